This is an optimization exercise on Yosys and OpenROAD, whose aim is small area and a short achievable clock period, not a production implementation. At most, simulation tests tie the RTL to the original design; equivalence was not proved. Runs are listed by start time; runs that overlapped did not see each other's results, and the first one shown may already differ from the original design. Some runs may be left out. An edit can pass the tests and still lose a function that they never use. Only the layout flow was run in runs 1 and 3; the RTL was not checked for function there.

==> design/flow/design.v <==
module prim_flop_2sync #(
  parameter int               Width      = 16,
  parameter logic [Width-1:0] ResetValue = '0
) (
  input                    clk_i,
  input                    rst_ni,
  input        [Width-1:0] d_i,
  output logic [Width-1:0] q_o
);
  logic [Width-1:0] intq;
  always_ff @(posedge clk_i or negedge rst_ni) begin
    if (!rst_ni) begin
      intq <= ResetValue;
      q_o  <= ResetValue;
    end else begin
      intq <= d_i;
      q_o  <= intq;
    end
  end
endmodule
module prim_max_tree #(
  parameter int NumSrc = 32,
  parameter int Width = 8,
  localparam int SrcWidth = $clog2(NumSrc)
) (
  input                             clk_i,  
  input                             rst_ni,  
  input        [NumSrc-1:0][Width-1:0] values_i,
  input        [NumSrc-1:0]          valid_i,
  output logic [Width-1:0]           max_value_o,
  output logic [SrcWidth-1:0]        max_idx_o,
  output logic                       max_valid_o
);
  localparam int NumLevels = $clog2(NumSrc);
  localparam int NumNodes  = 2**(NumLevels+1)-1;
  logic [NumNodes-1:0]               vld_tree;
  logic [NumNodes-1:0][SrcWidth-1:0] idx_tree;
  logic [NumNodes-1:0][Width-1:0]    max_tree;
  for (genvar level = 0; level < NumLevels+1; level++) begin : gen_tree
    localparam int Base0 = (2**level)-1;
    localparam int Base1 = (2**(level+1))-1;
    for (genvar offset = 0; offset < 2**level; offset++) begin : gen_level
      localparam int Pa = Base0 + offset;
      localparam int C0 = Base1 + 2*offset;
      localparam int C1 = Base1 + 2*offset + 1;
      if (level == NumLevels) begin : gen_leafs
        if (offset < NumSrc) begin : gen_assign
          assign vld_tree[Pa] = valid_i[offset];
          assign idx_tree[Pa] = offset;
          assign max_tree[Pa] = values_i[offset];
        end else begin : gen_tie_off
          assign vld_tree[Pa] = 1'b0;
          assign idx_tree[Pa] = '0;
          assign max_tree[Pa] = '0;
        end
      end else begin : gen_nodes
        logic sel;
        assign sel = (~vld_tree[C0] & vld_tree[C1]) |
                     (vld_tree[C0] & vld_tree[C1] & (max_tree[C1] > max_tree[C0]));
        assign vld_tree[Pa] = (sel) ? vld_tree[C1] : vld_tree[C0];
        assign idx_tree[Pa] = (sel) ? idx_tree[C1] : idx_tree[C0];
        assign max_tree[Pa] = (sel) ? max_tree[C1] : max_tree[C0];
      end
    end
  end
  assign max_valid_o = vld_tree[0];
  assign max_idx_o   = idx_tree[0];
  assign max_value_o = max_tree[0];
endmodule
module rv_plic_gateway #(
  parameter int N_SOURCE = 32
) (
  input clk_i,
  input rst_ni,
  input [N_SOURCE-1:0] src_i,
  input [N_SOURCE-1:0] le_i,       
  input [N_SOURCE-1:0] claim_i,  
  input [N_SOURCE-1:0] complete_i,  
  output logic [N_SOURCE-1:0] ip_o
);
  logic [N_SOURCE-1:0] ia;     
  logic [N_SOURCE-1:0] set;
  logic [N_SOURCE-1:0] src_q;
  always_ff @(posedge clk_i or negedge rst_ni) begin
    if (!rst_ni) src_q <= '0;
    else         src_q <= src_i;
  end
  assign set = src_i & ~(src_q & le_i);
  always_ff @(posedge clk_i or negedge rst_ni) begin
    if (!rst_ni) begin
      ip_o <= '0;
    end else begin
      ip_o <= (ip_o | (set & ~ia & ~ip_o)) & (~(ip_o & claim_i));
    end
  end
  always_ff @(posedge clk_i or negedge rst_ni) begin
    if (!rst_ni) begin
      ia <= '0;
    end else begin
      ia <= (ia | (set & ~ia)) & (~(ia & complete_i & ~ip_o));
    end
  end
endmodule
module rv_plic_target #(
  parameter int N_SOURCE = 32,
  parameter int MAX_PRIO = 7,
  localparam int SrcWidth  = $clog2(N_SOURCE),   
  localparam int PrioWidth = $clog2(MAX_PRIO+1)  
) (
  input clk_i,
  input rst_ni,
  input [N_SOURCE-1:0]  ip_i,
  input [N_SOURCE-1:0]  ie_i,
  input [N_SOURCE-1:0][PrioWidth-1:0] prio_i,
  input               [PrioWidth-1:0] threshold_i,
  output logic                irq_o,
  output logic [SrcWidth-1:0] irq_id_o
);
  logic max_valid;
  logic [PrioWidth-1:0] max_value;
  logic [SrcWidth-1:0] max_idx;
  prim_max_tree #(
    .NumSrc(N_SOURCE),
    .Width(PrioWidth)
  ) u_prim_max_tree (
    .clk_i,
    .rst_ni,
    .values_i(prio_i),
    .valid_i(ip_i & ie_i),
    .max_value_o(max_value),
    .max_idx_o(max_idx),
    .max_valid_o(max_valid)
  );
  logic irq_d, irq_q;
  logic [SrcWidth-1:0] irq_id_d, irq_id_q;
  assign irq_d    = (max_value > threshold_i) ? max_valid : 1'b0;
  assign irq_id_d = (max_valid) ? max_idx : '0;
  always_ff @(posedge clk_i or negedge rst_ni) begin : gen_regs
    if (!rst_ni) begin
      irq_q    <= 1'b0;
      irq_id_q <= '0;
    end else begin
      irq_q    <= irq_d;
      irq_id_q <= irq_id_d;
    end
  end
  assign irq_o    = irq_q;
  assign irq_id_o = irq_id_q;
endmodule
module rv_plic_core #(
  parameter int NumSrc = 186,
  parameter logic [NumSrc-1:0] LevelEdgeTrig = '0,  
  localparam int SRCW  = $clog2(NumSrc),
  localparam int MAX_PRIO = 3,
  localparam int PRIOW = $clog2(MAX_PRIO+1)
) (
  input                     clk_i,
  input                     rst_ni,
  input  [NumSrc-1:0]       intr_src_i,
  input  [NumSrc*PRIOW-1:0] prio_i,
  input  [NumSrc-1:0]       ie_i,
  input  [PRIOW-1:0]        threshold_i,
  input                     claim_i,
  input                     complete_i,
  input  [SRCW-1:0]         complete_id_i,
  output [NumSrc-1:0]       ip_o,
  output                    irq_o,
  output [SRCW-1:0]         irq_id_o
);
  logic [NumSrc-1:0] ip;
  logic [NumSrc-1:0] claim;     
  logic [NumSrc-1:0] complete;  
  logic [NumSrc-1:0][PRIOW-1:0] prio;
  assign prio = prio_i;
  always_comb begin
    for (int s = 0; s < NumSrc; s++) begin
      claim[s]    = claim_i & (irq_id_o == SRCW'(s));
      complete[s] = complete_i & (complete_id_i == SRCW'(s));
    end
  end
  assign ip_o = ip;
  logic [NumSrc-1:0] intr_src_synced;
  prim_flop_2sync #(
    .Width(NumSrc)
  ) u_prim_flop_2sync (
    .clk_i,
    .rst_ni,
    .d_i(intr_src_i),
    .q_o(intr_src_synced)
  );
  rv_plic_gateway #(
    .N_SOURCE   (NumSrc)
  ) u_gateway (
    .clk_i,
    .rst_ni,
    .src_i      (intr_src_synced),
    .le_i       (LevelEdgeTrig),
    .claim_i    (claim),
    .complete_i (complete),
    .ip_o       (ip)
  );
  rv_plic_target #(
    .N_SOURCE    (NumSrc),
    .MAX_PRIO    (MAX_PRIO)
  ) u_target (
    .clk_i,
    .rst_ni,
    .ip_i        (ip),
    .ie_i        (ie_i),
    .prio_i      (prio),
    .threshold_i (threshold_i),
    .irq_o       (irq_o),
    .irq_id_o    (irq_id_o)
  );
endmodule
==> design/flow/run.sh <==
#!/bin/bash
# synth_recipe.tcl (not shown) runs the flow's synth.tcl, then flattens the netlist and writes it again
# the make line also repeats each setting of config.mk as NAME=value (left out here)
make -C /OpenROAD-flow-scripts/flow DESIGN_CONFIG=/design/flow/config.mk WORK_HOME=/design/flow/orfs CLKGATE_MAP_FILE= SYNTH_SCRIPT=/design/flow/synth_recipe.tcl finish
==> design/flow/config.mk <==
export PLATFORM = sky130hd
export DESIGN_NAME = rv_plic_core
export DESIGN_NICKNAME = rv_plic_core
export VERILOG_FILES = /design/flow/design.v
export SDC_FILE = /design/flow/constraint.sdc
export NUM_CORES = 4
export LEC_CHECK = 0
export CAP_MARGIN = 20
export CORE_MARGIN = 2
export CORE_UTILIZATION = 40
export SLEW_MARGIN = 20
==> design/flow/constraint.sdc <==
create_clock -name core_clock -period 12.0 [get_ports {clk_i}]
set_input_delay 2.4000 -clock core_clock [delete_from_list [all_inputs] [get_ports {clk_i}]]
set_output_delay 2.4000 -clock core_clock [all_outputs]
set_load 0.01 [all_outputs]
==> results of run 1 <==
## sequential cells by signal, summed over array words and instances (netlist names)
signal,cells
u_target.irq_id_q,8
u_prim_flop_2sync.intq,186
u_gateway.ia,186
u_prim_flop_2sync.q_o,186
u_gateway.ip_o,186
u_target.irq_q,1
## cell usage after synthesis (all sizes together) (3+ instances only)
cell type,number,area share
and2,77,0.011
mux2i,447,0.11
nand4,79,0.011
inv,587,0.050
a22oi,65,0.012
mux2,16,0.0042
clkbuf,51,0.0044
ha,372,0.11
a211oi,17,0.0030
buf,3,0.00034
a21o,16,0.0027
o21ai,126,0.015
dfrtp,753,0.43
nand2b,23,0.0040
nand2,284,0.025
nor2b,195,0.028
o21bai,3,0.00060
nor3,206,0.024
a21boi,17,0.0039
a2bb2oi,10,0.0020
a31oi,213,0.031
nand3b,11,0.0025
or2,5,0.00077
nor2,241,0.021
a221oi,5,0.0010
o211ai,7,0.0012
o311ai,66,0.032
o22a,3,0.00060
nor4,8,0.0021
nand3,27,0.0031
a22o,14,0.0028
a21oi,451,0.054
## worst min path at each step
stage                                            end  slack [ns]  depth (start not counted)                   startpoint
final                       u_prim_flop_2sync.q_o[4]        0.33                          0    u_prim_flop_2sync.intq[4]
after global placement     u_prim_flop_2sync.q_o[36]        0.33                          0   u_prim_flop_2sync.intq[36]
after detailed placement  u_prim_flop_2sync.q_o[106]        0.33                          0  u_prim_flop_2sync.intq[106]
after floorplan             u_prim_flop_2sync.q_o[0]        0.33                          0    u_prim_flop_2sync.intq[0]
after CTS                   u_prim_flop_2sync.q_o[4]        0.33                          0    u_prim_flop_2sync.intq[4]
after global routing        u_prim_flop_2sync.q_o[4]        0.33                          0    u_prim_flop_2sync.intq[4]
## per-stage QoR
| stage | TNS [ns] | hold WS, ns | util |
|---|---|---|---|
| 2_1_floorplan | 0 | 0.3312 | - |
| 3_3_place_gp | -0.3627 | 0.3313 | 0.5301 |
| 3_5_place_dp | -0.6252 | 0.3347 | 0.5304 |
| 4_1_cts | 0 | 0.3284 | 0.5556 |
| 5_1_grt | -0.2306 | 0.3327 | 0.5621 |
| 6_report | 0 | 0.3274 | 0.5621 |
## layer usage
| metal | GRT usage | vias up | part of all wire |
|---|---|---|---|
| li1 | - | 18420 | - |
| met1 | 0.3773 | 18960 | 0.41 |
| met2 | 0.5178 | 1226 | 0.49 |
| met3 | 0.06318 | 294 | 0.065 |
| met4 | 0.1237 | 38 | 0.040 |
| met5 | 0 | - | 0.0015 |
## critical path, delay by kind of cell
kind                       cells  cell delay [ns]
AOI/OAI and AO/OA             17             2.63
adders and majority gates      9             2.61
muxes                          8             2.39
and+or+nand+nor                9             1.22
buffers and inverters          8             0.98
## cell type report
cell class,instances,area [µm²]
Clock inverter,38,420.4
Fill cell,9649,47660
Timing Repair Buffer,1332,12450
Antenna cell,39,97.59
Inverter,589,2216
Multi-Input combinational cell,3028,23070
Sequential cell,753,18840
Tap cell,1414,1769
Clock buffer,111,2325
## what timing repair did
item,4_1_cts,5_1_grt
buffers inserted,0,30
setup endpoints to repair,0,9
hold buffers,0,0
resized for setup,0,97
## cells by family after synthesis
logic type | share of synthesized area
AO/OA/AOI/OAI | 0.1648
adder cells (fa/ha/maj) | 0.1062
buffers and inverters | 0.05525
flip-flops | 0.4298
multiplexers | 0.1098
AND/OR/NAND/NOR | 0.1342
==> out/results.md, run 1 <==
* 57740 µm² — standard cell area after detailed placement
* 12.56 ns — data required time at the worst endpoint
* clkdlybuf4s50_1 — slowest CP cell
* 0.3341 ns — final critical-path setup slack
* 11.67 ns — minimum period implied by the final worst setup slack
* 753 — clock sink count
* input pin — sort of element at the start of the critical path
* 0 — number of maximum-capacitance constraint violations
* u_gateway.ip_o[32] — Reg-to-Reg Start
* 0.4298 — sequential-to-total area share from yosys stat
* 0.08572 GHz — Achievable Freq
* 5 — total iterations of the first detailed-routing run
* 47 — depth of the most critical reg-to-reg path
* 4 — Synth warnings
* 6917 — number of nets in the finished design
* finished clean — run status
* 2411 — Iter 0 DRT Violations
* 12.23 ns — CP Data Arrival Time
* 1.000 — proportion of synthesized flip-flops having asynchronous set or reset
* 9.910 µm² — Post-Synthesis Mean Instance Area
* 83 — Num CTS Buffers
* 24.02 µm — detailed-route wire length per cell
* 0.9722 — Period Utilization, post-route
* 72 — antenna violations before repair
* 953 — I/O pin count
* 335.1 µm — DIE WIDTH
* dfrtp_1 — most common flop cell mapped by yosys
* 7304 — Final Non-Filler Cells
* 140400 µm — estimated wirelength of the detail-placed design
* 7086 — Cells after DPL
* 82 — Unique masters post-synth
* flop to flop — hold crit path type
* 0.1362 — share of final-layout standard cells stronger than drive strength 1
* 61190 µm² — final cell area excluding filler cells
* 0 — final number of setup-violating endpoints
* -0.5334 ns — post-placement worst setup slack
* 38940 — detailed-route via count
* 43840 µm² — post-synthesis cell area
* 335.1 µm — Die Y-Extent
* 0 — Congestion Overflow GR
* 4424 — synthesized instance count
* 3 — number of buffers on the longest clock path
* 4 — worst-path fanout max
* 0.03022 ns — worst clock skew
* 0.06 ns — clk slew on worst S/H paths
* 0 — count of pins over their slew limit
* u_target.irq_q — last element of the critical path
* ha_1 — Critical Path Most Common Cell
* 948 x clkdlybuf4s50_1, 753 x dfrtp_1, 584 x inv_1 — commonest non-fill, non-tap cells in the layout
* 38340 — vias in the first global route
* 175400 µm — aggregate routed wire length
* 112300 µm² — Die Area
* u_target.irq_q — capture point of the worst reg-to-reg path
* 39.57% — synth-to-layout area growth
* flop — nature of the critical path endpoint
* 3 — H-tree Lvls
* 2.22 ns — setup slack of the worst register-to-register path
* 0.2360 — remaining max-slew budget at the tightest pin
* built — TritonCTS clock tree
* 0.65 ns — Skew-Pair Late Insertion Delay
* 753 — number of flip-flops and latches in the synthesized netlist
* prio_i[69] — start point of the critical path
* 952 — number of port buffers
* 121 — num rows
* 1.140 ns — slew at the pin closest to its max-slew limit
* clkdlybuf4s50_1 — commonest non-fill, non-tap cell in the layout
* 108900 µm² — Core Area
* 0.4028 — Starting Density
* true — unrepaired setup endpoints after global routing
* 250600 µm — global-route wire length before repair
* 0.3048 — Total Routing Usage GR
* 5554 — syn_nets
* 152 — maximum number of pins on one net before global-route repair
* 0 — antenna-violating nets left
* input pin to flop — Setup CP Type
* clkbuf_16 — root buffer selected by CTS
* 0 — DRC errors left
* 0 — number of enable flip-flop cells after synthesis
* 0.9347 — weighted congestion at the end of routability-driven global placement
* 0 — count of final hold-check violations
* 5.331 — per-cell via count in the routed design
* 0.49 ns — critical path's largest stage delay
Power of run 1 is not shown: the default activity estimate is doubtful for this run.
==> inputs of run 2 (changes only) <==
==> design/flow/design.v (replaced) <==
module prim_flop_2sync #(
  parameter int               Width      = 16,
  parameter logic [Width-1:0] ResetValue = '0
) (
  input                    clk_i,
  input                    rst_ni,
  input        [Width-1:0] d_i,
  output logic [Width-1:0] q_o
);
  logic [Width-1:0] intq;
  always_ff @(posedge clk_i or negedge rst_ni) begin
    if (!rst_ni) begin
      intq <= ResetValue;
      q_o  <= ResetValue;
    end else begin
      intq <= d_i;
      q_o  <= intq;
    end
  end
endmodule
module prim_max_tree #(
  parameter int NumSrc = 32,
  parameter int Width = 4,
  localparam int SrcWidth = $clog2(NumSrc)
) (
  input        [NumSrc-1:0][Width-1:0] therm_i,
  output logic [Width-1:0]             max_therm_o,
  output logic [SrcWidth-1:0]          max_idx_o
);
  localparam int NumLevels = SrcWidth;
  localparam int NumNodes  = 2**(NumLevels+1)-1;
  logic [NumNodes-1:0][Width-1:0]    t_tree;
  logic [NumNodes-1:0][SrcWidth-1:0] idx_tree;
  for (genvar level = 0; level < NumLevels+1; level++) begin : gen_tree
    localparam int Base0 = (2**level)-1;
    localparam int Base1 = (2**(level+1))-1;
    for (genvar offset = 0; offset < 2**level; offset++) begin : gen_level
      localparam int Pa = Base0 + offset;
      localparam int C0 = Base1 + 2*offset;
      localparam int C1 = Base1 + 2*offset + 1;
      if (level == NumLevels) begin : gen_leafs
        if (offset < NumSrc) begin : gen_assign
          assign t_tree[Pa] = therm_i[offset];
        end else begin : gen_tie_off
          assign t_tree[Pa] = '0;
        end
        assign idx_tree[Pa] = '0;
      end else begin : gen_nodes
        logic sel;
        assign sel = |(t_tree[C1] & ~t_tree[C0]);
        assign t_tree[Pa] = t_tree[C0] | t_tree[C1];
        if (level < NumLevels - 1) begin : gen_mux
          assign idx_tree[Pa][NumLevels-level-2:0] =
              sel ? idx_tree[C1][NumLevels-level-2:0] : idx_tree[C0][NumLevels-level-2:0];
        end
        assign idx_tree[Pa][NumLevels-level-1] = sel;
        if (level > 0) begin : gen_zero
          assign idx_tree[Pa][SrcWidth-1:NumLevels-level] = '0;
        end
      end
    end
  end
  assign max_therm_o = t_tree[0];
  assign max_idx_o   = idx_tree[0];
endmodule
module rv_plic_gateway #(
  parameter int N_SOURCE = 32,
  parameter int IDW      = 5
) (
  input clk_i,
  input rst_ni,
  input [N_SOURCE-1:0] src_i,
  input           claim_i,
  input [IDW-1:0] claim_id_i,
  input           complete_i,
  input [IDW-1:0] complete_id_i,
  output logic [N_SOURCE-1:0] ip_o
);
  localparam int LoW = 4;
  localparam int HiW = IDW - LoW;
  localparam int NLo = 2**LoW;
  localparam int NHi = (N_SOURCE + NLo - 1) / NLo;
  logic [NHi-1:0] claim_hi, comp_hi;
  logic [NLo-1:0] claim_lo, comp_lo;
  always_comb begin
    for (int h = 0; h < NHi; h++) begin
      claim_hi[h] = claim_i    & (claim_id_i[IDW-1:LoW]    == HiW'(h));
      comp_hi[h]  = complete_i & (complete_id_i[IDW-1:LoW] == HiW'(h));
    end
    for (int l = 0; l < NLo; l++) begin
      claim_lo[l] = (claim_id_i[LoW-1:0]    == LoW'(l));
      comp_lo[l]  = (complete_id_i[LoW-1:0] == LoW'(l));
    end
  end
  logic [N_SOURCE-1:0] ia;
  logic [N_SOURCE-1:0] ip_d, ia_d;
  always_comb begin
    for (int s = 0; s < N_SOURCE; s++) begin
      ip_d[s] = ip_o[s] ? ~(claim_hi[s/NLo] & claim_lo[s%NLo]) : (src_i[s] & ~ia[s]);
      ia_d[s] = ia[s] ? (ip_o[s] | ~(comp_hi[s/NLo] & comp_lo[s%NLo])) : src_i[s];
    end
  end
  always_ff @(posedge clk_i or negedge rst_ni) begin
    if (!rst_ni) begin
      ip_o <= '0;
      ia   <= '0;
    end else begin
      ip_o <= ip_d;
      ia   <= ia_d;
    end
  end
endmodule
module rv_plic_target #(
  parameter int N_SOURCE = 32,
  parameter int MAX_PRIO = 7,
  localparam int SrcWidth  = $clog2(N_SOURCE),
  localparam int PrioWidth = $clog2(MAX_PRIO+1)
) (
  input clk_i,
  input rst_ni,
  input [N_SOURCE-1:0]  ip_i,
  input [N_SOURCE-1:0]  ie_i,
  input [N_SOURCE*PrioWidth-1:0] prio_i,
  input [PrioWidth-1:0]          threshold_i,
  output logic                irq_o,
  output logic [SrcWidth-1:0] irq_id_o
);
  localparam int NLev = MAX_PRIO + 1;
  logic [N_SOURCE-1:0][NLev-1:0] therm;
  always_comb begin
    for (int s = 0; s < N_SOURCE; s++) begin
      for (int k = 0; k < NLev; k++) begin
        therm[s][k] = ip_i[s] & ie_i[s] & (prio_i[s*PrioWidth +: PrioWidth] >= PrioWidth'(k));
      end
    end
  end
  logic [NLev-1:0]     max_therm;
  logic [SrcWidth-1:0] max_idx;
  prim_max_tree #(
    .NumSrc(N_SOURCE),
    .Width(NLev)
  ) u_prim_max_tree (
    .therm_i(therm),
    .max_therm_o(max_therm),
    .max_idx_o(max_idx)
  );
  logic irq_d;
  always_comb begin
    irq_d = 1'b0;
    for (int k = 1; k < NLev; k++) begin
      if (threshold_i == PrioWidth'(k-1)) irq_d = max_therm[k];
    end
  end
  always_ff @(posedge clk_i or negedge rst_ni) begin
    if (!rst_ni) begin
      irq_o    <= 1'b0;
      irq_id_o <= '0;
    end else begin
      irq_o    <= irq_d;
      irq_id_o <= max_idx;
    end
  end
endmodule
module rv_plic_core #(
  parameter int NumSrc = 186,
  localparam int SRCW  = $clog2(NumSrc),
  localparam int MAX_PRIO = 3,
  localparam int PRIOW = $clog2(MAX_PRIO+1)
) (
  input                     clk_i,
  input                     rst_ni,
  input  [NumSrc-1:0]       intr_src_i,
  input  [NumSrc*PRIOW-1:0] prio_i,
  input  [NumSrc-1:0]       ie_i,
  input  [PRIOW-1:0]        threshold_i,
  input                     claim_i,
  input                     complete_i,
  input  [SRCW-1:0]         complete_id_i,
  output [NumSrc-1:0]       ip_o,
  output                    irq_o,
  output [SRCW-1:0]         irq_id_o
);
  logic [NumSrc-1:0] ip;
  logic [NumSrc-1:0] intr_src_synced;
  assign ip_o = ip;
  prim_flop_2sync #(
    .Width(NumSrc)
  ) u_prim_flop_2sync (
    .clk_i,
    .rst_ni,
    .d_i(intr_src_i),
    .q_o(intr_src_synced)
  );
  rv_plic_gateway #(
    .N_SOURCE   (NumSrc),
    .IDW        (SRCW)
  ) u_gateway (
    .clk_i,
    .rst_ni,
    .src_i         (intr_src_synced),
    .claim_i       (claim_i),
    .claim_id_i    (irq_id_o),
    .complete_i    (complete_i),
    .complete_id_i (complete_id_i),
    .ip_o          (ip)
  );
  rv_plic_target #(
    .N_SOURCE    (NumSrc),
    .MAX_PRIO    (MAX_PRIO)
  ) u_target (
    .clk_i,
    .rst_ni,
    .ip_i        (ip),
    .ie_i        (ie_i),
    .prio_i      (prio_i),
    .threshold_i (threshold_i),
    .irq_o       (irq_o),
    .irq_id_o    (irq_id_o)
  );
endmodule
==> out/results.md, run 2 <==
* 0.2243 — remaining max-slew budget at the tightest pin, was 0.2360
* 953 — I/O pin count, unchanged
* u_target.irq_id_o[0] — capture point of the worst reg-to-reg path, was u_target.irq_q
* 41080 — detailed-route via count, was 38940
* nor4_1 — Critical Path Most Common Cell, was ha_1
* 0 — number of maximum-capacitance constraint violations, unchanged
* dfrtp_1 — cell with the most instances after synthesis, unchanged
* nor4_1 — slowest CP cell, was clkdlybuf4s50_1
* 185300 µm — aggregate routed wire length, was 175400 µm
* 952 — number of port buffers, unchanged
* 19650 µm² — area used by multi-input combinational logic, was 23070 µm²
* 38130 — vias in the first global route, was 38340
* 5.751 ns — minimum period implied by the final worst setup slack, was 11.67 ns
* input pin to flop — Setup CP Type, unchanged
* 35.00% — synth-to-layout area growth, was 39.57%
* 0.02182 ns — worst clock skew, was 0.03022 ns
* 0.05402 — share of final-layout standard cells stronger than drive strength 1, was 0.1362
* 27.46 µm — detailed-route wire length per cell, was 24.02 µm
* 261900 µm — global-route wire length before repair, was 250600 µm
* ie_i[7] — start point of the critical path, was prio_i[69]
* 10 — depth of the most critical reg-to-reg path, was 47
* 99710 µm² — Core Area, was 108900 µm²
* 3 — number of buffers on the longest clock path, unchanged
* 0 — DRC errors left, unchanged
* 0 — CTS Hold Buffers Added, unchanged
* 951 x clkdlybuf4s50_1, 753 x dfrtp_1, 424 x a21oi_1 — commonest non-fill, non-tap cells in the layout, was 948 x clkdlybuf4s50_1, 753 x dfrtp_1, 584 x inv_1
* 0 — cts repair resizes, unchanged
* 0 ns — Total Neg Setup Slack, unchanged
* 144900 µm — estimated wirelength of the detail-placed design, was 140400 µm
* 6.087 — per-cell via count in the routed design, was 5.331
* 4 — worst-path fanout max, unchanged
* 6085 — number of nets in the finished design, was 6917
* finished clean — run status, unchanged
* u_gateway.ip_o[6] — Reg-to-Reg Start, was u_gateway.ip_o[32]
* 753 x dfrtp_1, 424 x a21oi_1, 325 x inv_1 — cell types with the highest counts after synthesis, was 753 x dfrtp_1, 585 x inv_1, 432 x a21oi_1
* clkbuf_16 — root buffer selected by CTS, unchanged
* 0.4792 — Period Utilization, post-route, was 0.9722
* 0.3488 — Total Routing Usage GR, was 0.3048
* u_target.irq_id_o[0] — last element of the critical path, was u_target.irq_q
* 0 — number of enable flip-flop cells after synthesis, unchanged
* 185 — maximum number of pins on one net before global-route repair, was 152
* 0 — final number of setup-violating endpoints, unchanged
* 102700 µm² — Die Area, was 112300 µm²
* 2 — buffers plus inverters on the worst setup path, was 8
* 3954 — Iter 0 DRT Violations, was 2411
* 6540 — Cells after DPL, was 7086
* 1.161 ns — slew at the pin closest to its max-slew limit, was 1.140 ns
* 9.123 µm² — Post-Synthesis Mean Instance Area, was 9.910 µm²
* 753 — clock sink count, unchanged
* 3 — Synth warnings, was 4
* clkdlybuf4s50_1, nand3_1, o22ai_1, nor4_1, nand4_1, nor4_1, a32o_1, or3_4, inv_2, and4b_1, nor4_1 — crit-path cells
* 8 — total iterations of the first detailed-routing run, was 5
* 0.4705 — sequential-to-total area share from yosys stat, was 0.4298
* 85 — Unique masters post-synth, was 82
* 0.65 ns — Skew-Pair Late Insertion Delay, about the same
* dfrtp_1 — top cell type by total area after synthesis, unchanged
* input pin — sort of element at the start of the critical path, unchanged
* 753 — number of flip-flops and latches in the synthesized netlist, unchanged
* dfrtp_1 — most common flop cell mapped by yosys, unchanged
* 320.4 µm — DIE WIDTH, was 335.1 µm
* 1.000 — proportion of synthesized flip-flops having asynchronous set or reset, unchanged
* 9008 — fill cell instance count of the final layout, was 9649
* 0 — count of final hold-check violations, unchanged
* built — TritonCTS clock tree, unchanged
* dfrtp_1 47%, a21oi_1 5.3%, a31oi_1 3.6% — leading cell types by total area after synthesis, was dfrtp_1 43%, ha_1 11%, mux2i_1 9.8%
* false — unrepaired setup endpoints after global routing, was true
* 11 — number of cells on the critical path, was 51
* 12.54 ns — data required time at the worst endpoint, was 12.56 ns
* 0.3370 ns — worst hold margin, was 0.3274 ns
* 0 — buffers inserted during post-CTS setup optimization, unchanged
* 0.74 ns — critical path's largest stage delay, was 0.49 ns
* 0.06 ns — clk slew on worst S/H paths, about the same
* 0 — count of pins over their slew limit, unchanged
* 82 — Num CTS Buffers, was 83
* 3 — H-tree Lvls, unchanged
* 0.4705 — share of the synthesized area in the top cell type, was 0.4298
* 40050 µm² — post-synthesis cell area, was 43840 µm²
* 91 — antenna violations before repair, was 72
* 4390 — synthesized instance count, was 4424
* 116 — num rows, was 121
* simple AND/OR/NAND/NOR gates — cell type group with the largest total delay on the critical path, was compound AO/OA/AOI/OAI gates
* 7.91 ns — setup slack of the worst register-to-register path, was 2.22 ns
* 5148 — syn_nets, was 5554
* 320.4 µm — Die Y-Extent, was 335.1 µm
* clkdlybuf4s50_1 — commonest non-fill, non-tap cell in the layout, unchanged
* 0.1739 GHz — Achievable Freq, was 0.08572 GHz
* 0.4016 — Starting Density, was 0.4028
* flop to flop — hold crit path type, unchanged
* 0.9980 — weighted congestion at the end of routability-driven global placement, was 0.9347
* 0 — Congestion Overflow GR, unchanged
* 6.29 ns — CP Data Arrival Time, was 12.23 ns
* 0 — antenna-violating nets left, unchanged
* 6750 — Final Non-Filler Cells, was 7304
* 18840 µm² — area taken by flip-flops and latches, unchanged
* flop — nature of the critical path endpoint, unchanged
-- run 2: changes by cell type in the layout (fill, tap and decap cells not counted), moves of 51 or more --
cell and delta:
o211ai_1 +130, and3_1 +51, ha_1 -371, buf_4 -340, nand3_1 +239, mux2i_2 -52, inv_1 -259, nand2b_1 +81
mux2i_1 -302, o22ai_1 +59, nand4_1 +57, nor2b_1 -112
-- run 2: worst min path at each step --
stage	start	to	slack, ns	cells after the start
floorplan	u_prim_flop_2sync.intq[0]	u_prim_flop_2sync.q_o[0]	0.33	0
global placement	u_prim_flop_2sync.intq[48]	u_prim_flop_2sync.q_o[48]	0.33	0
detailed placement	u_prim_flop_2sync.intq[100]	u_prim_flop_2sync.q_o[100]	0.33	0
CTS	u_prim_flop_2sync.intq[120]	u_prim_flop_2sync.q_o[120]	0.34	0
global route	u_prim_flop_2sync.intq[79]	u_prim_flop_2sync.q_o[79]	0.34	0
finish	u_prim_flop_2sync.intq[125]	u_prim_flop_2sync.q_o[125]	0.34	0
-- run 2: layout make-up --
class	instances	area share
multi-input combinational	3173	0.3635
sequential	753	0.3485
timing repair buffer	991	0.1824
clock buffer	118	0.04422
tap	1298	0.03004
inverter	326	0.02263
clock inverter	26	0.005693
antenna	65	0.003008
-- run 2: cells by family after synthesis --
family,Yosys count,synth area share
compound gates,1336,0.2222
fa+ha+maj,50,0.01250
buf+inv,464,0.04361
flops,753,0.4705
mux,109,0.02812
simple gates,1678,0.2231
-- run 2: per-stage QoR --
step	utilization	instance area [µm²]	worst slack (ns)
after detailed placement	0.5135	51200	5.678
after CTS	0.5405	53900	6.353
final	0.5422	54070	6.249
after global placement	0.5133	51180	5.692
after floorplan	-	40050	7.172
after global routing	0.5420	54040	6.121
-- run 2: routing by layer --
metal	routed length (µm)	GRT usage	vias up	part of all wire
met2	87610	0.5671	1951	0.47
li1	-	-	18530	-
met3	15930	0.09093	401	0.086
met1	73210	0.4359	20160	0.40
met4	8283	0.1577	48	0.045
met5	292	0	-	0.0016
Power of run 2 is not shown: the default activity estimate is doubtful for this run.
==> inputs of run 3 (changes only) <==
--- a/design/flow/design.v
+++ b/design/flow/design.v
@@ -21,14 +21,12 @@
 module prim_max_tree #(
   parameter int NumSrc = 32,
-  parameter int Width = 4,
   localparam int SrcWidth = $clog2(NumSrc)
 ) (
-  input        [NumSrc-1:0][Width-1:0] therm_i,
-  output logic [Width-1:0]             max_therm_o,
-  output logic [SrcWidth-1:0]          max_idx_o
+  input        [NumSrc-1:0]   req_i,
+  output logic [SrcWidth-1:0] idx_o
 );
   localparam int NumLevels = SrcWidth;
   localparam int NumNodes  = 2**(NumLevels+1)-1;
-  logic [NumNodes-1:0][Width-1:0]    t_tree;
+  logic [NumNodes-1:0]               any_tree;
   logic [NumNodes-1:0][SrcWidth-1:0] idx_tree;
   for (genvar level = 0; level < NumLevels+1; level++) begin : gen_tree
@@ -41,18 +39,17 @@
       if (level == NumLevels) begin : gen_leafs
         if (offset < NumSrc) begin : gen_assign
-          assign t_tree[Pa] = therm_i[offset];
+          assign any_tree[Pa] = req_i[offset];
         end else begin : gen_tie_off
-          assign t_tree[Pa] = '0;
+          assign any_tree[Pa] = 1'b0;
         end
         assign idx_tree[Pa] = '0;
       end else begin : gen_nodes
-        logic sel;
-        assign sel = |(t_tree[C1] & ~t_tree[C0]);
-        assign t_tree[Pa] = t_tree[C0] | t_tree[C1];
+        assign any_tree[Pa] = any_tree[C0] | any_tree[C1];
         if (level < NumLevels - 1) begin : gen_mux
           assign idx_tree[Pa][NumLevels-level-2:0] =
-              sel ? idx_tree[C1][NumLevels-level-2:0] : idx_tree[C0][NumLevels-level-2:0];
+              idx_tree[C0][NumLevels-level-2:0] |
+              (idx_tree[C1][NumLevels-level-2:0] & {(NumLevels-level-1){~any_tree[C0]}});
         end
-        assign idx_tree[Pa][NumLevels-level-1] = sel;
+        assign idx_tree[Pa][NumLevels-level-1] = ~any_tree[C0] & any_tree[C1];
         if (level > 0) begin : gen_zero
           assign idx_tree[Pa][SrcWidth-1:NumLevels-level] = '0;
@@ -61,6 +58,5 @@
     end
   end
-  assign max_therm_o = t_tree[0];
-  assign max_idx_o   = idx_tree[0];
+  assign idx_o = idx_tree[0];
 endmodule
 module rv_plic_gateway #(
@@ -113,5 +109,5 @@
 module rv_plic_target #(
   parameter int N_SOURCE = 32,
-  parameter int MAX_PRIO = 7,
+  parameter int MAX_PRIO = 3,
   localparam int SrcWidth  = $clog2(N_SOURCE),
   localparam int PrioWidth = $clog2(MAX_PRIO+1)
@@ -126,30 +122,29 @@
   output logic [SrcWidth-1:0] irq_id_o
 );
-  localparam int NLev = MAX_PRIO + 1;
-  logic [N_SOURCE-1:0][NLev-1:0] therm;
+  logic [N_SOURCE-1:0] v, p1, p0;
   always_comb begin
     for (int s = 0; s < N_SOURCE; s++) begin
-      for (int k = 0; k < NLev; k++) begin
-        therm[s][k] = ip_i[s] & ie_i[s] & (prio_i[s*PrioWidth +: PrioWidth] >= PrioWidth'(k));
-      end
-    end
-  end
-  logic [NLev-1:0]     max_therm;
-  logic [SrcWidth-1:0] max_idx;
+      v[s]  = ip_i[s] & ie_i[s];
+      p1[s] = prio_i[2*s+1];
+      p0[s] = prio_i[2*s];
+    end
+  end
+  logic any3, any2, any1, mp1, mp0;
+  assign any3 = |(v & p1 & p0);
+  assign any2 = |(v & p1);
+  assign any1 = |(v & p0);
+  assign mp1  = any2;
+  assign mp0  = any2 ? any3 : any1;
+  logic [N_SOURCE-1:0] cand;
+  assign cand = v & (p1 | {N_SOURCE{~mp1}}) & (p0 | {N_SOURCE{~mp0}});
+  logic [SrcWidth-1:0] first_idx;
   prim_max_tree #(
-    .NumSrc(N_SOURCE),
-    .Width(NLev)
+    .NumSrc(N_SOURCE)
   ) u_prim_max_tree (
-    .therm_i(therm),
-    .max_therm_o(max_therm),
-    .max_idx_o(max_idx)
+    .req_i(cand),
+    .idx_o(first_idx)
   );
   logic irq_d;
-  always_comb begin
-    irq_d = 1'b0;
-    for (int k = 1; k < NLev; k++) begin
-      if (threshold_i == PrioWidth'(k-1)) irq_d = max_therm[k];
-    end
-  end
+  assign irq_d = ({mp1, mp0} > threshold_i) & (|v);
   always_ff @(posedge clk_i or negedge rst_ni) begin
     if (!rst_ni) begin
@@ -158,5 +153,5 @@
     end else begin
       irq_o    <= irq_d;
-      irq_id_o <= max_idx;
+      irq_id_o <= first_idx;
     end
   end
==> out/results.md, run 3 <==
* 0 — number of maximum-capacitance constraint violations, unchanged
* 0 — antenna-violating nets left, unchanged
* 77 — Num CTS Buffers, was 82
* u_prim_flop_2sync.intq[133] — Hold Crit Start, was u_prim_flop_2sync.intq[125]
* 17 — depth of the most critical reg-to-reg path, was 10
* 951 x clkdlybuf4s50_1, 753 x dfrtp_1, 510 x a21oi_1 — commonest non-fill, non-tap cells in the layout, was 951 x clkdlybuf4s50_1, 753 x dfrtp_1, 424 x a21oi_1
* 4187 — synthesized instance count, was 4390
* 0.5033 — share of the synthesized area in the top cell type, was 0.4705
* 0.5033 — sequential-to-total area share from yosys stat, was 0.4705
* 42650 — vias in the first global route, was 38130
* 0.05370 — share of final-layout standard cells stronger than drive strength 1, was 0.05402
* 86 — worst-path fanout max, was 4
* clkdlybuf4s50_1 — commonest non-fill, non-tap cell in the layout, unchanged
* 9.407 ns — minimum period implied by the final worst setup slack, was 5.751 ns
* 112 — num rows, was 116
* u_prim_flop_2sync.q_o[133] — worst hold endpoint, was u_prim_flop_2sync.q_o[125]
* 952 — number of port buffers, unchanged
* 0.73 ns — Skew-Pair Late Insertion Delay, was 0.65 ns
* 96050 µm² — Die Area, was 102700 µm²
* 0.5835 — Total Routing Usage GR, was 0.3488
* 0 — buffers inserted during post-CTS setup optimization, unchanged
* input pin to flop — Setup CP Type, unchanged
* 8.941 µm² — Post-Synthesis Mean Instance Area, was 9.123 µm²
* 0.08 ns — clk slew on worst S/H paths, was 0.06 ns
* 37440 µm² — post-synthesis cell area, was 40050 µm²
* 101 — antenna violations before repair, was 91
* 1.247 — weighted congestion at the end of routability-driven global placement, was 0.9980
* 15 — total iterations of the first detailed-routing run, was 8
* 6326 — Cells after DPL, was 6540
* 309.9 µm — Die Y-Extent, was 320.4 µm
* false — unrepaired setup endpoints after global routing, unchanged
* flop to flop — hold crit path type, unchanged
* 4947 — syn_nets, was 5148
* 0.1063 GHz — Achievable Freq, was 0.1739 GHz
* 5912 — number of nets in the finished design, was 6085
* 0 — count of pins over their slew limit, unchanged
* 1.000 — proportion of synthesized flip-flops having asynchronous set or reset, unchanged
* 0.7839 — Period Utilization, post-route, was 0.4792
* 179 — maximum number of pins on one net before global-route repair, was 185
* 0 — final number of setup-violating endpoints, unchanged
* 0 ns — Total Neg Setup Slack, unchanged
* 236500 µm — estimated wirelength of the detail-placed design, was 144900 µm
* 290100 µm — aggregate routed wire length, was 185300 µm
* 753 x dfrtp_1, 510 x a21oi_1, 395 x nor2_1 — cell types with the highest counts after synthesis, was 753 x dfrtp_1, 424 x a21oi_1, 325 x inv_1
* 953 — I/O pin count, unchanged
* 12.54 ns — data required time at the worst endpoint, about the same
* 6559 — Final Non-Filler Cells, was 6750
* dfrtp_1 50%, a21oi_1 6.8%, nand3_1 4.6% — leading cell types by total area after synthesis, was dfrtp_1 47%, a21oi_1 5.3%, a31oi_1 3.6%
* 1.358 ns — slew at the pin closest to its max-slew limit, was 1.161 ns
* 3 — Synth warnings, unchanged
* 3 — number of buffers on the longest clock path, unchanged
* 0 — number of enable flip-flop cells after synthesis, unchanged
* 0 — CTS Hold Buffers Added, unchanged
* 371400 µm — global-route wire length before repair, was 261900 µm
* 753 — clock sink count, unchanged
* 38.05% — synth-to-layout area growth, was 35.00%
* 44.23 µm — detailed-route wire length per cell, was 27.46 µm
* 0.09488 — remaining max-slew budget at the tightest pin, was 0.2243
* 0.4023 — Starting Density, was 0.4016
* 93050 µm² — Core Area, was 99710 µm²
* 0 — DRC errors left, unchanged
* 309.9 µm — DIE WIDTH, was 320.4 µm
* 0.5554 — post-layout util, was 0.5422
* input pin — sort of element at the start of the critical path, unchanged
* 0 — count of final hold-check violations, unchanged
* finished clean — run status, unchanged
* 4.23 ns — setup slack of the worst register-to-register path, was 7.91 ns
* 86 — Unique masters post-synth, was 85
* u_target.irq_id_o[0] — capture point of the worst reg-to-reg path, unchanged
* 9.95 ns — CP Data Arrival Time, was 6.29 ns
* 3 — H-tree Lvls, unchanged
* dfrtp_1 — most common flop cell mapped by yosys, unchanged
* 0 — worst hold stages, unchanged
* clkbuf_16 — root buffer selected by CTS, unchanged
* built — TritonCTS clock tree, unchanged
* 0 — cts repair resizes, unchanged
* flop — nature of the critical path endpoint, unchanged
* u_gateway.ip_o[162] — Reg-to-Reg Start, was u_gateway.ip_o[6]
* dfrtp_1 — cell with the most instances after synthesis, unchanged
* dfrtp_1 — top cell type by total area after synthesis, unchanged
* 47230 — detailed-route via count, was 41080
* 0.04315 ns — worst clock skew, was 0.02182 ns
* 753 — number of flip-flops and latches in the synthesized netlist, unchanged
* 7.200 — per-cell via count in the routed design, was 6.087
* 9212 — Iter 0 DRT Violations, was 3954
* 0 — Congestion Overflow GR, unchanged
[run 3: layout make-up]
type,count,area [µm²]
clock inverter,33,530.5
clock buffer,108,2193
timing repair buffer,1029,10170
multi-input combinational,2963,16910
fill,8108,41370
tap,1254,1569
sequential,753,18840
antenna,91,227.7
inverter,328,1236
[run 3: how the worst max path moves through the flow]
stage | from | end | slack, ns | cells after the start
5_1_grt | ie_i[162] | u_target.irq_id_o[0] | 3.00 | 18
3_3_place_gp | prio_i[82] | u_target.irq_id_o[0] | 2.66 | 18
4_1_cts | prio_i[82] | u_target.irq_id_o[0] | 3.40 | 18
3_5_place_dp | prio_i[82] | u_target.irq_id_o[0] | 2.72 | 18
2_1_floorplan | ie_i[24] | u_target.irq_id_o[1] | 6.42 | 17
6_report | ie_i[162] | u_target.irq_id_o[0] | 2.59 | 18
[run 3: cell families (layout without fill, tap and decap cells)]
group	after synthesis	after routing	share of synthesized area
AOI/OAI and AO/OA	1316	1316	0.2269
adders and majority gates	2	2	0.0006683
buffers and inverters	471	1498	0.05013
DFF	753	753	0.5033
other	0	91	0
and+or+nand+nor	1645	1645	0.2190
[run 3: metal layers]
metal / wire length [µm] / global-route usage / vias to the layer above
met3: 42830 / 0.2545 / 1576
met5: 462 / 0 / -
li1: - / - / 17890
met1: 95970 / 0.6659 / 22800
met2: 115600 / 0.8082 / 4934
met4: 35250 / 0.5607 / 34
[run 3: metrics by stage]
stage / hold slack, ns / instance area [µm²] / worst slack (ns)
after floorplan: 0.3312 / 37440 / 6.419
after global placement: 0.3317 / 48700 / 2.659
after detailed placement: 0.3347 / 48720 / 2.717
after CTS: 0.3289 / 51440 / 3.405
after global routing: 0.3350 / 51570 / 2.998
final: 0.3174 / 51680 / 2.593
[run 3: worst max-delay path: stages]
cell and delay, ns:
clkdlybuf4s50_1 0.46, nand4_1 0.57, o2111ai_1 0.56, nor4_1 0.56, nand4_1 0.27, nor4_4 0.70
o31ai_4 0.16, buf_4 0.30, inv_6 0.61, buf_4 0.77, nor2_1 0.08, o221ai_1 0.85
o21ai_0 0.23, a32oi_1 0.23, a2bb2oi_1 0.17, o21ai_0 0.16, a221oi_1 0.56, o2111ai_1 0.19
Power of run 3 is not shown: the default activity estimate is doubtful for this run.
==> inputs of run 4 (changes only) <==
==> design/flow/design.v: back to that of run 2 <==
==> design/flow/flow/run.sh (new file) <==
#!/bin/bash
# Layout flow: the standard ORFS flow (standard.sh, with its standard
# synthesis), changed only in how it optimises:
#  - the port buffers that global placement inserts on every input and output
#    are sky130_fd_sc_hd__buf_1 instead of the resizer's default choice;
#  - timing repair aims for a larger setup slack at the same 12 ns clock.
# The SDC (clock period, I/O delays, loads) is the standard flow's, unchanged.
set -euo pipefail
export BUFFER_PORTS_ARGS="-buffer_cell sky130_fd_sc_hd__buf_1"
bash standard.sh SETUP_SLACK_MARGIN=6 finish > make_finish.log 2>&1
==> design/flow/standard.sh (new file) <==
#!/bin/bash
# synth_recipe.tcl (not shown) runs the flow's synth.tcl, then flattens the netlist and writes it again
# the make line also repeats each setting of config.mk as NAME=value (left out here)
make -C /OpenROAD-flow-scripts/flow DESIGN_CONFIG=/design/flow/config.mk WORK_HOME=/design/flow/orfs CLKGATE_MAP_FILE= SYNTH_SCRIPT=/design/flow/synth_recipe.tcl "${@:-finish}"
removed: design/flow/run.sh
==> out/results.md, run 4 <==
* 3 — Synth warnings, unchanged
* 951 x buf_1, 753 x dfrtp_1, 424 x a21oi_1 — commonest non-fill, non-tap cells in the layout, was 951 x clkdlybuf4s50_1, 753 x dfrtp_1, 510 x a21oi_1
* u_target.irq_id_o[0] — capture point of the worst reg-to-reg path, unchanged
* 48170 µm² — final cell area excluding filler cells, was 51680 µm²
* 0 — count of pins over their slew limit, unchanged
* 26.60 µm — detailed-route wire length per cell, was 44.23 µm
* 6 — total iterations of the first detailed-routing run, was 15
* 99710 µm² — Core Area, was 93050 µm²
* 45300 µm² — standard cell area after detailed placement, was 48720 µm²
* 176 — maximum number of pins on one net before global-route repair, was 179
* 3 — H-tree Lvls, unchanged
* 0 — number of enable flip-flop cells after synthesis, unchanged
* 0.1809 GHz — Achievable Freq, was 0.1063 GHz
* clkbuf_16 — root buffer selected by CTS, unchanged
* input pin — sort of element at the start of the critical path, unchanged
* 0.2231 — simple-gate portion of the synthesized area, was 0.2190
* 1.000 — proportion of synthesized flip-flops having asynchronous set or reset, unchanged
* 320.4 µm — DIE WIDTH, was 309.9 µm
* 0.3369 — Total Routing Usage GR, was 0.5835
* dfrtp_1 — top cell type by total area after synthesis, unchanged
* 102700 µm² — Die Area, was 96050 µm²
* 952 — number of port buffers, unchanged
* 0 — buffers inserted during post-CTS setup optimization, unchanged
* 753 — number of flip-flops and latches in the synthesized netlist, unchanged
* 6.08 ns — CP Data Arrival Time, was 9.95 ns
* 0.1683 — remaining max-slew budget at the tightest pin, was 0.09488
* buf_1 — commonest non-fill, non-tap cell in the layout, was clkdlybuf4s50_1
* 0.2222 — compound-gate portion of the synthesized area, was 0.2269
* 5.527 ns — minimum period implied by the final worst setup slack, was 9.407 ns
* 80 — Num CTS Buffers, was 77
* input pin to flop — Setup CP Type, unchanged
* 0 — antenna-violating nets left, unchanged
* 0.9638 — weighted congestion at the end of routability-driven global placement, was 1.247
* 0.01250 — post-synthesis share of cell area spent on full adders, half adders and majority gates, was 0.0006684
* 0 — Congestion Overflow GR, unchanged
* 0 — count of final hold-check violations, unchanged
* 320.4 µm — Die Y-Extent, was 309.9 µm
* 0.4705 — sequential-to-total area share from yosys stat, was 0.5033
* 0.06 ns — clk slew on worst S/H paths, was 0.08 ns
* simple AND/OR/NAND/NOR gates — largest family of logic cells by synthesized area, was compound AO/OA/AOI/OAI gates
* u_prim_flop_2sync.q_o[11] — worst hold endpoint, was u_prim_flop_2sync.q_o[133]
* 179200 µm — aggregate routed wire length, was 290100 µm
* 6.473 ns — final critical-path setup slack, was 2.593 ns
* 953 — I/O pin count, unchanged
* 85 — Unique masters post-synth, was 86
* 37750 — vias in the first global route, was 42650
* 10 — depth of the most critical reg-to-reg path, was 17
* 9.123 µm² — Post-Synthesis Mean Instance Area, was 8.941 µm²
* 69 — antenna violations before repair, was 101
* 0.05584 — share of final-layout standard cells stronger than drive strength 1, was 0.05370
* built — TritonCTS clock tree, unchanged
* 0 — final number of setup-violating endpoints, unchanged
* 0 — cts repair resizes, unchanged
* 1.236 ns — slew at the pin closest to its max-slew limit, was 1.358 ns
* 4390 — synthesized instance count, was 4187
* flop — nature of the critical path endpoint, unchanged
* 0.4016 — Starting Density, was 0.4023
* 753 — clock sink count, unchanged
* 139000 µm — estimated wirelength of the detail-placed design, was 236500 µm
* 3969 — Iter 0 DRT Violations, was 9212
* 5.913 ns — post-placement worst setup slack, was 2.717 ns
* 254900 µm — global-route wire length before repair, was 371400 µm
* finished clean — run status, unchanged
* 0.4705 — share of the synthesized area in the top cell type, was 0.5033
* u_gateway.ip_o[94] — Reg-to-Reg Start, was u_gateway.ip_o[162]
* 753 x dfrtp_1, 424 x a21oi_1, 325 x inv_1 — cell types with the highest counts after synthesis, was 753 x dfrtp_1, 510 x a21oi_1, 395 x nor2_1
* flop to flop — hold crit path type, unchanged
* 7.74 ns — setup slack of the worst register-to-register path, was 4.23 ns
* 6.092 — per-cell via count in the routed design, was 7.200
* dfrtp_1 — cell with the most instances after synthesis, unchanged
* 0.65 ns — Skew-Pair Late Insertion Delay, was 0.73 ns
* 6083 — number of nets in the finished design, was 5912
* 5148 — syn_nets, was 4947
* 40050 µm² — post-synthesis cell area, was 37440 µm²
* 0.02408 ns — worst clock skew, was 0.04315 ns
* 0.4606 — Period Utilization, post-route, was 0.7839
* 0 ns — Total Neg Setup Slack, unchanged
* 3 — number of buffers on the longest clock path, unchanged
* 0 — worst hold stages, unchanged
* 20.29% — synth-to-layout area growth, was 38.05%
* 5 — worst-path fanout max, was 86
* 0 — DRC errors left, unchanged
* 0 — post-synthesis share of cell area spent on xor and xnor gates, unchanged
* dfrtp_1 — most common flop cell mapped by yosys, unchanged
* 0.3403 ns — worst hold margin, was 0.3174 ns
* 0 — CTS Hold Buffers Added, unchanged
* 116 — num rows, was 112
* 0 — number of maximum-capacitance constraint violations, unchanged
* 41030 — detailed-route via count, was 47230
* u_prim_flop_2sync.intq[11] — Hold Crit Start, was u_prim_flop_2sync.intq[133]
* 12.55 ns — data required time at the worst endpoint, was 12.54 ns
* dfrtp_1 47%, a21oi_1 5.3%, a31oi_1 3.6% — leading cell types by total area after synthesis, was dfrtp_1 50%, a21oi_1 6.8%, nand3_1 4.6%
* 0.02812 — portion of netlist area occupied by mux cells, was 0
* false — unrepaired setup endpoints after global routing, unchanged
==> run 4: critical path, stage by stage <==
cell and delay (ns):
buf_1 0.14, a22oi_1 0.45, nand4_1 0.39, nor4_1 0.77, nand3_1 0.49, a211oi_1 0.58
a21o_1 0.19, or3_4 0.16, inv_2 0.04, and4b_1 0.18, nor4_1 0.26
==> run 4: cell families (layout without fill, tap and decap cells) <==
family,Yosys count,in the layout
AO/OA/AOI/OAI,1336,1336
buffers and inverters,464,1464
adder cells (fa/ha/maj),50,50
flip-flops,753,753
other,0,48
multiplexers,109,109
AND/OR/NAND/NOR,1678,1678
==> run 4: layout make-up <==
type                    count  area [µm²]
fillers                  9639       51540
multi-input cells        3173       19670
flip-flops and latches    753       18840
repair buffers            991        3944
clock buffers             109        2262
well taps                1298        1624
inverters                 326        1224
clock inverters            38       484.2
diodes                     48       120.1
==> run 4: through the flow <==
step,utilization,cells
after floorplan,-,4390
after global placement,0.4538,6539
after detailed placement,0.4543,6541
after CTS,0.4818,6688
after global routing,0.4828,6724
final,0.4831,6736
==> run 4: worst max-delay path by stage <==
| stage | start | to | slack, ns |
|---|---|---|---|
| after floorplan | prio_i[99] | u_target.irq_id_o[0] | 7.17 |
| after global placement | ie_i[32] | u_target.irq_id_o[0] | 5.91 |
| after detailed placement | ie_i[32] | u_target.irq_id_o[0] | 5.91 |
| after CTS | ie_i[32] | u_target.irq_id_o[0] | 6.60 |
| after global routing | ie_i[49] | u_target.irq_id_o[0] | 6.39 |
| final | ie_i[94] | u_target.irq_id_o[0] | 6.47 |
==> run 4: routing by layer <==
metal  wire length, µm  track usage
met5               263            0
met3             14710      0.07899
met2             83450       0.5390
met1             73330       0.4374
met4              7407       0.1442
Power of run 4 is not shown: the default activity estimate is doubtful for this run.
==> inputs of run 5 (changes only) <==
--- a/design/flow/flow/run.sh
+++ b/design/flow/flow/run.sh
@@ -8,3 +8,3 @@
 set -euo pipefail
 export BUFFER_PORTS_ARGS="-buffer_cell sky130_fd_sc_hd__buf_1"
-bash standard.sh SETUP_SLACK_MARGIN=6 finish > make_finish.log 2>&1
+bash standard.sh SETUP_SLACK_MARGIN=8 finish > make_finish.log 2>&1
==> out/results.md, run 5 <==
* 0.3834 — Period Utilization, post-route, was 0.4606
* 26.17 µm — detailed-route wire length per cell, was 26.60 µm
* clkbuf_16 — root buffer selected by CTS, unchanged
* 178700 µm — aggregate routed wire length, was 179200 µm
* 0.9785 — weighted congestion at the end of routability-driven global placement, was 0.9638
* 7 — worst-path fanout max, was 5
* 1.000 — proportion of synthesized flip-flops having asynchronous set or reset, unchanged
* 0 — Congestion Overflow GR, unchanged
* input pin — sort of element at the start of the critical path, unchanged
* dfrtp_1 — most common flop cell mapped by yosys, unchanged
* dfrtp_1 — top cell type by total area after synthesis, unchanged
* 0.06 ns — clk slew on worst S/H paths, about the same
* 0.4705 — sequential-to-total area share from yosys stat, unchanged
* 6171 — number of nets in the finished design, was 6083
* 4.601 ns — minimum period implied by the final worst setup slack, was 5.527 ns
* 70 — antenna violations before repair, was 69
* 0 — worst hold stages, unchanged
* 4109 — Iter 0 DRT Violations, was 3969
* 0.4016 — Starting Density, unchanged
* 167 — maximum number of pins on one net before global-route repair, was 176
* buf_1 — commonest non-fill, non-tap cell in the layout, unchanged
* dfrtp_1 — cell with the most instances after synthesis, unchanged
* 12.52 ns — data required time at the worst endpoint, was 12.55 ns
* 9.123 µm² — Post-Synthesis Mean Instance Area, unchanged
* 753 — clock sink count, unchanged
* 5.12 ns — CP Data Arrival Time, was 6.08 ns
* 753 — number of flip-flops and latches in the synthesized netlist, unchanged
* 116 — num rows, unchanged
* 1.076 ns — slew at the pin closest to its max-slew limit, was 1.236 ns
* 0.3345 — Total Routing Usage GR, was 0.3369
* 0 ns — Total Neg Setup Slack, unchanged
* 0.1060 — share of final-layout standard cells stronger than drive strength 1, was 0.05584
* 0 — antenna-violating nets left, unchanged
* 0 — count of pins over their slew limit, unchanged
* 38380 — vias in the first global route, was 37750
* 3 — Synth warnings, unchanged
* 9401 — fill cell instance count of the final layout, was 9639
* 0.4705 — share of the synthesized area in the top cell type, unchanged
* 0 — count of final hold-check violations, unchanged
* 40050 µm² — post-synthesis cell area, unchanged
* input pin to flop — Setup CP Type, unchanged
* flop to flop — hold crit path type, unchanged
* 320.4 µm — DIE WIDTH, unchanged
* 0.2173 GHz — Achievable Freq, was 0.1809 GHz
* 0.63 ns — Skew-Pair Late Insertion Delay, was 0.65 ns
* 7 — total iterations of the first detailed-routing run, was 6
* built — TritonCTS clock tree, unchanged
* finished clean — run status, unchanged
* 41540 — detailed-route via count, was 41030
* 5148 — syn_nets, unchanged
* 99710 µm² — Core Area, unchanged
* 102700 µm² — Die Area, unchanged
* 3 — number of buffers on the longest clock path, unchanged
* 6.083 — per-cell via count in the routed design, was 6.092
* 0.02550 ns — worst clock skew, was 0.02408 ns
* 0 — final number of setup-violating endpoints, unchanged
* 20970 µm² — area used by multi-input combinational logic, was 19670 µm²
* 753 x dfrtp_1, 424 x a21oi_1, 325 x inv_1 — cell types with the highest counts after synthesis, unchanged
* 253900 µm — global-route wire length before repair, was 254900 µm
* 0 — DRC errors left, unchanged
* 3 — H-tree Lvls, unchanged
* 0 — number of enable flip-flop cells after synthesis, unchanged
* 913 x buf_1, 748 x dfrtp_1, 421 x a21oi_1 — commonest non-fill, non-tap cells in the layout, was 951 x buf_1, 753 x dfrtp_1, 424 x a21oi_1
* 0.2807 — remaining max-slew budget at the tightest pin, was 0.1683
* 26.03% — synth-to-layout area growth, was 20.29%
* 79 — Num CTS Buffers, was 80
* true — unrepaired setup endpoints after global routing, was false
* 4390 — synthesized instance count, unchanged
* 9 — depth of the most critical reg-to-reg path, was 10
* 320.4 µm — Die Y-Extent, unchanged
* 952 — number of port buffers, unchanged
* 953 — I/O pin count, unchanged
* dfrtp_1 47%, a21oi_1 5.3%, a31oi_1 3.6% — leading cell types by total area after synthesis, unchanged
* 0 — CTS Hold Buffers Added, unchanged
* flop — nature of the critical path endpoint, unchanged
* 0 — number of maximum-capacitance constraint violations, unchanged
* 85 — Unique masters post-synth, unchanged
* 18850 µm² — area taken by flip-flops and latches, was 18840 µm²
* 137500 µm — estimated wirelength of the detail-placed design, was 139000 µm
-- run 5: through the flow --
| stage | setup slack, ns | hold WS (ns) | instance area, µm² | util | cells |
|---|---|---|---|---|---|
| CTS | 7.530 | 0.3252 | 49840 | 0.4999 | 6745 |
| floorplan | 7.292 | 0.3312 | 40090 | - | 4390 |
| detailed placement | 5.927 | 0.3347 | 45350 | 0.4548 | 6541 |
| global placement | 5.882 | 0.3311 | 45280 | 0.4541 | 6538 |
| finish | 7.399 | 0.3248 | 50470 | 0.5062 | 6829 |
| global route | 7.309 | 0.3477 | 50440 | 0.5059 | 6817 |
-- run 5: cell families (layout without fill, tap and decap cells) --
family / after synthesis / in the layout / share of synthesized area
compound gates: 1336 / 1336 / 0.2222
fa+ha+maj: 50 / 50 / 0.01250
flops: 753 / 753 / 0.4705
mux: 109 / 109 / 0.02812
buf+inv: 464 / 1548 / 0.04361
simple gates: 1678 / 1678 / 0.2231
other cells: 0 / 57 / 0
-- run 5: final timing paths --
path | from | end | slack [ns]
max | ie_i[146] | u_target.irq_id_o[0] | 7.40
min | u_prim_flop_2sync.intq[140] | u_prim_flop_2sync.q_o[140] | 0.32
max reg2reg | u_gateway.ip_o[63] | u_target.irq_id_o[0] | 8.74
min reg2reg | u_prim_flop_2sync.intq[140] | u_prim_flop_2sync.q_o[140] | 0.32
max in group asynchronous | rst_ni | u_gateway.ia[29] | 8.42
min in group asynchronous | rst_ni | u_prim_flop_2sync.intq[145] | 1.84
-- run 5: layer usage --
| layer | up-vias | part of all wire | global-route usage |
|---|---|---|---|
| li1 | 18690 | - | - |
| met1 | 20510 | 0.41 | 0.4348 |
| met2 | 1889 | 0.47 | 0.5377 |
| met3 | 417 | 0.073 | 0.06939 |
| met4 | 34 | 0.046 | 0.1517 |
| met5 | - | 0.0012 | 0 |
-- run 5: critical path, cell delays in order --
cell and delay [ns]:
buf_1 0.14, nand3_1 0.16, nand4_1 0.38, nor4_2 0.50, nor2b_1 0.13, nor4_4 0.52, a21oi_1 0.11, a32oi_2 0.28
o22ai_1 0.18, nor4_1 0.31
-- run 5: cell type report --
class                           instances  share of cell area
Timing Repair Buffer                 1080             0.09678
Inverter                              326             0.02424
Tap cell                             1298             0.03218
Sequential cell                       753              0.3735
Multi-Input combinational cell       3173              0.4154
Clock inverter                         30            0.009321
Clock buffer                          112             0.04584
Antenna cell                           57            0.002826
-- run 5: what timing repair did --
| action | 4_1_cts | 5_1_grt |
|---|---|---|
| resized for setup | 267 | 67 |
| cloned | 0 | 1 |
| setup buffers | 62 | 26 |
| hold endpoints to repair | 0 | 0 |
| setup endpoints to repair | 172 | 252 |
| pin swaps | 59 | 26 |
Power of run 5 is not shown: the default activity estimate is doubtful for this run.
==> inputs of run 6 (changes only) <==
--- a/design/flow/design.v
+++ b/design/flow/design.v
@@ -21,14 +21,13 @@
 module prim_max_tree #(
   parameter int NumSrc = 32,
-  parameter int Width = 4,
   localparam int SrcWidth = $clog2(NumSrc)
 ) (
-  input        [NumSrc-1:0][Width-1:0] therm_i,
-  output logic [Width-1:0]             max_therm_o,
-  output logic [SrcWidth-1:0]          max_idx_o
+  input        [NumSrc-1:0]   req_i,
+  output logic                any_o,
+  output logic [SrcWidth-1:0] idx_o
 );
   localparam int NumLevels = SrcWidth;
   localparam int NumNodes  = 2**(NumLevels+1)-1;
-  logic [NumNodes-1:0][Width-1:0]    t_tree;
+  logic [NumNodes-1:0]               any_tree;
   logic [NumNodes-1:0][SrcWidth-1:0] idx_tree;
   for (genvar level = 0; level < NumLevels+1; level++) begin : gen_tree
@@ -41,18 +40,17 @@
       if (level == NumLevels) begin : gen_leafs
         if (offset < NumSrc) begin : gen_assign
-          assign t_tree[Pa] = therm_i[offset];
+          assign any_tree[Pa] = req_i[offset];
         end else begin : gen_tie_off
-          assign t_tree[Pa] = '0;
+          assign any_tree[Pa] = 1'b0;
         end
         assign idx_tree[Pa] = '0;
       end else begin : gen_nodes
-        logic sel;
-        assign sel = |(t_tree[C1] & ~t_tree[C0]);
-        assign t_tree[Pa] = t_tree[C0] | t_tree[C1];
+        assign any_tree[Pa] = any_tree[C0] | any_tree[C1];
         if (level < NumLevels - 1) begin : gen_mux
           assign idx_tree[Pa][NumLevels-level-2:0] =
-              sel ? idx_tree[C1][NumLevels-level-2:0] : idx_tree[C0][NumLevels-level-2:0];
+              idx_tree[C0][NumLevels-level-2:0] |
+              (idx_tree[C1][NumLevels-level-2:0] & {(NumLevels-level-1){~any_tree[C0]}});
         end
-        assign idx_tree[Pa][NumLevels-level-1] = sel;
+        assign idx_tree[Pa][NumLevels-level-1] = ~any_tree[C0] & any_tree[C1];
         if (level > 0) begin : gen_zero
           assign idx_tree[Pa][SrcWidth-1:NumLevels-level] = '0;
@@ -61,6 +59,6 @@
     end
   end
-  assign max_therm_o = t_tree[0];
-  assign max_idx_o   = idx_tree[0];
+  assign any_o = any_tree[0];
+  assign idx_o = idx_tree[0];
 endmodule
 module rv_plic_gateway #(
@@ -113,5 +111,5 @@
 module rv_plic_target #(
   parameter int N_SOURCE = 32,
-  parameter int MAX_PRIO = 7,
+  parameter int MAX_PRIO = 3,
   localparam int SrcWidth  = $clog2(N_SOURCE),
   localparam int PrioWidth = $clog2(MAX_PRIO+1)
@@ -127,27 +125,33 @@
 );
   localparam int NLev = MAX_PRIO + 1;
-  logic [N_SOURCE-1:0][NLev-1:0] therm;
-  always_comb begin
-    for (int s = 0; s < N_SOURCE; s++) begin
-      for (int k = 0; k < NLev; k++) begin
-        therm[s][k] = ip_i[s] & ie_i[s] & (prio_i[s*PrioWidth +: PrioWidth] >= PrioWidth'(k));
+  logic [NLev-1:0][N_SOURCE-1:0] ge;    
+  always_comb begin
+    for (int k = 0; k < NLev; k++) begin
+      for (int s = 0; s < N_SOURCE; s++) begin
+        ge[k][s] = ip_i[s] & ie_i[s] & (prio_i[s*PrioWidth +: PrioWidth] >= PrioWidth'(k));
       end
     end
   end
-  logic [NLev-1:0]     max_therm;
-  logic [SrcWidth-1:0] max_idx;
-  prim_max_tree #(
-    .NumSrc(N_SOURCE),
-    .Width(NLev)
-  ) u_prim_max_tree (
-    .therm_i(therm),
-    .max_therm_o(max_therm),
-    .max_idx_o(max_idx)
-  );
-  logic irq_d;
-  always_comb begin
+  logic [NLev-1:0]               any;
+  logic [NLev-1:0][SrcWidth-1:0] idx;
+  for (genvar k = 0; k < NLev; k++) begin : gen_level
+    prim_max_tree #(
+      .NumSrc(N_SOURCE)
+    ) u_prim_max_tree (
+      .req_i(ge[k]),
+      .any_o(any[k]),
+      .idx_o(idx[k])
+    );
+  end
+  logic                irq_d;
+  logic [SrcWidth-1:0] irq_id_d;
+  always_comb begin
+    irq_id_d = idx[0];
+    for (int k = 1; k < NLev; k++) begin
+      if (any[k]) irq_id_d = idx[k];
+    end
     irq_d = 1'b0;
     for (int k = 1; k < NLev; k++) begin
-      if (threshold_i == PrioWidth'(k-1)) irq_d = max_therm[k];
+      if (threshold_i == PrioWidth'(k-1)) irq_d = any[k];
     end
   end
@@ -158,5 +162,5 @@
     end else begin
       irq_o    <= irq_d;
-      irq_id_o <= max_idx;
+      irq_id_o <= irq_id_d;
     end
   end
--- a/design/flow/config.mk
+++ b/design/flow/config.mk
@@ -6,4 +6,5 @@
 export NUM_CORES = 4
 export LEC_CHECK = 0
+export ABC_AREA = 1
 export CAP_MARGIN = 20
 export CORE_MARGIN = 2
==> out/results.md, run 6 <==
* finished clean — run status, unchanged
* 952 — number of port buffers, unchanged
* 0 ns — Total Neg Setup Slack, unchanged
* 0.4037 — Starting Density, was 0.4016
* 40020 — vias in the first global route, was 38380
* 1.57 ns — CP Data Arrival Time, was 5.12 ns
* 0.4661 — sequential-to-total area share from yosys stat, was 0.4705
* 42410 — detailed-route via count, was 41540
* 0 — DRC errors left, unchanged
* 3928 — Iter 0 DRT Violations, was 4109
* 0.69 ns — Skew-Pair Late Insertion Delay, was 0.63 ns
* buffers and inverters — cell type group with the largest total delay on the critical path, was simple AND/OR/NAND/NOR gates
* 0 — post-synthesis share of cell area spent on xor and xnor gates, unchanged
* 1203 x nand2_1, 753 x dfrtp_1, 636 x inv_1 — cell types with the highest counts after synthesis, was 753 x dfrtp_1, 424 x a21oi_1, 325 x inv_1
* 1 — buffers plus inverters on the worst setup path, unchanged
* simple AND/OR/NAND/NOR gates — largest family of logic cells by synthesized area, unchanged
* 9.60 ns — data required time at the worst endpoint, was 12.52 ns
* nand2_1 — commonest non-fill, non-tap cell in the layout, was buf_1
* 42 — Unique masters post-synth, was 85
* 0 — number of maximum-capacitance constraint violations, unchanged
* 753 — number of flip-flops and latches in the synthesized netlist, unchanged
* true — unrepaired setup endpoints after global routing, unchanged
* 0.3689 — Total Routing Usage GR, was 0.3345
* 5374 — synthesized instance count, was 4390
* 25.08 µm — detailed-route wire length per cell, was 26.17 µm
* 0 — final number of setup-violating endpoints, unchanged
* 164 — maximum number of pins on one net before global-route repair, was 167
* 753 — clock sink count, unchanged
* 195900 µm — aggregate routed wire length, was 178700 µm
* 0 — count of final hold-check violations, unchanged
* 7150 — number of nets in the finished design, was 6171
* 5.429 — per-cell via count in the routed design, was 6.083
* buf_1 — slowest CP cell, was nor4_4
* 100100 µm² — Core Area, was 99710 µm²
* buf_1 — crit-path cells, was buf_1, nand3_1, nand4_1, nor4_2, nor2b_1, nor4_4, a21oi_1, a32oi_2, o22ai_1, nor4_1
* 1200 x nand2_1, 949 x buf_1, 753 x dfrtp_1 — commonest non-fill, non-tap cells in the layout, was 913 x buf_1, 748 x dfrtp_1, 421 x a21oi_1
* 0.1863 — remaining max-slew budget at the tightest pin, was 0.2807
* 0.07 ns — clk slew on worst S/H paths, was 0.06 ns
* 3 — Synth warnings, unchanged
* 321.9 µm — Die Y-Extent, was 320.4 µm
* 21.80% — synth-to-layout area growth, was 26.03%
* dfrtp_1 — most common flop cell mapped by yosys, unchanged
* 0.1322 — share of final-layout standard cells stronger than drive strength 1, was 0.1060
* 0.44 ns — critical path's largest stage delay, was 0.52 ns
* 6 — total iterations of the first detailed-routing run, was 7
* 0 — portion of netlist area occupied by mux cells, was 0.02812
* 116 — num rows, unchanged
* 67 — antenna violations before repair, was 70
* 3.970 ns — minimum period implied by the final worst setup slack, was 4.601 ns
* 1.000 — proportion of synthesized flip-flops having asynchronous set or reset, unchanged
* 3 — H-tree Lvls, unchanged
* 6132 — syn_nets, was 5148
* dfrtp_1 — top cell type by total area after synthesis, unchanged
* 85 — Num CTS Buffers, was 79
* clkbuf_16 — root buffer selected by CTS, unchanged
* 0 — post-synthesis share of cell area spent on full adders, half adders and majority gates, was 0.01250
* 0.1697 — compound-gate portion of the synthesized area, was 0.2222
* 321.9 µm — DIE WIDTH, was 320.4 µm
* 0.2519 GHz — Achievable Freq, was 0.2173 GHz
* built — TritonCTS clock tree, unchanged
* 103600 µm² — Die Area, was 102700 µm²
* 3 — number of buffers on the longest clock path, unchanged
* 0.4661 — share of the synthesized area in the top cell type, was 0.4705
* 271600 µm — global-route wire length before repair, was 253900 µm
* 0.3308 — Period Utilization, post-route, was 0.3834
* flop to flop — hold crit path type, unchanged
* 1.048 — weighted congestion at the end of routability-driven global placement, was 0.9785
* 5 — worst-path fanout max, was 7
* 157400 µm — estimated wirelength of the detail-placed design, was 137500 µm
* 0 — count of pins over their slew limit, unchanged
* 953 — I/O pin count, unchanged
* dfrtp_1 47%, nand2_1 11%, a31oi_1 6.1% — leading cell types by total area after synthesis, was dfrtp_1 47%, a21oi_1 5.3%, a31oi_1 3.6%
* 40430 µm² — post-synthesis cell area, was 40050 µm²
* 7.523 µm² — Post-Synthesis Mean Instance Area, was 9.123 µm²
* 0 — number of enable flip-flop cells after synthesis, unchanged
* flop to output port — Setup CP Type, was input pin to flop
* 0 — antenna-violating nets left, unchanged
* flop — sort of element at the start of the critical path, was input pin
* 1.218 ns — slew at the pin closest to its max-slew limit, was 1.076 ns
* 0.02765 ns — worst clock skew, was 0.02550 ns
* output port — nature of the critical path endpoint, was flop
* 0.2818 — simple-gate portion of the synthesized area, was 0.2231
* nand2_1 — cell with the most instances after synthesis, was dfrtp_1
* 0 — Congestion Overflow GR, unchanged
==> run 6: repair_timing <==
item | CTS | global route
pin swaps | 0 | 2
hold endpoints to repair | 0 | 0
buffers inserted | 0 | 1
gates resized for setup | 1 | 21
setup endpoints to repair | 1 | 93
hold buffers | 0 | 0
==> run 6: layer usage <==
metal / up-vias / track usage / wire, µm
met5: - / 0 / 163
met4: 26 / 0.2069 / 12060
met3: 462 / 0.07193 / 15500
met2: 2054 / 0.5955 / 90780
met1: 20300 / 0.4635 / 77390
li1: 19560 / - / -
==> run 6: cells by family after synthesis <==
logic type,after synthesis
AOI/OAI and AO/OA,1204
DFF,753
and+or+nand+nor,2531
buffers and inverters,886
==> run 6: worst paths after layout <==
check | from | to | slack [ns] | cells past startpoint
worst max-delay path | u_target.irq_id_o[4] | irq_id_o[4] | 8.03 | 1
worst min-delay path | u_prim_flop_2sync.intq[143] | u_prim_flop_2sync.q_o[143] | 0.34 | 0
worst max register to register | u_gateway.ip_o[169] | u_target.irq_id_o[5] | 9.35 | 14
worst min register to register | u_prim_flop_2sync.intq[143] | u_prim_flop_2sync.q_o[143] | 0.34 | 0
max in group asynchronous | rst_ni | u_prim_flop_2sync.q_o[36] | 8.37 | 3
min in group asynchronous | rst_ni | u_gateway.ip_o[105] | 1.69 | 1
==> run 6: area by class of cell <==
type	instances	area, µm²
well taps	1298	1624
clock buffers	117	2397
multi-input cells	3735	18650
inverters	832	3132
fillers	10170	50900
diodes	54	135.1
flip-flops and latches	753	18840
repair buffers	985	3905
clock inverters	38	560.5
==> run 6: through the flow <==
step,setup slack [ns],cells,util,hold slack [ns],cell area [µm²]
CTS,8.020,7757,0.4897,0.3401,49040
finish,8.030,7812,0.4917,0.3385,49240
global placement,7.269,7601,0.4598,0.3311,46050
detailed placement,7.316,7602,0.4601,0.3347,46080
floorplan,8.116,5374,-,0.3312,40430
global route,7.971,7802,0.4915,0.3486,49220
Power of run 6 is not shown: the default activity estimate is doubtful for this run.
==> inputs of run 7 (changes only) <==
==> design/flow/flow/run.sh (replaced) <==
#!/bin/bash
# Layout flow: the standard ORFS flow (standard.sh, with its standard
# synthesis), changed only in how it optimises:
#  - the port buffers that global placement inserts on every input and output
#    are sky130_fd_sc_hd__buf_1 instead of the resizer's default choice;
#  - clock tree synthesis clusters up to 20 flip-flops within 120 um per leaf
#    buffer and inserts no dummy loads;
#  - timing repair aims for a larger setup slack at the same 12 ns clock.
# The SDC (clock period, I/O delays, loads) is the standard flow's, unchanged.
set -euo pipefail
export BUFFER_PORTS_ARGS="-buffer_cell sky130_fd_sc_hd__buf_1"
export CTS_ARGS="-sink_clustering_enable -repair_clock_nets -dont_use_dummy_load -sink_clustering_size 20 -sink_clustering_max_diameter 120"
bash standard.sh SETUP_SLACK_MARGIN=8.25 finish > make_finish.log 2>&1
==> out/results.md, run 7 <==
* finished clean — run status, unchanged
* 1203 x nand2_1, 753 x dfrtp_1, 636 x inv_1 — cell types with the highest counts after synthesis, unchanged
* 4.41 ns — CP Data Arrival Time, was 1.57 ns
* 38910 — vias in the first global route, was 40020
* 321.9 µm — DIE WIDTH, unchanged
* 116 — num rows, unchanged
* 753 — clock sink count, unchanged
* 7206 — number of nets in the finished design, was 7150
* 1068 x nand2_1, 897 x buf_1, 684 x dfrtp_1 — commonest non-fill, non-tap cells in the layout, was 1200 x nand2_1, 949 x buf_1, 753 x dfrtp_1
* 953 — I/O pin count, unchanged
* 25.34 µm — detailed-route wire length per cell, was 25.08 µm
* 0 — CTS Hold Buffers Added, unchanged
* 3.808 ns — minimum period implied by the final worst setup slack, was 3.970 ns
* 0.10 ns — clk slew on worst S/H paths, was 0.07 ns
* dfrtp_1 47%, nand2_1 11%, a31oi_1 6.1% — leading cell types by total area after synthesis, unchanged
* 42560 — detailed-route via count, was 42410
* 0 — count of final hold-check violations, unchanged
* input pin — sort of element at the start of the critical path, was flop
* 7 — worst-path fanout max, was 5
* 155600 µm — estimated wirelength of the detail-placed design, was 157400 µm
* 23.30% — synth-to-layout area growth, was 21.80%
* 8 — total iterations of the first detailed-routing run, was 6
* 0 — count of pins over their slew limit, unchanged
* 40430 µm² — post-synthesis cell area, unchanged
* 0 — number of maximum-capacitance constraint violations, unchanged
* 197300 µm — aggregate routed wire length, was 195900 µm
* 49850 µm² — final cell area excluding filler cells, was 49240 µm²
* 179 — maximum number of pins on one net before global-route repair, was 164
* 269300 µm — global-route wire length before repair, was 271600 µm
* 100100 µm² — Core Area, unchanged
* 12.60 ns — data required time at the worst endpoint, was 9.60 ns
* flop — nature of the critical path endpoint, was output port
* 0.1953 — share of final-layout standard cells stronger than drive strength 1, was 0.1322
* 0 — Congestion Overflow GR, unchanged
* 1.002 — weighted congestion at the end of routability-driven global placement, was 1.048
* 0 — final number of setup-violating endpoints, unchanged
* 3 — number of buffers on the longest clock path, unchanged
* 0.4661 — sequential-to-total area share from yosys stat, unchanged
* nand2_1 — cell with the most instances after synthesis, unchanged
* 42 — Unique masters post-synth, unchanged
* 7.523 µm² — Post-Synthesis Mean Instance Area, unchanged
* 103600 µm² — Die Area, unchanged
* built — TritonCTS clock tree, unchanged
* 0.67 ns — Skew-Pair Late Insertion Delay, was 0.69 ns
* input pin to flop — Setup CP Type, was flop to output port
* 321.9 µm — Die Y-Extent, unchanged
* 2 — H-tree Lvls, was 3
* 0 — DRC errors left, unchanged
* 1.000 — proportion of synthesized flip-flops having asynchronous set or reset, unchanged
* 0 — number of enable flip-flop cells after synthesis, unchanged
* 5374 — synthesized instance count, unchanged
* 0.1620 — remaining max-slew budget at the tightest pin, was 0.1863
* 0.05821 ns — worst clock skew, was 0.02765 ns
* 6132 — syn_nets, unchanged
* dfrtp_1 — top cell type by total area after synthesis, unchanged
* clkbuf_16 — root buffer selected by CTS, unchanged
* 5.466 — per-cell via count in the routed design, was 5.429
* 0.3173 — Period Utilization, post-route, was 0.3308
* 0.2626 GHz — Achievable Freq, was 0.2519 GHz
* 46440 µm² — standard cell area after detailed placement, was 46080 µm²
* 0.3656 — Total Routing Usage GR, was 0.3689
* 1.254 ns — slew at the pin closest to its max-slew limit, was 1.218 ns
* 753 — number of flip-flops and latches in the synthesized netlist, unchanged
* flop to flop — hold crit path type, unchanged
* 0 ns — Total Neg Setup Slack, unchanged
* 0 — antenna-violating nets left, unchanged
* nand2_1 — commonest non-fill, non-tap cell in the layout, unchanged
* 3 — Synth warnings, unchanged
* 0.4661 — share of the synthesized area in the top cell type, unchanged
* 44 — Num CTS Buffers, was 85
* true — unrepaired setup endpoints after global routing, unchanged
* dfrtp_1 — most common flop cell mapped by yosys, unchanged
* 952 — number of port buffers, unchanged
* 65 — antenna violations before repair, was 67
* 4023 — Iter 0 DRT Violations, was 3928
* 0.4037 — Starting Density, unchanged
-- run 7: cell counts after synthesis --
Identical to the previous run, type by type.
-- run 7: what timing repair did --
action | in CTS | in global routing
cloned | 0 | 1
buffers inserted | 31 | 68
setup endpoints to repair | 298 | 231
resized for setup | 153 | 367
pin swaps | 13 | 110
-- run 7: through the flow --
| step | hold WS (ns) | utilization | cells | worst slack, ns |
|---|---|---|---|---|
| 3_3_place_gp | 0.3313 | 0.4637 | 7600 | 7.071 |
| 5_1_grt | 0.3205 | 0.4976 | 7777 | 8.124 |
| 3_5_place_dp | 0.3347 | 0.4637 | 7600 | 7.119 |
| 6_report | 0.3122 | 0.4978 | 7786 | 8.192 |
| 2_1_floorplan | 0.3312 | - | 5374 | 8.140 |
| 4_1_cts | 0.3232 | 0.4805 | 7675 | 8.236 |
-- run 7: final timing paths --
path                                                  from                         to  slack (ns)  cells past startpoint
max in group asynchronous                           rst_ni        u_gateway.ip_o[160]        8.58                      3
worst max-delay path                              ie_i[80]       u_target.irq_id_o[2]        8.19                     18
min in group asynchronous                           rst_ni  u_prim_flop_2sync.q_o[79]        1.74                      1
worst min register to register  u_prim_flop_2sync.intq[56]  u_prim_flop_2sync.q_o[56]        0.31                      0
worst max register to register          u_gateway.ip_o[28]       u_target.irq_id_o[5]        9.42                     19
worst min-delay path            u_prim_flop_2sync.intq[56]  u_prim_flop_2sync.q_o[56]        0.31                      0
-- run 7: metal layers --
layer  part of all wire  up-vias  track usage
li1                   -    19600            -
met3              0.085      432      0.07325
met2               0.47     2025       0.5979
met1               0.39    20470       0.4638
met4              0.054       30       0.1735
met5            0.00091        -            0
-- run 7: cells by family after synthesis --
| logic type | Yosys count | share of synthesized area |
|---|---|---|
| buffers and inverters | 886 | 0.08247 |
| DFF | 753 | 0.4661 |
| AOI/OAI and AO/OA | 1204 | 0.1697 |
| and+or+nand+nor | 2531 | 0.2818 |
-- run 7: layout make-up --
class / instances / area (µm²)
inverters: 832 / 3158
multi-input cells: 3735 / 20160
diodes: 42 / 105.1
clock buffers: 44 / 1101
flip-flops and latches: 753 / 18930
fillers: 10140 / 50300
well taps: 1298 / 1624
repair buffers: 1082 / 4777
-- run 7: worst max-delay path: stages --
cell,delay (ns)
buf_1,0.13
nand2_1,0.17
inv_2,0.06
nand2_1,0.10
nand2_1,0.09
nor2_2,0.15
nand2_2,0.11
nor2_4,0.13
nand2_4,0.08
nor2_8,0.17
nand2_4,0.11
inv_4,0.11
nand2_1,0.10
nand2_1,0.12
nor2_1,0.09
nand2_1,0.11
nand2_1,0.06
a21oi_1,0.13
Power of run 7 is not shown: the default activity estimate is doubtful for this run.
==> inputs of run 8 (changes only) <==
--- a/design/flow/flow/run.sh
+++ b/design/flow/flow/run.sh
@@ -6,8 +6,10 @@
 #  - clock tree synthesis clusters up to 20 flip-flops within 120 um per leaf
 #    buffer and inserts no dummy loads;
-#  - timing repair aims for a larger setup slack at the same 12 ns clock.
+#  - timing repair up to clock tree synthesis aims for a larger setup slack at
+#    the same 12 ns clock; the repair after global routing aims lower.
 # The SDC (clock period, I/O delays, loads) is the standard flow's, unchanged.
 set -euo pipefail
 export BUFFER_PORTS_ARGS="-buffer_cell sky130_fd_sc_hd__buf_1"
 export CTS_ARGS="-sink_clustering_enable -repair_clock_nets -dont_use_dummy_load -sink_clustering_size 20 -sink_clustering_max_diameter 120"
-bash standard.sh SETUP_SLACK_MARGIN=8.25 finish > make_finish.log 2>&1
+bash standard.sh SETUP_SLACK_MARGIN=8.25 cts > make_cts.log 2>&1
+bash standard.sh SETUP_SLACK_MARGIN=7.5 finish > make_finish.log 2>&1
==> out/results.md, run 8 <==
* finished clean — run status, unchanged
* 0.05916 ns — worst clock skew, was 0.05821 ns
* 0 — DRC errors left, unchanged
* 4 — worst-path fanout max, was 7
* 0 — number of maximum-capacitance constraint violations, unchanged
* 0.10 ns — clk slew on worst S/H paths, about the same
* 48230 µm² — final cell area excluding filler cells, was 49850 µm²
* 0.5979 — global-route track usage on met2, unchanged
* 100100 µm² — Core Area, unchanged
* 155600 µm — estimated wirelength of the detail-placed design, unchanged
* built — TritonCTS clock tree, unchanged
* 46440 µm² — standard cell area after detailed placement, unchanged
* flop to flop — hold crit path type, unchanged
* 179 — maximum number of pins on one net before global-route repair, unchanged
* 0.4037 — Starting Density, unchanged
* input pin to flop — Setup CP Type, unchanged
* 0 — number of enable flip-flop cells after synthesis, unchanged
* 16 — number of cells on the critical path, was 18
* 1.232 ns — slew at the pin closest to its max-slew limit, was 1.254 ns
* 17 — depth of the most critical reg-to-reg path, was 19
* 44 — Num CTS Buffers, unchanged
* 0.4661 — share of the synthesized area in the top cell type, unchanged
* 321.9 µm — Die Y-Extent, unchanged
* nand2_1 — commonest non-fill, non-tap cell in the layout, unchanged
* 0 — worst hold stages, unchanged
* 0 — Congestion Overflow GR, unchanged
* 953 — I/O pin count, unchanged
* 12.60 ns — data required time at the worst endpoint, about the same
* 0.4661 — sequential-to-total area share from yosys stat, unchanged
* 42 — Unique masters post-synth, unchanged
* 753 — clock sink count, unchanged
* 116 — num rows, unchanged
* 19.29% — synth-to-layout area growth, was 23.30%
* input pin — sort of element at the start of the critical path, unchanged
* nand2_1 — Critical Path Most Common Cell, unchanged
* 65 — antenna violations before repair, unchanged
* 0.67 ns — Skew-Pair Late Insertion Delay, about the same
* nand2_1 — cell with the most instances after synthesis, unchanged
* 6 — total iterations of the first detailed-routing run, was 8
* false — unrepaired setup endpoints after global routing, was true
* 3 — Synth warnings, unchanged
* 1158 x nand2_1, 921 x buf_1, 702 x dfrtp_1 — commonest non-fill, non-tap cells in the layout, was 1068 x nand2_1, 897 x buf_1, 684 x dfrtp_1
* clkbuf_16 — root buffer selected by CTS, unchanged
* 0 — count of final hold-check violations, unchanged
* 0 ns — Total Neg Setup Slack, unchanged
* 0 — count of pins over their slew limit, unchanged
* 5374 — synthesized instance count, unchanged
* 2 — H-tree Lvls, unchanged
* 0.38 ns — critical path's largest stage delay, was 0.17 ns
* buf_1, nand2_1, nand2_1, nor3_1, nand2_1, nor2_1, nand2_1, inv_2, nand2_1, nand3_1, nand2_1, nand3_1, nor2_1, nor2_1, nand2_1, a21oi_1 — crit-path cells, was buf_1, nand2_1, inv_2, nand2_1, nand2_1, nor2_2, nand2_2, nor2_4, nand2_4, nor2_8, nand2_4, inv_4, nand2_1, nand2_1, nor2_1, nand2_1, nand2_1, a21oi_1
* 3 — number of buffers on the longest clock path, unchanged
* met2 — routing layer with the top usage in global route, unchanged
* 0.1480 — share of final-layout standard cells stronger than drive strength 1, was 0.1953
* 7.523 µm² — Post-Synthesis Mean Instance Area, unchanged
* 4148 — Iter 0 DRT Violations, was 4023
* 1203 x nand2_1, 753 x dfrtp_1, 636 x inv_1 — cell types with the highest counts after synthesis, unchanged
* 3.922 ns — minimum period implied by the final worst setup slack, was 3.808 ns
* 6132 — syn_nets, unchanged
* 0.1768 — remaining max-slew budget at the tightest pin, was 0.1620
* 7600 — Cells after DPL, unchanged
* 1.002 — weighted congestion at the end of routability-driven global placement, unchanged
* 0.3269 — Period Utilization, post-route, was 0.3173
* 753 — number of flip-flops and latches in the synthesized netlist, unchanged
* 0 — final number of setup-violating endpoints, unchanged
* 2 — buffers plus inverters on the worst setup path, was 3
* 1.000 — proportion of synthesized flip-flops having asynchronous set or reset, unchanged
* 4.52 ns — CP Data Arrival Time, was 4.41 ns
* 269300 µm — global-route wire length before repair, unchanged
* 195500 µm — aggregate routed wire length, was 197300 µm
* dfrtp_1 47%, nand2_1 11%, a31oi_1 6.1% — leading cell types by total area after synthesis, unchanged
* 7137 — number of nets in the finished design, was 7206
* 0.3656 — Total Routing Usage GR, unchanged
* 0 — antenna-violating nets left, unchanged
* 103600 µm² — Die Area, unchanged
* 0.2550 GHz — Achievable Freq, was 0.2626 GHz
* 321.9 µm — DIE WIDTH, unchanged
* nor3_1 — slowest CP cell, was nand2_1
* 0.4638 — GRT met1 Usage, unchanged
* 0.3162 ns — worst hold margin, was 0.3122 ns
* simple AND/OR/NAND/NOR gates — cell type group with the largest total delay on the critical path, unchanged
* 0.07325 — GRT met3 Usage, unchanged
* 41930 — detailed-route via count, was 42560
* dfrtp_1 — top cell type by total area after synthesis, unchanged
* 10200 — fill cell instance count of the final layout, was 10140
* 5.434 — per-cell via count in the routed design, was 5.466
* 38910 — vias in the first global route, unchanged
* dfrtp_1 — most common flop cell mapped by yosys, unchanged
* 0 — CTS Hold Buffers Added, unchanged
* 40430 µm² — post-synthesis cell area, unchanged
* 7717 — Final Non-Filler Cells, was 7786
* flop — nature of the critical path endpoint, unchanged
* 952 — number of port buffers, unchanged
* 25.33 µm — detailed-route wire length per cell, was 25.34 µm
-- run 8: cell count changes in the layout (fill, tap and decap cells not counted), sizes merged --
cell | previous run | this run
buf | 1063 | 1012
clkbuf | 63 | 45
-- run 8: logic make-up (layout without fill, tap and decap cells) --
| kind of cell | count (synthesis) | in the layout | share of synthesized area |
|---|---|---|---|
| AO/OA/AOI/OAI | 1204 | 1204 | 0.1697 |
| buffers and inverters | 886 | 1889 | 0.08247 |
| flip-flops | 753 | 753 | 0.4661 |
| other | 0 | 42 | 0 |
| AND/OR/NAND/NOR | 2531 | 2531 | 0.2818 |
-- run 8: layer usage --
layer / wire, µm / up-vias
met4: 10390 / 30
met1: 77330 / 20090
met3: 16450 / 418
li1: - / 19460
met2: 91110 / 1937
met5: 184 / -
-- run 8: path summary, 6_finish.rpt --
kind | slack, ns | endpoint | from
worst max-delay path | 8.08 | u_target.irq_id_o[2] | ie_i[157]
worst min-delay path | 0.32 | u_prim_flop_2sync.q_o[56] | u_prim_flop_2sync.intq[56]
worst max register to register | 9.30 | u_target.irq_id_o[0] | u_gateway.ip_o[28]
worst min register to register | 0.32 | u_prim_flop_2sync.q_o[56] | u_prim_flop_2sync.intq[56]
max in group asynchronous | 8.37 | u_gateway.ip_o[140] | rst_ni
min in group asynchronous | 1.74 | u_prim_flop_2sync.q_o[79] | rst_ni
-- run 8: layout make-up --
cell class	instances	area [µm²]	share of cell area
antenna	42	105.1	0.002179
clock buffer	44	1101	0.02283
inverter	832	3146	0.06522
multi-input combinational	3735	19160	0.3974
sequential	753	18910	0.3920
tap	1298	1624	0.03367
timing repair buffer	1013	4182	0.08670
-- run 8: timing repair --
action,CTS,global route
endpoints found under the setup margin,298,0
setup buffers,31,0
gates resized for setup,153,0
-- run 8: per-stage QoR --
step / setup slack, ns / util
finish: 8.078 / 0.4816
detailed placement: 7.119 / 0.4637
floorplan: 8.140 / -
CTS: 8.236 / 0.4805
global placement: 7.071 / 0.4637
global route: 7.940 / 0.4814
Power of run 8 is not shown: the default activity estimate is doubtful for this run.
==> inputs of run 9 (changes only) <==
--- a/design/flow/design.v
+++ b/design/flow/design.v
@@ -144,4 +144,8 @@
     );
   end
+  logic [NLev-1:0] has;
+  always_comb begin
+    for (int k = 0; k < NLev; k++) has[k] = |ge[k];
+  end
   logic                irq_d;
   logic [SrcWidth-1:0] irq_id_d;
@@ -149,9 +153,9 @@
     irq_id_d = idx[0];
     for (int k = 1; k < NLev; k++) begin
-      if (any[k]) irq_id_d = idx[k];
+      if (has[k]) irq_id_d = idx[k];
     end
     irq_d = 1'b0;
     for (int k = 1; k < NLev; k++) begin
-      if (threshold_i == PrioWidth'(k-1)) irq_d = any[k];
+      if (threshold_i == PrioWidth'(k-1)) irq_d = has[k];
     end
   end
==> design/flow/flow/run.sh (replaced) <==
#!/bin/bash
# Layout flow: the standard ORFS flow (standard.sh, with its standard
# synthesis), changed only in how it optimises:
#  - the port buffers that global placement inserts on every input and output
#    are sky130_fd_sc_hd__buf_1 instead of the resizer's default choice;
#  - clock tree synthesis clusters up to 20 flip-flops within 120 um per leaf
#    buffer and inserts no dummy loads;
#  - timing repair aims for a larger setup slack at the same 12 ns clock.
# The SDC (clock period, I/O delays, loads) is the standard flow's, unchanged.
set -euo pipefail
export BUFFER_PORTS_ARGS="-buffer_cell sky130_fd_sc_hd__buf_1"
export CTS_ARGS="-sink_clustering_enable -repair_clock_nets -dont_use_dummy_load -sink_clustering_size 20 -sink_clustering_max_diameter 120"
bash standard.sh SETUP_SLACK_MARGIN=8.25 finish > make_finish.log 2>&1
==> out/results.md, run 9 <==
* finished clean — run status, unchanged
* nand2_1 — commonest non-fill, non-tap cell in the layout, unchanged
* 24.52% — synth-to-layout area growth, was 19.29%
* u_gateway.ip_o[140] — Reg-to-Reg Start, was u_gateway.ip_o[28]
* 1.042 — weighted congestion at the end of routability-driven global placement, was 1.002
* flop to flop — hold crit path type, unchanged
* 155 — maximum number of pins on one net before global-route repair, was 179
* 319.7 µm — DIE WIDTH, was 321.9 µm
* 7176 — number of nets in the finished design, was 7137
* 203700 µm — aggregate routed wire length, was 195500 µm
* 753 — number of flip-flops and latches in the synthesized netlist, unchanged
* u_prim_flop_2sync.intq[60] — Hold Crit Start, was u_prim_flop_2sync.intq[56]
* true — unrepaired setup endpoints after global routing, was false
* input pin to flop — Setup CP Type, unchanged
* 953 — I/O pin count, unchanged
* 0 — Congestion Overflow GR, unchanged
* 1212 x nand2_1, 753 x dfrtp_1, 678 x inv_1 — cell types with the highest counts after synthesis, was 1203 x nand2_1, 753 x dfrtp_1, 636 x inv_1
* 0.08 ns — clk slew on worst S/H paths, was 0.10 ns
* 2 — H-tree Lvls, unchanged
* 0 — count of pins over their slew limit, unchanged
* 102200 µm² — Die Area, was 103600 µm²
* 280900 µm — global-route wire length before repair, was 269300 µm
* 5304 — synthesized instance count, was 5374
* input pin — sort of element at the start of the critical path, unchanged
* 115 — num rows, was 116
* 0 — number of maximum-capacitance constraint violations, unchanged
* 0.2098 — remaining max-slew budget at the tightest pin, was 0.1768
* 98560 µm² — Core Area, was 100100 µm²
* 39810 — vias in the first global route, was 38910
* 47 — antenna violations before repair, was 65
* 0 — number of enable flip-flop cells after synthesis, unchanged
* dfrtp_1 — top cell type by total area after synthesis, unchanged
* 13 — depth of the most critical reg-to-reg path, was 17
* 6062 — syn_nets, was 6132
* flop — nature of the critical path endpoint, unchanged
* 39870 µm² — post-synthesis cell area, was 40430 µm²
* 26.35 µm — detailed-route wire length per cell, was 25.33 µm
* 753 — clock sink count, unchanged
* 3 — number of buffers on the longest clock path, unchanged
* 1064 x nand2_1, 904 x buf_1, 675 x dfrtp_1 — commonest non-fill, non-tap cells in the layout, was 1158 x nand2_1, 921 x buf_1, 702 x dfrtp_1
* 0 — count of final hold-check violations, unchanged
* 0.3222 — Period Utilization, post-route, was 0.3269
* u_target.irq_id_o[5] — capture point of the worst reg-to-reg path, was u_target.irq_id_o[0]
* 9998 — fill cell instance count of the final layout, was 10200
* 5.517 — per-cell via count in the routed design, was 5.434
* nand2_1 — cell with the most instances after synthesis, unchanged
* 1.182 ns — slew at the pin closest to its max-slew limit, was 1.232 ns
* 0.66 ns — Skew-Pair Late Insertion Delay, was 0.67 ns
* 0 — antenna-violating nets left, unchanged
* 162500 µm — estimated wirelength of the detail-placed design, was 155600 µm
* 4.38 ns — CP Data Arrival Time, was 4.52 ns
* 3.866 ns — minimum period implied by the final worst setup slack, was 3.922 ns
* 0 — DRC errors left, unchanged
* 0.3870 — Total Routing Usage GR, was 0.3656
* 0.4046 — Starting Density, was 0.4037
* 45 — Unique masters post-synth, was 42
* 1.000 — proportion of synthesized flip-flops having asynchronous set or reset, unchanged
* 6 — total iterations of the first detailed-routing run, unchanged
* 4350 — Iter 0 DRT Violations, was 4148
* 0 — final number of setup-violating endpoints, unchanged
* 319.7 µm — Die Y-Extent, was 321.9 µm
* 0.1880 — share of final-layout standard cells stronger than drive strength 1, was 0.1480
* dfrtp_1 — most common flop cell mapped by yosys, unchanged
* u_prim_flop_2sync.q_o[60] — worst hold endpoint, was u_prim_flop_2sync.q_o[56]
* 0 — worst hold stages, unchanged
* 952 — number of port buffers, unchanged
* 12.51 ns — data required time at the worst endpoint, was 12.60 ns
* dfrtp_1 47%, nand2_1 11%, inv_1 6.4% — leading cell types by total area after synthesis, was dfrtp_1 47%, nand2_1 11%, a31oi_1 6.1%
* 3 — Synth warnings, unchanged
* 0 ns — Total Neg Setup Slack, unchanged
* 7.518 µm² — Post-Synthesis Mean Instance Area, was 7.523 µm²
* 0.1131 ns — worst clock skew, was 0.05916 ns
* clkbuf_16 — root buffer selected by CTS, unchanged
* 9.28 ns — setup slack of the worst register-to-register path, was 9.30 ns
* 6 — worst-path fanout max, was 4
* 42650 — detailed-route via count, was 41930
* 0.4726 — sequential-to-total area share from yosys stat, was 0.4661
* built — TritonCTS clock tree, unchanged
* 0.2587 GHz — Achievable Freq, was 0.2550 GHz
* 45 — Num CTS Buffers, was 44
* 0.4726 — share of the synthesized area in the top cell type, was 0.4661
[run 9: cell type report]
class	instances	area, µm²	area share
diodes	28	70.07	0.001411
inverters	822	3126	0.06295
flip-flops and latches	753	18940	0.3815
well taps	1287	1610	0.03243
repair buffers	1121	5130	0.1033
clock buffers	45	1126	0.02268
multi-input cells	3675	19650	0.3957
[run 9: how the worst max path moves through the flow]
stage / start / endpoint / slack, ns
6_report: ie_i[126] / u_target.irq_id_o[0] / 8.13
5_1_grt: ie_i[121] / u_target.irq_id_o[0] / 8.03
4_1_cts: ie_i[73] / u_target.irq_id_o[3] / 8.20
3_5_place_dp: rst_ni / u_gateway.ia[56] / 6.86
3_3_place_gp: rst_ni / u_gateway.ip_o[56] / 6.85
2_1_floorplan: ie_i[149] / u_target.irq_id_o[1] / 8.11
[run 9: logic make-up after synthesis]
kind of cell	after synthesis	share of synthesized area
buf+inv	876	0.08290
compound gates	1229	0.1736
simple gates	2446	0.2709
flops	753	0.4726
[run 9: per-stage QoR]
| step | instance area (µm²) | utilization | setup WS, ns | hold slack [ns] | std cells |
|---|---|---|---|---|---|
| after detailed placement | 45810 | 0.4648 | 6.859 | 0.3347 | 7525 |
| after floorplan | 40260 | - | 8.108 | 0.3312 | 5304 |
| after global placement | 45800 | 0.4647 | 6.853 | 0.3312 | 7525 |
| after CTS | 48560 | 0.4927 | 8.199 | 0.2160 | 7655 |
| final | 49650 | 0.5038 | 8.134 | 0.2283 | 7731 |
| after global routing | 49650 | 0.5037 | 8.031 | 0.2111 | 7729 |
[run 9: what timing repair did]
item,CTS,global route
pin swaps,63,77
buffers inserted,84,46
gates cloned,1,1
hold buffers,0,0
gates resized for setup,363,198
endpoints found under the setup margin,436,302
[run 9: critical path, stage by stage]
cell and delay [ns]:
buf_1 0.10, nand2_2 0.11, nor2_1 0.07, inv_2 0.07, nand4_1 0.19, nor2_4 0.17, nand2_4 0.08, nor3_4 0.33
nand2_4 0.12, nor2_8 0.17, nand3_4 0.16, clkinv_4 0.11, nand2_1 0.06, inv_1 0.05, nand2_1 0.05, a21oi_2 0.12
[run 9: layer usage]
layer,track usage,wire [µm],vias to the layer above,part of all wire
met2,0.6194,92140,2027,0.45
met4,0.2019,12630,20,0.062
met5,0,136,-,0.00067
met3,0.07282,16180,466,0.079
li1,-,-,19510,-
met1,0.4992,82600,20630,0.41
Power of run 9 is not shown: the default activity estimate is doubtful for this run.
==> inputs of run 10 (changes only) <==
--- a/design/flow/design.v
+++ b/design/flow/design.v
@@ -144,8 +144,4 @@
     );
   end
-  logic [NLev-1:0] has;
-  always_comb begin
-    for (int k = 0; k < NLev; k++) has[k] = |ge[k];
-  end
   logic                irq_d;
   logic [SrcWidth-1:0] irq_id_d;
@@ -153,9 +149,9 @@
     irq_id_d = idx[0];
     for (int k = 1; k < NLev; k++) begin
-      if (has[k]) irq_id_d = idx[k];
+      if (any[k]) irq_id_d = idx[k];
     end
     irq_d = 1'b0;
     for (int k = 1; k < NLev; k++) begin
-      if (threshold_i == PrioWidth'(k-1)) irq_d = has[k];
+      if (threshold_i == PrioWidth'(k-1)) irq_d = any[k];
     end
   end
--- a/design/flow/flow/run.sh
+++ b/design/flow/flow/run.sh
@@ -6,8 +6,9 @@
 #  - clock tree synthesis clusters up to 20 flip-flops within 120 um per leaf
 #    buffer and inserts no dummy loads;
-#  - timing repair aims for a larger setup slack at the same 12 ns clock.
+#  - timing repair aims for a larger setup slack at the same 12 ns clock,
+#    on the worst 5% of endpoints (TNS_END_PERCENT in config.mk).
 # The SDC (clock period, I/O delays, loads) is the standard flow's, unchanged.
 set -euo pipefail
 export BUFFER_PORTS_ARGS="-buffer_cell sky130_fd_sc_hd__buf_1"
 export CTS_ARGS="-sink_clustering_enable -repair_clock_nets -dont_use_dummy_load -sink_clustering_size 20 -sink_clustering_max_diameter 120"
-bash standard.sh SETUP_SLACK_MARGIN=8.25 finish > make_finish.log 2>&1
+bash standard.sh SETUP_SLACK_MARGIN=8.5 finish > make_finish.log 2>&1
--- a/design/flow/config.mk
+++ b/design/flow/config.mk
@@ -11,2 +11,3 @@
 export CORE_UTILIZATION = 40
 export SLEW_MARGIN = 20
+export TNS_END_PERCENT = 5
==> out/results.md, run 10 <==
* 194100 µm — aggregate routed wire length, was 203700 µm
* compound AO/OA/AOI/OAI gates — cell type group with the largest total delay on the critical path, was simple AND/OR/NAND/NOR gates
* 3 — worst-path fanout max, was 6
* 7599 — Cells after DPL, was 7525
* 1.000 — proportion of synthesized flip-flops having asynchronous set or reset, unchanged
* nand2_1 — cell with the most instances after synthesis, unchanged
* 40430 µm² — post-synthesis cell area, was 39870 µm²
* true — unrepaired setup endpoints after global routing, unchanged
* 952 — number of port buffers, unchanged
* 158 — maximum number of pins on one net before global-route repair, was 155
* 0.4661 — share of the synthesized area in the top cell type, was 0.4726
* 42 — Unique masters post-synth, was 45
* input pin — sort of element at the start of the critical path, unchanged
* 0 ns — Total Neg Setup Slack, unchanged
* 266900 µm — global-route wire length before repair, was 280900 µm
* 6132 — syn_nets, was 6062
* flop to flop — hold crit path type, unchanged
* dfrtp_1 — most common flop cell mapped by yosys, unchanged
* 0 — Congestion Overflow GR, unchanged
* 0.4661 — sequential-to-total area share from yosys stat, was 0.4726
* 0.3626 — Total Routing Usage GR, was 0.3870
* built — TritonCTS clock tree, unchanged
* 0 — count of pins over their slew limit, unchanged
* 5374 — synthesized instance count, was 5304
* nand2_1 — Critical Path Most Common Cell
* 953 — I/O pin count, unchanged
* 0 — number of enable flip-flop cells after synthesis, unchanged
* 5.422 — per-cell via count in the routed design, was 5.517
* 42110 — detailed-route via count, was 42650
* dfrtp_1 — top cell type by total area after synthesis, unchanged
* 0.9949 — weighted congestion at the end of routability-driven global placement, was 1.042
* 3.791 ns — minimum period implied by the final worst setup slack, was 3.866 ns
* 21.74% — synth-to-layout area growth, was 24.52%
* 321.9 µm — Die Y-Extent, was 319.7 µm
* flop — nature of the critical path endpoint, unchanged
* 116 — num rows, was 115
* 0 — number of maximum-capacitance constraint violations, unchanged
* 0.4037 — Starting Density, was 0.4046
* 0 — antenna-violating nets left, unchanged
* 7.523 µm² — Post-Synthesis Mean Instance Area, was 7.518 µm²
* buf_1, nand2_2, inv_2, nand2_2, nor2_1, a21oi_2, nand2_1, inv_2, nand2_1, nor2_1, nor3_1, o21ai_0, o21ai_0, a21oi_1, nand2_1 — crit-path cells, was buf_1, nand2_2, nor2_1, inv_2, nand4_1, nor2_4, nand2_4, nor3_4, nand2_4, nor2_8, nand3_4, clkinv_4, nand2_1, inv_1, nand2_1, a21oi_2
* 100100 µm² — Core Area, was 98560 µm²
* 0.3159 — Period Utilization, post-route, was 0.3222
* 0.09 ns — clk slew on worst S/H paths, was 0.08 ns
* 321.9 µm — DIE WIDTH, was 319.7 µm
* 45 — Num CTS Buffers, unchanged
* 25.00 µm — detailed-route wire length per cell, was 26.35 µm
* 0 — CTS Hold Buffers Added, unchanged
* 753 — number of flip-flops and latches in the synthesized netlist, unchanged
* 3 — number of buffers on the longest clock path, unchanged
* 12.53 ns — data required time at the worst endpoint, was 12.51 ns
* 0.2638 GHz — Achievable Freq, was 0.2587 GHz
* 0.2171 — remaining max-slew budget at the tightest pin, was 0.2098
* 3 — Synth warnings, unchanged
* 154700 µm — estimated wirelength of the detail-placed design, was 162500 µm
* 7181 — number of nets in the finished design, was 7176
* 58 — antenna violations before repair, was 47
* 1.172 ns — slew at the pin closest to its max-slew limit, was 1.182 ns
* 753 — clock sink count, unchanged
* 0.66 ns — Skew-Pair Late Insertion Delay, about the same
* 0.1735 — share of final-layout standard cells stronger than drive strength 1, was 0.1880
* 0 — DRC errors left, unchanged
* o21ai_0 — slowest CP cell, was nor3_4
* dfrtp_1 47%, nand2_1 11%, a31oi_1 6.1% — leading cell types by total area after synthesis, was dfrtp_1 47%, nand2_1 11%, inv_1 6.4%
* 0.03875 ns — worst clock skew, was 0.1131 ns
* input pin to flop — Setup CP Type, unchanged
* 0 — final number of setup-violating endpoints, unchanged
* 2 — H-tree Lvls, unchanged
* 0 — count of final hold-check violations, unchanged
* nand2_1 — commonest non-fill, non-tap cell in the layout, unchanged
* 7766 — Final Non-Filler Cells, was 7731
* 0.38 ns — critical path's largest stage delay, was 0.33 ns
* 8 — total iterations of the first detailed-routing run, was 6
* 1105 x nand2_1, 918 x buf_1, 714 x dfrtp_1 — commonest non-fill, non-tap cells in the layout, was 1064 x nand2_1, 904 x buf_1, 675 x dfrtp_1
* 4.32 ns — CP Data Arrival Time, was 4.38 ns
* 4124 — Iter 0 DRT Violations, was 4350
* 103600 µm² — Die Area, was 102200 µm²
* clkbuf_16 — root buffer selected by CTS, unchanged
* finished clean — run status, unchanged
* 3 — buffers plus inverters on the worst setup path, was 4
* 38920 — vias in the first global route, was 39810
* 1203 x nand2_1, 753 x dfrtp_1, 636 x inv_1 — cell types with the highest counts after synthesis, was 1212 x nand2_1, 753 x dfrtp_1, 678 x inv_1
* 10190 — fill cell instance count of the final layout, was 9998
-- run 10: cell count changes in the layout (fill, tap and decap cells not counted), moves of 36 or more --
cell | previous run | this run
dfrtp_2 | 78 | 39
nor2_1 | 472 | 521
nand2_1 | 1064 | 1105
dfrtp_1 | 675 | 714
inv_2 | 155 | 191
buf_4 | 155 | 97
-- run 10: per-layer routing --
metal  global-route usage  share of wire  up-vias
li1                     -              -    19580
met4               0.1713          0.052       18
met3              0.06200          0.075      375
met5                    0        0.00060        -
met1               0.4705           0.40    20310
met2               0.5893           0.47     1826
-- run 10: what timing repair did --
item / CTS / global route
gates resized for setup: 94 / 252
pin swaps: 4 / 62
setup endpoints to repair: 632 / 568
gates cloned: 1 / 1
buffers inserted: 10 / 62
-- run 10: layout make-up --
type	instances	area, µm²	area share
multi-input cells	3735	19740	0.4010
clock buffers	45	1126	0.02288
diodes	47	117.6	0.002389
inverters	832	3152	0.06403
repair buffers	1056	4572	0.09288
well taps	1298	1624	0.03300
flip-flops and latches	753	18890	0.3838
-- run 10: worst paths after layout --
kind | start | depth (start not counted) | slack [ns] | endpoint
setup / recovery | ie_i[112] | 15 | 8.21 | u_target.irq_id_o[4]
hold / removal | u_prim_flop_2sync.intq[8] | 0 | 0.35 | u_prim_flop_2sync.q_o[8]
setup reg to reg | u_gateway.ip_o[46] | 18 | 9.44 | u_target.irq_id_o[0]
hold reg to reg | u_prim_flop_2sync.intq[8] | 0 | 0.35 | u_prim_flop_2sync.q_o[8]
max in group asynchronous | rst_ni | 3 | 8.62 | u_gateway.ip_o[11]
min in group asynchronous | rst_ni | 1 | 1.73 | u_prim_flop_2sync.intq[100]
-- run 10: cells by family after synthesis --
group | count (synthesis) | share of synthesized area
DFF | 753 | 0.4661
buffers and inverters | 886 | 0.08247
and+or+nand+nor | 2531 | 0.2818
AOI/OAI and AO/OA | 1204 | 0.1697
-- run 10: stage by stage --
step                      worst slack, ns    util  area [µm²]  hold WS [ns]
after global placement              7.220  0.4626       46330        0.3313
after detailed placement            7.227  0.4629       46360        0.3347
after CTS                           8.238  0.4772       47790        0.3329
final                               8.209  0.4915       49220        0.3459
after floorplan                     8.140       -       40750        0.3312
after global routing                8.154  0.4913       49200        0.3459
-- run 10: worst register-to-register path, delay by kind of cell (launching register included) --
family / cells / cell delay, ns
compound gates: 1 / 0.12
simple gates: 12 / 1.41
buf+inv: 5 / 0.49
flops: 1 / 0.47
Power of run 10 is not shown: the default activity estimate is doubtful for this run.
==> inputs of run 11 (changes only) <==
--- a/design/flow/flow/run.sh
+++ b/design/flow/flow/run.sh
@@ -12,3 +12,3 @@
 export BUFFER_PORTS_ARGS="-buffer_cell sky130_fd_sc_hd__buf_1"
 export CTS_ARGS="-sink_clustering_enable -repair_clock_nets -dont_use_dummy_load -sink_clustering_size 20 -sink_clustering_max_diameter 120"
-bash standard.sh SETUP_SLACK_MARGIN=8.5 finish > make_finish.log 2>&1
+bash standard.sh SETUP_SLACK_MARGIN=8.75 finish > make_finish.log 2>&1
==> out/results.md, run 11 <==
* finished clean — run status, unchanged
* 42 — Unique masters post-synth, unchanged
* input pin to flop — Setup CP Type, unchanged
* 4.27 ns — CP Data Arrival Time, was 4.32 ns
* 0 — post-synthesis share of cell area spent on full adders, half adders and majority gates, unchanged
* 0 — Congestion Overflow GR, unchanged
* 42770 — detailed-route via count, was 42110
* 3 — number of buffers on the longest clock path, unchanged
* 4043 — Iter 0 DRT Violations, was 4124
* dfrtp_1 — top cell type by total area after synthesis, unchanged
* 0 — DRC errors left, unchanged
* 116 — num rows, unchanged
* 6 — worst-path fanout max, was 3
* nand2_1 — commonest non-fill, non-tap cell in the layout, unchanged
* 0.1697 — compound-gate portion of the synthesized area, unchanged
* 18940 µm² — area taken by flip-flops and latches, was 18890 µm²
* 2 — H-tree Lvls, unchanged
* 1.216 ns — slew at the pin closest to its max-slew limit, was 1.172 ns
* 0 ns — Total Neg Setup Slack, unchanged
* 272200 µm — global-route wire length before repair, was 266900 µm
* 0.2670 GHz — Achievable Freq, was 0.2638 GHz
* 0 — count of final hold-check violations, unchanged
* 0.05073 ns — worst clock skew, was 0.03875 ns
* true — unrepaired setup endpoints after global routing, unchanged
* 6132 — syn_nets, unchanged
* 753 — clock sink count, unchanged
* 7 — total iterations of the first detailed-routing run, was 8
* 953 — I/O pin count, unchanged
* 20250 µm² — area used by multi-input combinational logic, was 19740 µm²
* simple AND/OR/NAND/NOR gates — largest family of logic cells by synthesized area, unchanged
* 100100 µm² — Core Area, unchanged
* 0 — post-synthesis share of cell area spent on xor and xnor gates, unchanged
* dfrtp_1 — most common flop cell mapped by yosys, unchanged
* 7271 — number of nets in the finished design, was 7181
* 7.523 µm² — Post-Synthesis Mean Instance Area, unchanged
* 1203 x nand2_1, 753 x dfrtp_1, 636 x inv_1 — cell types with the highest counts after synthesis, unchanged
* 0 — portion of netlist area occupied by mux cells, unchanged
* nand2_1 — cell with the most instances after synthesis, unchanged
* 0 — final number of setup-violating endpoints, unchanged
* clkbuf_16 — root buffer selected by CTS, unchanged
* 79 — antenna violations before repair, was 58
* 5374 — synthesized instance count, unchanged
* 0.22 ns — critical path's largest stage delay, was 0.38 ns
* 321.9 µm — DIE WIDTH, unchanged
* 0.2107 — share of final-layout standard cells stronger than drive strength 1, was 0.1735
* 103600 µm² — Die Area, unchanged
* 1061 x nand2_1, 880 x buf_1, 672 x dfrtp_1 — commonest non-fill, non-tap cells in the layout, was 1105 x nand2_1, 918 x buf_1, 714 x dfrtp_1
* 40430 µm² — post-synthesis cell area, unchanged
* 39440 — vias in the first global route, was 38920
* 0.4661 — sequential-to-total area share from yosys stat, unchanged
* buf_1, nand2_1, inv_1, o21ai_0, nand2_1, nor2_4, nand2_2, nor2_4, nand3_4, nand2_1, nor2_1, nand3_1, nand3_1, nand2_1, nand2_1, nand2_1 — crit-path cells, was buf_1, nand2_2, inv_2, nand2_2, nor2_1, a21oi_2, nand2_1, inv_2, nand2_1, nor2_1, nor3_1, o21ai_0, o21ai_0, a21oi_1, nand2_1
* 3.745 ns — minimum period implied by the final worst setup slack, was 3.791 ns
* built — TritonCTS clock tree, unchanged
* nor2_1 — slowest CP cell, was o21ai_0
* 952 — number of port buffers, unchanged
* input pin — sort of element at the start of the critical path, unchanged
* 1.012 — weighted congestion at the end of routability-driven global placement, was 0.9949
* 12.53 ns — data required time at the worst endpoint, about the same
* 25.28 µm — detailed-route wire length per cell, was 25.00 µm
* 0 — count of pins over their slew limit, unchanged
* 0 — antenna-violating nets left, unchanged
* 0.2818 — simple-gate portion of the synthesized area, unchanged
* 0 — number of maximum-capacitance constraint violations, unchanged
* 321.9 µm — Die Y-Extent, unchanged
* 25.57% — synth-to-layout area growth, was 21.74%
* 5.437 — per-cell via count in the routed design, was 5.422
* 0.4037 — Starting Density, unchanged
* nand2_1 — Critical Path Most Common Cell, unchanged
* 0.3698 — Total Routing Usage GR, was 0.3626
* 157600 µm — estimated wirelength of the detail-placed design, was 154700 µm
* dfrtp_1 47%, nand2_1 11%, a31oi_1 6.1% — leading cell types by total area after synthesis, unchanged
* flop to flop — hold crit path type, unchanged
* 0 — number of enable flip-flop cells after synthesis, unchanged
* 753 — number of flip-flops and latches in the synthesized netlist, unchanged
* 1.000 — proportion of synthesized flip-flops having asynchronous set or reset, unchanged
* 3 — Synth warnings, unchanged
* 0.67 ns — Skew-Pair Late Insertion Delay, was 0.66 ns
* 45 — Num CTS Buffers, unchanged
* 0.1877 — remaining max-slew budget at the tightest pin, was 0.2171
* flop — nature of the critical path endpoint, unchanged
* 0 — CTS Hold Buffers Added, unchanged
* 0.3121 — Period Utilization, post-route, was 0.3159
* 156 — maximum number of pins on one net before global-route repair, was 158
* 0.4661 — share of the synthesized area in the top cell type, unchanged
* 0.09 ns — clk slew on worst S/H paths, about the same
* 198900 µm — aggregate routed wire length, was 194100 µm
* 10170 — fill cell instance count of the final layout, was 10190
## run 11: cell counts after synthesis
No cell type changed its count.
## run 11: per-stage QoR
| step | hold WS (ns) | cells | cell area (µm²) | utilization | worst slack (ns) |
|---|---|---|---|---|---|
| after floorplan | 0.3312 | 5374 | 40880 | - | 8.140 |
| after global placement | 0.3312 | 7602 | 46440 | 0.4637 | 7.088 |
| after detailed placement | 0.3347 | 7604 | 46480 | 0.4642 | 7.090 |
| after CTS | 0.3255 | 7673 | 48180 | 0.4811 | 8.268 |
| after global routing | 0.3412 | 7852 | 50730 | 0.5065 | 8.192 |
| final | 0.3170 | 7867 | 50770 | 0.5069 | 8.255 |
## run 11: cell type report
type | count | share of cell area
well taps | 1298 | 0.03199
inverters | 832 | 0.06265
multi-input cells | 3735 | 0.3989
flip-flops and latches | 753 | 0.3732
clock buffers | 45 | 0.02218
repair buffers | 1146 | 0.1082
diodes | 58 | 0.002859
## run 11: logic make-up after synthesis
| logic type | Yosys count |
|---|---|
| compound gates | 1204 |
| buf+inv | 886 |
| flops | 753 |
| simple gates | 2531 |
## run 11: worst max-delay path: cells and delay by family
family / cells / cell delay [ns]
and+or+nand+nor: 13 / 1.38
AOI/OAI and AO/OA: 1 / 0.19
buffers and inverters: 2 / 0.29
## run 11: worst paths after layout
kind,from,endpoint,slack [ns],cells after the start
max,ie_i[184],u_target.irq_id_o[1],8.26,16
min,u_prim_flop_2sync.intq[62],u_prim_flop_2sync.q_o[62],0.32,0
max reg2reg,u_gateway.ip_o[30],u_target.irq_id_o[4],9.40,17
min reg2reg,u_prim_flop_2sync.intq[62],u_prim_flop_2sync.q_o[62],0.32,0
max in group asynchronous,rst_ni,u_gateway.ip_o[36],8.58,3
min in group asynchronous,rst_ni,u_gateway.ia[118],1.74,1
## run 11: what timing repair did
action                                  in CTS  in global routing
endpoints found under the setup margin     792                825
setup buffers                               23                135
gates cloned                                 1                  0
resized for setup                          156                481
pin swaps                                   11                140
## run 11: per-layer routing
| metal | vias up | global-route usage | wire [µm] |
|---|---|---|---|
| li1 | 19770 | - | - |
| met1 | 20570 | 0.4698 | 79240 |
| met2 | 1971 | 0.5999 | 92600 |
| met3 | 438 | 0.07143 | 15300 |
| met4 | 32 | 0.1891 | 11560 |
| met5 | - | 0 | 205 |
Power of run 11 is not shown: the default activity estimate is doubtful for this run.
==> inputs of run 12 (changes only) <==
==> design/flow/flow/run.sh (replaced) <==
#!/bin/bash
# Layout flow: the standard ORFS flow (standard.sh, with its standard
# synthesis), changed only in how it optimises:
#  - the port buffers that global placement inserts on every input and output
#    are sky130_fd_sc_hd__buf_1 instead of the resizer's default choice;
#  - clock tree synthesis clusters up to 25 flip-flops within 100 um per leaf
#    buffer and inserts no dummy loads;
#  - timing repair aims for a larger setup slack at the same 12 ns clock,
#    on the worst 5% of endpoints (TNS_END_PERCENT in config.mk).
# The SDC (clock period, I/O delays, loads) is the standard flow's, unchanged.
set -euo pipefail
export BUFFER_PORTS_ARGS="-buffer_cell sky130_fd_sc_hd__buf_1"
export CTS_ARGS="-sink_clustering_enable -repair_clock_nets -dont_use_dummy_load -sink_clustering_size 25 -sink_clustering_max_diameter 100"
bash standard.sh SETUP_SLACK_MARGIN=8.5 finish > make_finish.log 2>&1
==> out/results.md, run 12 <==
* 8.202 ns — final critical-path setup slack, was 8.255 ns
* 0 — count of pins over their slew limit, unchanged
* input pin to flop — Setup CP Type, unchanged
* 1203 x nand2_1, 753 x dfrtp_1, 636 x inv_1 — cell types with the highest counts after synthesis, unchanged
* 4.29 ns — CP Data Arrival Time, was 4.27 ns
* 0 — DRC errors left, unchanged
* dfrtp_1 — top cell type by total area after synthesis, unchanged
* 6 — total iterations of the first detailed-routing run, was 7
* true — unrepaired setup endpoints after global routing, unchanged
* 0.10 ns — clk slew on worst S/H paths, was 0.09 ns
* finished clean — run status, unchanged
* 12.49 ns — data required time at the worst endpoint, was 12.53 ns
* 7173 — number of nets in the finished design, was 7271
* 321.9 µm — DIE WIDTH, unchanged
* 0.3165 — Period Utilization, post-route, was 0.3121
* 0 — number of enable flip-flop cells after synthesis, unchanged
* 0 — post-synthesis share of cell area spent on xor and xnor gates, unchanged
* nand2_1 — cell with the most instances after synthesis, unchanged
* simple AND/OR/NAND/NOR gates — largest family of logic cells by synthesized area, unchanged
* 42 — Unique masters post-synth, unchanged
* 0 — antenna-violating nets left, unchanged
* 5.439 — per-cell via count in the routed design, was 5.437
* 41 — Num CTS Buffers, was 45
* 7.523 µm² — Post-Synthesis Mean Instance Area, unchanged
* 0.1989 — remaining max-slew budget at the tightest pin, was 0.1877
* 4050 — Iter 0 DRT Violations, was 4043
* 3 — number of buffers on the longest clock path, unchanged
* clkbuf_16 — root buffer selected by CTS, unchanged
* 265700 µm — global-route wire length before repair, was 272200 µm
* 753 — clock sink count, unchanged
* flop to flop — hold crit path type, unchanged
* 0 — portion of netlist area occupied by mux cells, unchanged
* 0 — post-synthesis share of cell area spent on full adders, half adders and majority gates, unchanged
* 0.4661 — share of the synthesized area in the top cell type, unchanged
* 15550 µm — routed wire length on met3, was 15300 µm
* 0.3615 — Total Routing Usage GR, was 0.3698
* 0 — final number of setup-violating endpoints, unchanged
* 77220 µm — total routed wire length on the met1 layer, was 79240 µm
* 0.9949 — weighted congestion at the end of routability-driven global placement, was 1.012
* 753 — number of flip-flops and latches in the synthesized netlist, unchanged
* 194000 µm — aggregate routed wire length, was 198900 µm
* 90310 µm — sum of met2 wire segment lengths after detailed routing, was 92600 µm
* 21.67% — synth-to-layout area growth, was 25.57%
* 42190 — detailed-route via count, was 42770
* 0.4661 — sequential-to-total area share from yosys stat, unchanged
* 0 — number of maximum-capacitance constraint violations, unchanged
* 58 — antenna violations before repair, was 79
* 2 — H-tree Lvls, unchanged
* 0.1743 — share of final-layout standard cells stronger than drive strength 1, was 0.2107
* input pin — sort of element at the start of the critical path, unchanged
* 1.199 ns — slew at the pin closest to its max-slew limit, was 1.216 ns
* 7.227 ns — post-placement worst setup slack, was 7.090 ns
* 0.2633 GHz — Achievable Freq, was 0.2670 GHz
* 0.65 ns — Skew-Pair Late Insertion Delay, was 0.67 ns
* 40430 µm² — post-synthesis cell area, unchanged
* 100100 µm² — Core Area, unchanged
* 952 — number of port buffers, unchanged
* 3 — Synth warnings, unchanged
* 0.1697 — compound-gate portion of the synthesized area, unchanged
* 0 ns — Total Neg Setup Slack, unchanged
* 0.4037 — Starting Density, unchanged
* 953 — I/O pin count, unchanged
* 0 — Congestion Overflow GR, unchanged
* met5 — top routing layer in use, unchanged
* dfrtp_1 — most common flop cell mapped by yosys, unchanged
* 6132 — syn_nets, unchanged
* nand2_1 — commonest non-fill, non-tap cell in the layout, unchanged
* 5374 — synthesized instance count, unchanged
* 3 — worst-path fanout max, was 6
* 38920 — vias in the first global route, was 39440
* flop — nature of the critical path endpoint, unchanged
* 158 — maximum number of pins on one net before global-route repair, was 156
* 321.9 µm — Die Y-Extent, unchanged
* 0 — count of final hold-check violations, unchanged
* 116 — num rows, unchanged
* 3.798 ns — minimum period implied by the final worst setup slack, was 3.745 ns
* built — TritonCTS clock tree, unchanged
* 154700 µm — estimated wirelength of the detail-placed design, was 157600 µm
* 103600 µm² — Die Area, unchanged
* 0.2818 — simple-gate portion of the synthesized area, unchanged
* 0.08999 ns — worst clock skew, was 0.05073 ns
* 1103 x nand2_1, 919 x buf_1, 721 x dfrtp_1 — commonest non-fill, non-tap cells in the layout, was 1061 x nand2_1, 880 x buf_1, 672 x dfrtp_1
* 1.000 — proportion of synthesized flip-flops having asynchronous set or reset, unchanged
* dfrtp_1 47%, nand2_1 11%, a31oi_1 6.1% — leading cell types by total area after synthesis, unchanged
* 25.01 µm — detailed-route wire length per cell, was 25.28 µm
[run 12: layout make-up]
type / instances / area (µm²)
Fill cell: 10190 / 50950
Multi-Input combinational cell: 3735 / 19870
Sequential cell: 753 / 18880
Timing Repair Buffer: 1052 / 4532
Inverter: 832 / 3143
Tap cell: 1298 / 1624
Clock buffer: 41 / 1026
Antenna cell: 46 / 115.1
[run 12: through the flow]
| stage | instances | utilization | hold slack [ns] | instance area (µm²) |
|---|---|---|---|---|
| detailed placement | 7599 | 0.4629 | 0.3347 | 46360 |
| floorplan | 5374 | - | 0.3312 | 40750 |
| global placement | 7598 | 0.4626 | 0.3313 | 46330 |
| finish | 7757 | 0.4912 | 0.3271 | 49190 |
| CTS | 7649 | 0.4761 | 0.3296 | 47680 |
| global route | 7748 | 0.4910 | 0.3319 | 49170 |
[run 12: layer usage]
metal / global-route usage / up-vias
met1: 0.4646 / 20280
li1: - / 19560
met4: 0.1876 / 26
met5: 0 / -
met3: 0.06439 / 399
met2: 0.5833 / 1922
[run 12: what timing repair did]
item                       4_1_cts  5_1_grt
setup buffers                    8       60
setup endpoints to repair      636      583
gates cloned                     1        1
hold buffers                     0        0
gates resized for setup         92      273
pin swaps                        3       69
[run 12: critical path, cell delays in order]
cell and delay [ns]:
buf_1 0.15, inv_1 0.11, nor2_4 0.15, inv_2 0.05, nand2_1 0.10, nor2_2 0.06, nand2_2 0.10, nor2_4 0.07
buf_4 0.15, nand2_1 0.05, a21oi_1 0.04, a21oi_1 0.30, nand2_1 0.13, nand2_1 0.13, nand3_1 0.09, nor2_1 0.12
a21oi_1 0.07
[run 12: worst paths after layout]
path,start,endpoint,slack [ns],cells past startpoint
setup reg to reg,u_gateway.ip_o[46],u_target.irq_id_o[2],9.41,14
setup / recovery,prio_i[143],u_target.irq_id_o[2],8.20,17
max in group asynchronous,rst_ni,u_gateway.ip_o[43],8.60,3
min in group asynchronous,rst_ni,u_prim_flop_2sync.intq[100],1.72,1
hold reg to reg,u_prim_flop_2sync.intq[152],u_prim_flop_2sync.q_o[152],0.33,0
hold / removal,u_prim_flop_2sync.intq[152],u_prim_flop_2sync.q_o[152],0.33,0
[run 12: cell families after synthesis]
kind of cell,Yosys count
and+or+nand+nor,2531
AOI/OAI and AO/OA,1204
buffers and inverters,886
DFF,753
Power of run 12 is not shown: the default activity estimate is doubtful for this run.
==> inputs of run 13 (changes only) <==
==> design/flow/flow/run.sh (replaced) <==
#!/bin/bash
# Layout flow: the standard ORFS flow (standard.sh, with its standard
# synthesis), changed only in how it optimises:
#  - the port buffers that global placement inserts on every input and output
#    are sky130_fd_sc_hd__buf_1 instead of the resizer's default choice;
#  - clock tree synthesis clusters up to 20 flip-flops within 120 um per leaf
#    buffer and inserts no dummy loads;
#  - timing repair aims for a larger setup slack at the same 12 ns clock,
#    on the worst 5% of endpoints (TNS_END_PERCENT in config.mk).
# The SDC (clock period, I/O delays, loads) is the standard flow's, unchanged.
set -euo pipefail
export BUFFER_PORTS_ARGS="-buffer_cell sky130_fd_sc_hd__buf_1"
export CTS_ARGS="-sink_clustering_enable -repair_clock_nets -dont_use_dummy_load -sink_clustering_size 20 -sink_clustering_max_diameter 120"
bash standard.sh SETUP_SLACK_MARGIN=8.4 finish > make_finish.log 2>&1
==> out/results.md, run 13 <==
* 1203 x nand2_1, 753 x dfrtp_1, 636 x inv_1 — cell types with the highest counts after synthesis, unchanged
* 1.000 — proportion of synthesized flip-flops having asynchronous set or reset, unchanged
* 0.4601 — GRT met1 Usage, was 0.4646
* 100100 µm² — Core Area, unchanged
* 1.019 — weighted congestion at the end of routability-driven global placement, was 0.9949
* 0.4037 — Starting Density, unchanged
* nand2_1 — commonest non-fill, non-tap cell in the layout, unchanged
* true — unrepaired setup endpoints after global routing, unchanged
* 7.523 µm² — Post-Synthesis Mean Instance Area, unchanged
* 0 ns — Total Neg Setup Slack, unchanged
* flop to flop — hold crit path type, unchanged
* 42230 — detailed-route via count, was 42190
* 139 — maximum number of pins on one net before global-route repair, was 158
* 1.255 ns — slew at the pin closest to its max-slew limit, was 1.199 ns
* 6 — total iterations of the first detailed-routing run, unchanged
* 4238 — Iter 0 DRT Violations, was 4050
* 7184 — number of nets in the finished design, was 7173
* nand2_1 — cell with the most instances after synthesis, unchanged
* 38890 — vias in the first global route, was 38920
* 2 — H-tree Lvls, unchanged
* 0.2560 GHz — Achievable Freq, was 0.2633 GHz
* 0.1638 — share of final-layout standard cells stronger than drive strength 1, was 0.1743
* 0 — count of final hold-check violations, unchanged
* 0.3584 — Total Routing Usage GR, was 0.3615
* 0 — final number of setup-violating endpoints, unchanged
* flop — nature of the critical path endpoint, unchanged
* 0 — CTS Hold Buffers Added, unchanged
* 40430 µm² — post-synthesis cell area, unchanged
* 3.906 ns — minimum period implied by the final worst setup slack, was 3.798 ns
* 0 — DRC errors left, unchanged
* 0.4661 — share of the synthesized area in the top cell type, unchanged
* 0.1614 — remaining max-slew budget at the tightest pin, was 0.1989
* met2 — routing layer with the top usage in global route, unchanged
* 3 — number of buffers on the longest clock path, unchanged
* built — TritonCTS clock tree, unchanged
* 0 — count of pins over their slew limit, unchanged
* clkbuf_16 — root buffer selected by CTS, unchanged
* 60 — antenna violations before repair, was 58
* 0.64 ns — Skew-Pair Late Insertion Delay, was 0.65 ns
* 953 — I/O pin count, unchanged
* nand2_1 — Critical Path Most Common Cell, unchanged
* 4.44 ns — CP Data Arrival Time, was 4.29 ns
* 24.70 µm — detailed-route wire length per cell, was 25.01 µm
* 5.437 — per-cell via count in the routed design, was 5.439
* 753 — number of flip-flops and latches in the synthesized netlist, unchanged
* finished clean — run status, unchanged
* 0.06451 — GRT met3 Usage, was 0.06439
* 0.3255 — Period Utilization, post-route, was 0.3165
* 1121 x nand2_1, 933 x buf_1, 744 x dfrtp_1 — commonest non-fill, non-tap cells in the layout, was 1103 x nand2_1, 919 x buf_1, 721 x dfrtp_1
* input pin — sort of element at the start of the critical path, unchanged
* a21oi_1 — slowest CP cell, unchanged
* 321.9 µm — DIE WIDTH, unchanged
* 0 — number of enable flip-flop cells after synthesis, unchanged
* buf_1, inv_1, nor2_4, inv_2, nand2_1, nor2_4, nand2_2, inv_1, nand2_1, nand3_1, a21oi_1, nand2_1, nand2_1, nand3_1, nor2_1, a21oi_2 — crit-path cells, was buf_1, inv_1, nor2_4, inv_2, nand2_1, nor2_2, nand2_2, nor2_4, buf_4, nand2_1, a21oi_1, a21oi_1, nand2_1, nand2_1, nand3_1, nor2_1, a21oi_1
* 321.9 µm — Die Y-Extent, unchanged
* 0 — antenna-violating nets left, unchanged
* 0.08 ns — clk slew on worst S/H paths, was 0.10 ns
* dfrtp_1 — most common flop cell mapped by yosys, unchanged
* 12.53 ns — data required time at the worst endpoint, was 12.49 ns
* 0.02750 ns — worst clock skew, was 0.08999 ns
* 153100 µm — estimated wirelength of the detail-placed design, was 154700 µm
* 753 — clock sink count, unchanged
* 6132 — syn_nets, unchanged
* 0.5756 — global-route track usage on met2, was 0.5833
* 21.14% — synth-to-layout area growth, was 21.67%
* 3 — Synth warnings, unchanged
* 3 — worst-path fanout max, unchanged
* 42 — Unique masters post-synth, unchanged
* 45 — Num CTS Buffers, was 41
* input pin to flop — Setup CP Type, unchanged
* 952 — number of port buffers, unchanged
* 5374 — synthesized instance count, unchanged
* 0.31 ns — critical path's largest stage delay, was 0.30 ns
* 0 — number of maximum-capacitance constraint violations, unchanged
* 0.4661 — sequential-to-total area share from yosys stat, unchanged
* 191800 µm — aggregate routed wire length, was 194000 µm
* 264300 µm — global-route wire length before repair, was 265700 µm
* dfrtp_1 47%, nand2_1 11%, a31oi_1 6.1% — leading cell types by total area after synthesis, unchanged
* 103600 µm² — Die Area, unchanged
* 116 — num rows, unchanged
* dfrtp_1 — top cell type by total area after synthesis, unchanged
* 0 — Congestion Overflow GR, unchanged
run 13: cell count changes in the layout (fill, tap and decap cells not counted), sizes merged:
cell / previous run / this run
clkbuf: 50 / 52
bufbuf: 1 / 0
clkinvlp: 0 / 1
buf: 1042 / 1052
inv: 827 / 826
run 13: area by class of cell:
class / count / area (µm²)
Sequential cell: 753 / 18850
Antenna cell: 46 / 115.1
Inverter: 832 / 3142
Clock buffer: 45 / 1126
Multi-Input combinational cell: 3735 / 19570
Tap cell: 1298 / 1624
Timing Repair Buffer: 1059 / 4547
Fill cell: 10190 / 51170
run 13: logic make-up (layout without fill, tap and decap cells):
group                  count (synthesis)  count (layout)  synth area share
AO/OA/AOI/OAI                       1204            1204            0.1697
buffers and inverters                886            1936           0.08247
other                                  0              46                 0
flip-flops                           753             753            0.4661
AND/OR/NAND/NOR                     2531            2531            0.2818
run 13: repair_timing:
action / 4_1_cts / 5_1_grt
buffers inserted: 1 / 74
endpoints found under the setup margin: 615 / 632
pin swaps: 1 / 89
gates resized for setup: 17 / 308
run 13: worst paths after layout:
path                                             start                         end  slack (ns)  cells after the start
min in group asynchronous                       rst_ni  u_prim_flop_2sync.q_o[102]        1.77                      1
max in group asynchronous                       rst_ni         u_gateway.ip_o[147]        8.47                      3
max reg2reg                         u_gateway.ip_o[46]        u_target.irq_id_o[5]        9.40                     19
max                                        prio_i[133]        u_target.irq_id_o[0]        8.09                     16
min                        u_prim_flop_2sync.intq[130]  u_prim_flop_2sync.q_o[130]        0.33                      0
min reg2reg                u_prim_flop_2sync.intq[130]  u_prim_flop_2sync.q_o[130]        0.33                      0
run 13: metrics by stage:
step           hold WS, ns  std cells  utilization  setup WS (ns)  instance area, µm²
2_1_floorplan       0.3312       5374            -          8.131               40640
3_3_place_gp        0.3312       7601       0.4613          7.094               46200
3_5_place_dp        0.3347       7601       0.4614          7.113               46210
4_1_cts             0.3292       7647       0.4733          8.094               47400
5_1_grt             0.3297       7761       0.4889          8.058               48960
6_report            0.3301       7768       0.4891          8.094               48980
run 13: worst max-delay path, delay by kind of cell:
family,cells,cell delay [ns]
simple gates,10,1.21
buf+inv,4,0.42
compound gates,2,0.38
run 13: layer usage:
metal / vias up / wire, µm
met2: 1883 / 89040
met3: 404 / 14640
li1: 19550 / -
met4: 20 / 10790
met1: 20380 / 77250
met5: - / 116
Power of run 13 is not shown: the default activity estimate is doubtful for this run.

## what the ideal ports hide
Ports are ideal in the flow. The routed layouts listed here were re-timed in OpenROAD.
Step 1, drivers: a clkbuf_16 drives clk_i and a buf_2 each remaining input, both assumed.
Step 2 also shifts input and output timing later by t, the mid clock arrival at the registers, as if the neighbouring blocks saw the same clock.
a / b / c = ideal ports / drivers / drivers and shift; a / b = the first two.
run | shift t [ns] | setup WS [ns] | worst setup path at the end | worst register clock-pin slew, ns
run 1 | 0.710 | 0.334 / 0.384 / -0.326 | input to register | 0.07 / 0.07
run 2 | 0.706 | 6.249 / 6.300 / 5.594 | input to register | 0.07 / 0.07
run 3 | 0.788 | 2.593 / 2.627 / 1.839 | input to register | 0.08 / 0.08
run 4 | 0.712 | 6.473 / 6.519 / 5.807 | input to register | 0.07 / 0.07
run 5 | 0.693 | 7.399 / 7.444 / 6.751 | input to register | 0.07 / 0.07
run 6 | 0.762 | 8.030 / 7.950 / 7.378 | input to register | 0.07 / 0.07
run 7 | 0.709 | 8.192 / 8.188 / 7.507 | input to register | 0.10 / 0.10
run 8 | 0.710 | 8.078 / 8.126 / 7.416 | input to register | 0.10 / 0.10
run 9 | 0.685 | 8.134 / 8.176 / 7.491 | input to register | 0.10 / 0.10
run 10 | 0.715 | 8.209 / 8.144 / 7.547 | input to register | 0.10 / 0.10
run 11 | 0.719 | 8.255 / 8.207 / 7.563 | input to register | 0.10 / 0.10
run 12 | 0.681 | 8.202 / 8.147 / 7.571 | input to register | 0.11 / 0.11
run 13 | 0.703 | 8.094 / 8.088 / 7.440 | input to register | 0.10 / 0.10
Met with ideal ports but missed after step 2: setup timing in run 1. For run 3, which loses most, drivers alone change the setup slack by +0.034 ns; drivers and shift together by -0.754 ns.
